Background: an optimization exercise with open tools, aiming at small area and few clock cycles. Do not read the settings as production practice.
Only simulation tests tie the RTL to the original design; equivalence was not proved.
The runs stand in the order in which they began. Some may have run side by side, so a run need not build on the results above it, and the first need not be the original design.
Not every run is shown, and edits may drop behaviour that the tests do not exercise.
No activity file was given, so power comes from the tool's default toggle rates.

### flow/config.mk
export PLATFORM = sky130hd
export DESIGN_NAME = pipeline_top
export DESIGN_NICKNAME = pipeline_top
export VERILOG_FILES = /design/flow/design.v
export SDC_FILE = /design/flow/constraint.sdc
export NUM_CORES = 4
export LEC_CHECK = 0
export CAP_MARGIN = 20
export CORE_MARGIN = 2
export CORE_UTILIZATION = 40
export SLEW_MARGIN = 20
export SYNTH_HIERARCHICAL = 1
export SYNTH_MINIMUM_KEEP_SIZE = 0
### flow/constraint.sdc
create_clock -name core_clock -period 10.0 [get_ports {clk}]
set_input_delay 2.0000 -clock core_clock [delete_from_list [all_inputs] [get_ports {clk}]]
set_output_delay 2.0000 -clock core_clock [all_outputs]
set_load 0.01 [all_outputs]
### flow/design.v
module rf_aoi3(s, d, y);
    input [2:0] s;
    input [2:0] d;
    output y;
    assign y = ~((s[0] & d[0]) | (s[1] & d[1]) | (s[2] & d[2]));
endmodule
module rf_read(sel, q, y);
    input [31:1] sel;
    input [32*31-1:0] q;    
    output [31:0] y;
    genvar b, g;
    generate
        for (b = 0; b < 32; b = b + 1) begin : bt
            wire [10:0] n;
            for (g = 0; g < 10; g = g + 1) begin : grp
                rf_aoi3 a(.s(sel[3*g+3:3*g+1]),
                          .d({q[32*(3*g+2)+b], q[32*(3*g+1)+b], q[32*(3*g)+b]}),
                          .y(n[g]));
            end
            assign n[10] = ~(sel[31] & q[32*30+b]);
            assign y[b] = ~&n;
        end
    endgenerate
endmodule
module pipeline_top(clk,rst,imem_addr,imem_rdata,dmem_addr,dmem_wdata,dmem_wstrb,dmem_rdata);
    input clk,rst;
    output [31:0] imem_addr;
    input [31:0] imem_rdata;
    output [31:0] dmem_addr,dmem_wdata;
    output [3:0] dmem_wstrb;
    input [31:0] dmem_rdata;
    reg [31:2] pc;
    assign imem_addr = {pc, 2'b00};
    wire [31:0] ins = imem_rdata;
    wire [2:0] f3 = ins[14:12];
    wire is_load   = ~ins[6] & ~ins[5] & ~ins[4];
    wire is_opimm  = ~ins[6] & ~ins[5] &  ins[4];
    wire is_store  = ~ins[6] &  ins[5] & ~ins[4];
    wire is_op     = ~ins[6] &  ins[5] &  ins[4];
    wire is_branch =  ins[6] & ~ins[2];
    wire is_jalr   =  ins[6] &  ins[2] & ~ins[3];
    wire is_jal    =  ins[6] &  ins[3];
    wire is_alu    = ~ins[6] & ins[4];           
    wire [31:0] rs1, rs2, wb;
    wire reg_we = rst & ~is_store & ~is_branch;
    wire [4:0] ra1 = ins[19:15], ra2 = ins[24:20], wa = ins[11:7];
    wire [32*31-1:0] rq;
    wire [31:1] sel1, sel2;
    genvar g;
    generate
        for (g = 1; g < 32; g = g + 1) begin : r
            reg [31:0] x;
            always @(posedge clk)
                if (reg_we && wa == g)
                    x <= wb;
            assign rq[32*(g-1) +: 32] = x;
            assign sel1[g] = (ra1 == g);
            assign sel2[g] = (ra2 == g);
        end
    endgenerate
    rf_read rd1 (.sel(sel1), .q(rq), .y(rs1));
    rf_read rd2 (.sel(sel2), .q(rq), .y(rs2));
    wire [31:0] imm_is = {{21{ins[31]}}, ins[30:25], is_store ? ins[11:7] : ins[24:20]};
    wire use_rs2 = is_op | is_branch;
    wire [31:0] b = use_rs2 ? rs2 : imm_is;
    wire sub = is_branch | (is_alu & (f3[1] & ~f3[2])) | (is_op & ins[30] & (f3 == 3'b000));
    wire [31:0] bx = sub ? ~b : b;
    wire [32:0] sum = {1'b0, rs1} + {1'b0, bx} + {32'd0, sub};
    wire ltu = ~sum[32];
    wire lt = (rs1[31] ^ b[31]) ? rs1[31] : sum[31];
    wire [31:0] x_xor = rs1 ^ b;
    wire eq = ~|x_xor;
    wire shl = ~f3[2];
    reg [31:0] a_rev, s_rev;
    integer k;
    always @(*) for (k = 0; k < 32; k = k + 1) a_rev[k] = rs1[31-k];
    wire [31:0] sh_in = shl ? a_rev : rs1;
    wire fill = ins[30] & rs1[31] & f3[2];
    wire [32:0] sh_full = $signed({fill, sh_in}) >>> b[4:0];
    wire [31:0] sh_out = sh_full[31:0];
    always @(*) for (k = 0; k < 32; k = k + 1) s_rev[k] = sh_out[31-k];
    wire [31:0] shifted = shl ? s_rev : sh_out;
    reg [31:0] alu;
    always @(*) begin
        case (f3)
            3'b000: alu = sum[31:0];
            3'b001: alu = shifted;
            3'b010: alu = {31'd0, lt};
            3'b011: alu = {31'd0, ltu};
            3'b100: alu = x_xor;
            3'b101: alu = shifted;
            3'b110: alu = rs1 | b;
            default: alu = rs1 & b;
        endcase
    end
    wire [1:0] ba = sum[1:0];
    assign dmem_addr = sum[31:0];
    assign dmem_wdata = {
        f3[1] ? rs2[31:24] : (f3[0] ? rs2[15:8] : rs2[7:0]),
        f3[1] ? rs2[23:16] : rs2[7:0],
        (f3[1] | f3[0]) ? rs2[15:8] : rs2[7:0],
        rs2[7:0]};
    wire [3:0] strb = f3[1] ? 4'b1111 :
                      f3[0] ? (ba[1] ? 4'b1100 : 4'b0011) :
                      (4'b0001 << ba);
    assign dmem_wstrb = (rst & is_store) ? strb : 4'b0000;
    wire [7:0] lbyte = ba[1] ? (ba[0] ? dmem_rdata[31:24] : dmem_rdata[23:16])
                             : (ba[0] ? dmem_rdata[15:8]  : dmem_rdata[7:0]);
    wire [7:0] lhigh = ba[1] ? dmem_rdata[31:24] : dmem_rdata[15:8];
    wire lsign = ~f3[2] & (f3[0] ? lhigh[7] : lbyte[7]);
    wire [31:0] ldata = f3[1] ? dmem_rdata :
                        {{16{lsign}}, f3[0] ? lhigh : {8{lsign}}, lbyte};
    wire [31:2] pc_inc = pc + 30'd1;
    wire [31:2] imm_bj = {{12{ins[31]}}, is_jal ? ins[19:12] : {8{ins[31]}},
                          is_jal ? ins[20] : ins[7], ins[30:25],
                          is_jal ? ins[24:22] : ins[11:9]};
    wire [31:2] pc_tgt = pc + imm_bj;
    wire cond = f3[0] ^ (f3[2] ? (f3[1] ? ltu : lt) : eq);
    wire [31:2] pc_next = is_jalr ? sum[31:2] :
                          (is_jal | (is_branch & cond)) ? pc_tgt : pc_inc;
    assign wb = ins[6] ? {pc_inc, 2'b00} : is_load ? ldata : alu;
    always @(posedge clk or negedge rst) begin
        if (!rst)
            pc <= 30'd0;
        else
            pc <= pc_next;
    end
endmodule
### flow/run.sh
#!/bin/bash
# synth_recipe.tcl (not shown) runs the flow's synth.tcl, then flattens the netlist and writes it again
# the make line also repeats each setting of config.mk as NAME=value (left out here)
make -C /OpenROAD-flow-scripts/flow DESIGN_CONFIG=/design/flow/config.mk WORK_HOME=/design/flow/orfs CLKGATE_MAP_FILE= SYNTH_SCRIPT=/design/flow/synth_recipe.tcl finish
==> flow_metrics.py, run 1 <==
metrics = {
    "drt": {
        "num_vias": 44532,
        "drtIter0Drc": 10087,
        "final_antenna_net_count": 0,
        "wirelength_um": 228000,
        "drcViolationCount": 0,
        "dr.pass1.iters": 13,
        "post_drt_wl_per_cell_um": 36.2,
        "via_per_inst": 7.09,
    },
    "floorplanning": {
        "die_height_um": 361,
        "die_area_sq_um": 130000,
        "io_pins": 166,
        "start_util_pct": 40.2,
        "core_region_area_sq_um": 127000,
        "rows": 131,
        "die_w_um": 361,
    },
    "clock_tree": {
        "cts.clk_slew.worst_paths_ns": 0.06,
        "cts_tree": "yes",
        "cts_buffers": 104,
        "clockBufferDepth": 3,
        "clock_sinks": 1022,
        "clock_latency_ns": 0.76,
        "htree_levels": 3,
        "cts-root-buf": "clkbuf_16",
    },
    "global_route": {
        "grt_max_degree": 61,
        "grt_pass1_wl_um": 314000,
        "antenna_found_initial": 7,
        "grt_pass1_vias": 41700,
        "track_usage_pct": 33.7,
        "globalRoute.totalOverflow": 0,
    },
    "sta": {
        "fin_crit_ns": 10.03,
        "hold_viol_final": 0,
        "setup_violations": 1,
        "fmax_mhz": 99.7,
        "finalMaxSlewViolations": 0,
        "tightest_slew_ns": 1.20,
        "fin_ws_ns": -0.0277,
        "min_period_over_period_pct": 100,
        "finalClockSkew_ns": 0.0644,
        "rsz0062_at_grt": "true",
        "max_slew_margin_pct": 20.0,
    },
    "place": {
        "gp_congestion": 1.04,
        "dpl_cell_area_sq_um": 59800,
        "post-place-ws_ns": -0.246,
        "port_buffers": 161,
        "hpwlAfterDp_um": 163000,
    },
    "worst_setup_path": {
        "endpoint_kind": "output port",
        "worstRegToRegCells": 13,
        "cp_max_fo": 6,
        "critPathKind": "input pin to output port",
        "cp-start-kind": "input pin",
        "startpoint": "imem_rdata[20]",
        "rr_startpoint": "r[22].x[31]",
        "cp.required_ns": 8.00,
        "worst_ep_arrival_time_ns": 8.03,
    },
    "synth": {
        "synth_flop_cell": "edfxtp_1",
        "synth_seq_cells": 1022,
        "yosysSeqAreaShare_pct": 59.9,
        "synth_area_sq_um": 51000,
        "syn_area_per_cell_sq_um": 13.5,
        "postSynthCellCount": 3793,
        "synth_edf_count": 992,
        "async_flop_share_pct": 2.94,
        "ys_warn_count": 7,
        "ys_types": 98,
    },
    "power_and_ir_drop": {
        "seq_power_share_pct": 38.8,
        "p_leak_nw": 22.5,
        "finalPower_mw": 13.7,
        "power_switching_mw": 4.64,
        "power-per-cell-area_nw_per_um2": 215,
        "p_int_mw": 9.06,
        "clock_power_share_pct": 28.8,
        "vdd_drop_max_mv": 0.150,
        "p_comb_share_pct": 32.4,
        "switching_share_pct": 33.9,
    },
    "final_layout": {
        "postLayoutCoreUtil_pct": 50.1,
        "area_growth_pct": 24.6,
        "nNetsFinal": 4722,
        "stdcell_area_sq_um": 63600,
        "drive_above_1_share_pct": 21.5,
    },
    "min_path": {
        "min_from": "pc[12]",
        "holdPathStages": 3,
        "hold_class": "register to register",
    },
    "outcome": {
        "so_faults": "setup timing",
        "status": "finished with violations",
    },
    "flow_run": {
        "maxCapViolations": 0,
    },
}
-- logic make-up after synthesis --
logic type | share of synthesized area (%)
DFF | 59.9
buffers and inverters | 1.96
adders and majority gates | 3.17
other | 0.00735
xor gates and xnor gates | 1.99
muxes | 3.02
AOI/OAI and AO/OA | 22.2
and+or+nand+nor | 7.76
-- timing repair --
action                                  in CTS  in global routing
hold buffers                                 0                  0
gates resized for setup                     12                 24
pin swaps                                   10                 21
buffers inserted                             8                 12
cloned                                       0                  1
endpoints found under the setup margin      10                 14
-- path summary, 6_finish.rpt --
path	endpoint	slack, ns
max reg2reg	pc[29]	3.93
max in group asynchronous	pc[2]	8.30
min	pc[12]	0.77
min reg2reg	pc[12]	0.77
min in group asynchronous	pc[27]	1.31
max	dmem_addr[19]	-0.03
-- critical path, cell delays in order --
cell	delay (ns)
clkdlybuf4s50_1	0.45
buf_12	0.17
nor2b_1	0.19
and4b_2	0.33
buf_4	0.19
buf_12	0.14
a222oi_1	0.44
nand4_1	0.17
buf_4	0.21
a2111o_1	0.39
mux2i_1	0.28
xnor2_1	0.16
ha_1	0.26
a21oi_1	0.20
o21ai_1	0.16
buf_4	0.16
a311o_1	0.38
o2bb2ai_1	0.24
or2_2	0.34
nor3_1	0.22
xnor2_1	0.27
clkdlybuf4s50_1	0.63
-- synthesized netlist by cell type, drive strengths merged (51+ instances only) --
library cell	instances	area (sq um)
buf	51	278
mux2i	78	781
o21ai	136	684
nand2	246	926
clkbuf	93	349
nand3	63	328
a2111o	65	732
ha	126	1580
nand4	146	913
a222oi	643	6440
inv	95	359
xnor2	83	746
a21oi	180	905
edfxtp	992	29800
nor2	185	694
-- power groups by stage --
stage | combinational, mW | sequential (mW) | clock, mW
CTS | 4.31 | 5.31 | 3.97
floorplan | 1.98 | 5.39 | 0
global placement | 4.26 | 5.40 | 0
global route | 4.61 | 5.32 | 4.16
finish | 4.44 | 5.31 | 3.94
detailed placement | 4.28 | 5.40 | 0
-- cell type report --
class / count / area [sq um]
Timing Repair Buffer: 771 / 6680
Fill cell: 10935 / 63400
Sequential cell: 1022 / 30500
Tap cell: 1662 / 2080
Antenna cell: 3 / 7.51
Clock buffer: 122 / 2670
Clock inverter: 72 / 790
Inverter: 99 / 374
Multi-Input combinational cell: 2530 / 20500
-- metal layers --
layer / GRT usage, % / wire, um / up-vias
met2: 51.5 / 99800 / 3512
met4: 20.7 / 16500 / 6
met1: 43.5 / 81800 / 22141
met5: 0 / 95 / -
li1: - / - / 18330
met3: 7.69 / 29300 / 543
-- cells in the final DEF (no fill, tap or decap), types with 14 or more instances in the layout --
| master | Yosys | final |
|---|---|---|
| o21ai_0 | 133 | 121 |
| nand2b_1 | 20 | 18 |
| clkinv_2 | 0 | 18 |
| inv_1 | 93 | 93 |
| a221oi_1 | 21 | 20 |
| and3_1 | 18 | 17 |
| buf_4 | 4 | 568 |
| a2111o_1 | 65 | 65 |
| buf_12 | 0 | 38 |
| clkinv_1 | 4 | 33 |
| nor4_1 | 21 | 17 |
| mux2i_1 | 78 | 74 |
| nor2_1 | 185 | 111 |
| clkbuf_16 | 0 | 104 |
| nor3_1 | 39 | 25 |
| a21oi_1 | 179 | 172 |
| a21o_1 | 47 | 47 |
| o211ai_1 | 21 | 21 |
| mux2_2 | 40 | 40 |
| nand3_1 | 62 | 61 |
| a211oi_1 | 30 | 30 |
| edfxtp_1 | 992 | 992 |
| and2_1 | 14 | 14 |
| a222oi_1 | 643 | 643 |
| nand2_1 | 245 | 244 |
| nand4_1 | 146 | 146 |
| nor2_4 | 0 | 67 |
| dfrtp_1 | 30 | 30 |
| ha_1 | 126 | 125 |
| clkdlybuf4s50_1 | 0 | 148 |
| a31oi_1 | 36 | 32 |
| clkbuf_1 | 93 | 18 |
| xor2_1 | 31 | 31 |
| xnor2_1 | 82 | 81 |
-- registers in the layout, indices dropped and copies added (netlist names) --
register	flops
pc	30
r.x	992
-- modules after synthesis, one instance, submodules excluded --
module | cell area (sq um) | cells inside | flops+latches | times used
rf_aoi3 | 10.0 | 1 | 0 | 640
rf_read | 915 | 131 | 0 | 2
pipeline_top | 42800 | 2891 | 1022 | 1
-- through the flow --
step / instances / hold WS, ns / TNS, ns
global placement: 6055 / 0.747 / -1.20
CTS: 6265 / 0.759 / 0
finish: 6281 / 0.765 / -0.0277
global route: 6278 / 0.777 / -0.303
detailed placement: 6063 / 0.751 / -0.876
floorplan: 3794 / 0.689 / 0
Testbench counts, summed over its fixed seeds: cycles 25,674.
==> inputs of run 2 (changes only) <==
--- a/flow/design.v
+++ b/flow/design.v
@@ -1,2 +1,39 @@
+module alu_add(a, b, sub, sum);
+    input [31:0] a, b;
+    input sub;
+    output [32:0] sum;
+    wire [31:0] bx = sub ? ~b : b;
+    assign sum = {1'b0, a} + {1'b0, bx} + {32'd0, sub};
+endmodule
+module alu_muxi(a, b, s, y);
+    input a, b, s;
+    output y;
+    assign y = ~(s ? b : a);
+endmodule
+module alu_shift(a, sh, shl, arith, sr);
+    input [31:0] a;
+    input [4:0] sh;
+    input shl, arith;
+    output [31:0] sr;
+    wire fill_n = ~(arith & a[31]);           
+    wire fill = arith & a[31];
+    wire [31:0] x [0:5];
+    genvar i, l;
+    generate
+        for (i = 0; i < 32; i = i + 1) begin : l0
+            alu_muxi m (.a(a[i]), .b(a[31-i]), .s(shl), .y(x[0][i]));
+        end
+        for (l = 0; l < 5; l = l + 1) begin : lv
+            for (i = 0; i < 32; i = i + 1) begin : bt
+                if (i + (1 << l) < 32) begin : in
+                    alu_muxi m (.a(x[l][i]), .b(x[l][i + (1 << l)]), .s(sh[l]), .y(x[l+1][i]));
+                end else begin : fl
+                    alu_muxi m (.a(x[l][i]), .b((l % 2 == 0) ? fill_n : fill), .s(sh[l]), .y(x[l+1][i]));
+                end
+            end
+        end
+    endgenerate
+    assign sr = x[5];
+endmodule
 module rf_aoi3(s, d, y);
     input [2:0] s;
@@ -65,33 +102,16 @@
     wire [31:0] b = use_rs2 ? rs2 : imm_is;
     wire sub = is_branch | (is_alu & (f3[1] & ~f3[2])) | (is_op & ins[30] & (f3 == 3'b000));
-    wire [31:0] bx = sub ? ~b : b;
-    wire [32:0] sum = {1'b0, rs1} + {1'b0, bx} + {32'd0, sub};
+    wire [32:0] sum;
+    alu_add add (.a(rs1), .b(b), .sub(sub), .sum(sum));
     wire ltu = ~sum[32];
     wire lt = (rs1[31] ^ b[31]) ? rs1[31] : sum[31];
-    wire [31:0] x_xor = rs1 ^ b;
-    wire eq = ~|x_xor;
-    wire shl = ~f3[2];
-    reg [31:0] a_rev, s_rev;
+    wire [31:0] p = rs1 ^ b;
+    wire [31:0] gn = rs1 & b;
+    wire eq = ~|p;
     integer k;
-    always @(*) for (k = 0; k < 32; k = k + 1) a_rev[k] = rs1[31-k];
-    wire [31:0] sh_in = shl ? a_rev : rs1;
-    wire fill = ins[30] & rs1[31] & f3[2];
-    wire [32:0] sh_full = $signed({fill, sh_in}) >>> b[4:0];
-    wire [31:0] sh_out = sh_full[31:0];
-    always @(*) for (k = 0; k < 32; k = k + 1) s_rev[k] = sh_out[31-k];
-    wire [31:0] shifted = shl ? s_rev : sh_out;
-    reg [31:0] alu;
-    always @(*) begin
-        case (f3)
-            3'b000: alu = sum[31:0];
-            3'b001: alu = shifted;
-            3'b010: alu = {31'd0, lt};
-            3'b011: alu = {31'd0, ltu};
-            3'b100: alu = x_xor;
-            3'b101: alu = shifted;
-            3'b110: alu = rs1 | b;
-            default: alu = rs1 & b;
-        endcase
-    end
+    wire [31:0] sr;
+    alu_shift shf (.a(rs1), .sh(b[4:0]), .shl(~f3[2]), .arith(ins[30] & f3[2]), .sr(sr));
+    reg [31:0] sl;
+    always @(*) for (k = 0; k < 32; k = k + 1) sl[k] = sr[31-k];
     wire [1:0] ba = sum[1:0];
     assign dmem_addr = sum[31:0];
@@ -105,19 +125,65 @@
                       (4'b0001 << ba);
     assign dmem_wstrb = (rst & is_store) ? strb : 4'b0000;
-    wire [7:0] lbyte = ba[1] ? (ba[0] ? dmem_rdata[31:24] : dmem_rdata[23:16])
-                             : (ba[0] ? dmem_rdata[15:8]  : dmem_rdata[7:0]);
-    wire [7:0] lhigh = ba[1] ? dmem_rdata[31:24] : dmem_rdata[15:8];
-    wire lsign = ~f3[2] & (f3[0] ? lhigh[7] : lbyte[7]);
-    wire [31:0] ldata = f3[1] ? dmem_rdata :
-                        {{16{lsign}}, f3[0] ? lhigh : {8{lsign}}, lbyte};
     wire [31:2] pc_inc = pc + 30'd1;
     wire [31:2] imm_bj = {{12{ins[31]}}, is_jal ? ins[19:12] : {8{ins[31]}},
                           is_jal ? ins[20] : ins[7], ins[30:25],
                           is_jal ? ins[24:22] : ins[11:9]};
-    wire [31:2] pc_tgt = pc + imm_bj;
+    wire [29:0] tg [0:5];
+    wire [29:0] tp [0:5];
+    assign tg[0] = pc & imm_bj;
+    assign tp[0] = pc ^ imm_bj;
+    genvar tl, ti;
+    generate
+        for (tl = 0; tl < 5; tl = tl + 1) begin : tlv
+            for (ti = 0; ti < 30; ti = ti + 1) begin : tbt
+                if ((ti >> tl) & 1) begin : c
+                    assign tg[tl+1][ti] = tg[tl][ti] | (tp[tl][ti] & tg[tl][((ti >> tl) << tl) - 1]);
+                    assign tp[tl+1][ti] = tp[tl][ti] & tp[tl][((ti >> tl) << tl) - 1];
+                end else begin : n
+                    assign tg[tl+1][ti] = tg[tl][ti];
+                    assign tp[tl+1][ti] = tp[tl][ti];
+                end
+            end
+        end
+    endgenerate
+    wire [31:2] pc_tgt = tp[0] ^ {tg[5][28:0], 1'b0};
     wire cond = f3[0] ^ (f3[2] ? (f3[1] ? ltu : lt) : eq);
-    wire [31:2] pc_next = is_jalr ? sum[31:2] :
-                          (is_jal | (is_branch & cond)) ? pc_tgt : pc_inc;
-    assign wb = ins[6] ? {pc_inc, 2'b00} : is_load ? ldata : alu;
+    wire take = is_jal | (is_branch & cond);
+    wire [31:2] pc_next = ({30{is_jalr}} & sum[31:2]) |
+                          ({30{take}} & pc_tgt) |
+                          ({30{~is_jalr & ~take}} & pc_inc);
+    wire s_add = is_alu & (f3 == 3'b000);
+    wire s_sll = is_alu & (f3 == 3'b001);
+    wire s_slt = is_alu & (f3 == 3'b010);
+    wire s_sltu = is_alu & (f3 == 3'b011);
+    wire s_sr  = is_alu & (f3 == 3'b101);
+    wire s_p   = is_alu & (f3 == 3'b100 || f3 == 3'b110);    
+    wire s_g   = is_alu & (f3 == 3'b110 || f3 == 3'b111);    
+    wire s_pc  = ins[6];
+    wire l_w   = is_load & f3[1];
+    wire l_h   = is_load & ~f3[1] & f3[0];
+    wire l_b   = is_load & ~f3[1] & ~f3[0];
+    wire [3:0] l_lane0 = {4{is_load}} & (4'b0001 << ba);        
+    wire l_mid_lo = l_w | (l_h & ~ba[1]);                        
+    wire l_mid_hi = l_h & ba[1];                                 
+    wire [7:0] lbyte = ba[1] ? (ba[0] ? dmem_rdata[31:24] : dmem_rdata[23:16])
+                             : (ba[0] ? dmem_rdata[15:8]  : dmem_rdata[7:0]);
+    wire lsign = ~f3[2] & (f3[0] ? (ba[1] ? dmem_rdata[31] : dmem_rdata[15]) : lbyte[7]);
+    wire l_ext_mid = l_b & lsign;                                
+    wire l_ext_hi = (l_b | l_h) & lsign;                         
+    wire [31:0] ld_part;
+    assign ld_part[7:0] = ({8{l_lane0[0]}} & dmem_rdata[7:0]) | ({8{l_lane0[1]}} & dmem_rdata[15:8]) |
+                          ({8{l_lane0[2]}} & dmem_rdata[23:16]) | ({8{l_lane0[3]}} & dmem_rdata[31:24]);
+    assign ld_part[15:8] = ({8{l_mid_lo}} & dmem_rdata[15:8]) | ({8{l_mid_hi}} & dmem_rdata[31:24]) |
+                           {8{l_ext_mid}};
+    assign ld_part[31:16] = ({16{l_w}} & dmem_rdata[31:16]) | {16{l_ext_hi}};
+    assign wb = ({32{s_add}} & sum[31:0]) |
+                ({32{s_sll}} & sl) |
+                ({32{s_sr}} & sr) |
+                ({32{s_p}} & p) |
+                ({32{s_g}} & gn) |
+                {31'd0, (s_slt & lt) | (s_sltu & ltu)} |
+                ({32{s_pc}} & {pc_inc, 2'b00}) |
+                ld_part;
     always @(posedge clk or negedge rst) begin
         if (!rst)
==> flow/flow/run.sh (new file) <==
#!/bin/bash
# The standard layout (standard.sh), with two changes made through ORFS's
# own hooks: the port buffers are buf_2 cells instead of the slow
# clkdlybuf4s50 delay cells, and every step that sizes or inserts buffers
# is kept off the largest buffer cells (flow/dont_use.tcl).
here=$(pwd)
export BUFFER_PORTS_ARGS="-buffer_cell sky130_fd_sc_hd__buf_2"
for step in FLOORPLAN GLOBAL_PLACE RESIZE REPAIR_TIMING_POST_PLACE DETAIL_PLACE CTS GLOBAL_ROUTE DETAIL_ROUTE; do
    export PRE_${step}_TCL=$here/flow/dont_use.tcl
done
bash standard.sh > standard.log 2>&1
status=$?
grep -l "dont_use.tcl: large buffers" orfs/logs/*/*/*/*.log > hooks_applied.log 2>&1
exit $status
==> flow/flow/dont_use.tcl (new file) <==
set_dont_use {sky130_fd_sc_hd__buf_6 sky130_fd_sc_hd__buf_8 sky130_fd_sc_hd__buf_12
              sky130_fd_sc_hd__buf_16 sky130_fd_sc_hd__bufbuf_8 sky130_fd_sc_hd__bufbuf_16
              sky130_fd_sc_hd__clkbuf_16 sky130_fd_sc_hd__bufinv_8 sky130_fd_sc_hd__bufinv_16
              sky130_fd_sc_hd__clkdlybuf4s50_1 sky130_fd_sc_hd__clkdlybuf4s50_2}
puts "flow/dont_use.tcl: large buffers set dont_use"
==> flow/standard.sh (new file) <==
#!/bin/bash
# synth_recipe.tcl (not shown) runs the flow's synth.tcl, then flattens the netlist and writes it again
# the make line also repeats each setting of config.mk as NAME=value (left out here)
make -C /OpenROAD-flow-scripts/flow DESIGN_CONFIG=/design/flow/config.mk WORK_HOME=/design/flow/orfs CLKGATE_MAP_FILE= SYNTH_SCRIPT=/design/flow/synth_recipe.tcl "${@:-finish}"
--- a/flow/config.mk
+++ b/flow/config.mk
@@ -8,5 +8,9 @@
 export CAP_MARGIN = 20
 export CORE_MARGIN = 2
-export CORE_UTILIZATION = 40
+export CORE_UTILIZATION = 50
+export CTS_BUF_LIST = sky130_fd_sc_hd__clkbuf_8
+export CTS_CLUSTER_DIAMETER = 60
+export CTS_CLUSTER_SIZE = 16
+export GPL_TIMING_DRIVEN = 0
 export SLEW_MARGIN = 20
 export SYNTH_HIERARCHICAL = 1
removed: flow/run.sh
==> flow_metrics.py, run 2 <==
metrics = {
    "synth": {
        "yosysTopAreaCell": "edfxtp_1",
        "synth_top_family_by_area": "compound AO/OA/AOI/OAI gates",
        "synthMuxAreaShare_pct": 5.09,
        "synth_flop_cell": "edfxtp_1",
        "ys_types": 89,
        "postSynthCellCount": 3324,
        "synth_compound_area_share_pct": 20.4,
        "yosysSeqAreaShare_pct": 62.2,
        "yosys.area_share.xor_xnor_pct": 1.89,
        "synth_area_sq_um": 49100,
        "syn_area_per_cell_sq_um": 14.8,
        "synthTopCellsByArea": "edfxtp_1, a222oi_1, mux2i_1",
        "synthAdderAreaFrac_pct": 2.67,
        "synth_seq_cells": 1022,
        "synth-simple-area-share_pct": 6.65,
        "synthMostInstantiatedCell": "edfxtp_1",
        "async_flop_share_pct": 2.94,
        "synth_edf_count": 992,
        "synth_top_cell_area_share_pct": 60.7,
        "ys_warn_count": 8,
        "synth.top_cells.by_count": "edfxtp_1, a222oi_1, mux2i_1, nand2_1, nand4_1",
    },
    "drt": {
        "drcViolationCount": 0,
        "drtIter0Drc": 11239,
        "final_antenna_net_count": 0,
        "post_drt_wl_per_cell_um": 43.7,
        "via_per_inst": 8.03,
        "num_vias": 41078,
        "wirelength_um": 223000,
        "dr.pass1.iters": 12,
    },
    "min_path": {
        "hold_class": "register to register",
        "holdPathStages": 1,
        "min_to": "pc[2]",
        "min_from": "pc[2]",
    },
    "worst_setup_path": {
        "cp_cell_sequence": "clkbuf_1 -> nand2_1 -> nor2_4 -> buf_4 -> a222oi_1 -> nand4_1 -> a2111o_1 -> mux2_2 -> inv_1 -> fa_1 -> nand2b_1 -> a211oi_2 -> o211ai_1 -> o211ai_1 -> a211oi_1 -> xnor2_1 -> buf_2",
        "worst_ep_arrival_time_ns": 8.08,
        "endpoint_kind": "output port",
        "reg2reg_slack_ns": 2.90,
        "critPathKind": "input pin to output port",
        "cp_common_cell": "o211ai_1",
        "critPathMaxStageDelay_ns": 0.71,
        "critPathSlowestCell": "xnor2_1",
        "cp.required_ns": 8.00,
        "r2r_end": "r[15].x[15]",
        "cp-start-kind": "input pin",
        "worstRegToRegCells": 16,
        "rr_startpoint": "r[10].x[0]",
        "cp_max_fo": 19,
    },
    "place": {
        "port_buffers": 154,
        "dpl_cell_area_sq_um": 53600,
        "hpwlAfterDp_um": 161000,
        "gp_congestion": 1.09,
    },
    "final_layout": {
        "multi_input_area_sq_um": 19000,
        "largest_reg_flops": 992,
        "largest-register": "r.x",
        "final_common_cell": "edfxtp_1",
        "area_growth_pct": 13.0,
        "drive_above_1_share_pct": 19.4,
        "num-fill-cells": 7770,
        "nNetsFinal": 3949,
        "layout_common_cells": "edfxtp_1, a222oi_1, buf_2",
        "stdcell_area_sq_um": 55500,
        "top_regs": "r.x: 992 flops, pc: 30 flops",
        "postLayoutCoreUtil_pct": 57.2,
        "seq_area_sq_um": 30500,
    },
    "clock_tree": {
        "clockBufferDepth": 3,
        "clock_sinks": 1022,
        "hold_buffers": 0,
        "cts-root-buf": "clkbuf_8",
        "cts.clk_slew.worst_paths_ns": 0.08,
        "clock_latency_ns": 0.84,
        "cts_tree": "yes",
        "cts_buffers": 87,
        "htree_levels": 3,
    },
    "floorplanning": {
        "core_region_area_sq_um": 97000,
        "die_area_sq_um": 101000,
        "die_height_um": 317,
        "rows": 114,
        "io_pins": 166,
        "start_util_pct": 50.6,
        "die_w_um": 317,
    },
    "sta": {
        "finalMaxSlewViolations": 0,
        "setup_violations": 6,
        "max_slew_margin_pct": 14.1,
        "fin_crit_ns": 10.08,
        "fin_ws_ns": -0.0822,
        "rsz0062_at_grt": "false",
        "min_period_over_period_pct": 101,
        "fmax_mhz": 99.2,
        "tightest_slew_ns": 1.28,
        "hold_viol_final": 0,
        "finalClockSkew_ns": 0.0649,
    },
    "global_route": {
        "grt_pass1_vias": 38655,
        "met3_usage_pct": 14.1,
        "grt_use_met1_pct": 55.8,
        "antenna_found_initial": 12,
        "grt_pass1_wl_um": 302000,
        "grt_busiest_layer": "met2",
        "globalRoute.totalOverflow": 0,
        "track_usage_pct": 43.4,
        "use_met2_pct": 65.0,
        "grt_max_degree": 33,
    },
    "outcome": {
        "status": "finished with violations",
        "so_faults": "setup timing",
    },
    "power_and_ir_drop": {
        "power-per-cell-area_nw_per_um2": 206,
        "vdd_drop_max_mv": 0.144,
        "finalPower_mw": 11.4,
        "p_leak_nw": 19.4,
    },
    "flow_run": {
        "maxCapViolations": 0,
    },
}
[run 2: metrics by stage]
| stage | setup TNS (ns) | setup slack (ns) | hold slack, ns | cells |
|---|---|---|---|---|
| floorplan | 0 | 0.0204 | 0.605 | 3325 |
| detailed placement | -116.36 | -0.966 | 0.709 | 4953 |
| global route | 0 | 0.0149 | 0.746 | 5114 |
| finish | -0.168 | -0.0822 | 0.714 | 5118 |
| global placement | -7037.41 | -7.41 | 0.681 | 4755 |
| CTS | 0 | 0.0153 | 0.721 | 5105 |
[run 2: layout make-up]
class	count	area share [%]
Clock inverter	52	0.677
Clock buffer	89	2.21
Buffer	85	0.805
Timing Repair Buffer	374	3.95
Sequential cell	1022	55.1
Inverter	27	0.183
Multi-Input combinational cell	2185	34.2
Antenna cell	8	0.0361
Tap cell	1276	2.88
[run 2: cells by family (layout without fill, tap and decap cells)]
kind of cell,count (synthesis),count (layout)
buffers and inverters,118,627
adders and majority gates,101,101
AOI/OAI and AO/OA,1088,1088
xor gates and xnor gates,105,105
and+or+nand+nor,651,651
muxes,238,238
DFF,1022,1022
other,1,10
[run 2: worst max-delay path by stage]
stage / start / cells past startpoint / slack, ns / end
5_1_grt: imem_rdata[21] / 19 / 0.01 / dmem_addr[28]
6_report: imem_rdata[17] / 17 / -0.08 / dmem_addr[20]
3_3_place_gp: imem_rdata[16] / 16 / -7.41 / dmem_addr[24]
2_1_floorplan: imem_rdata[24] / 17 / 0.02 / dmem_addr[30]
4_1_cts: imem_rdata[21] / 20 / 0.02 / dmem_addr[30]
3_5_place_dp: imem_rdata[21] / 20 / -0.97 / dmem_addr[24]
[run 2: per-module statistics from Yosys, one instance, submodules excluded]
module / cells inside / cell area (sq um) / copies in the design / flops+latches
pipeline_top: 1874 / 36300 / 1 / 1022
alu_add: 354 / 2600 / 1 / 0
rf_read: 131 / 915 / 2 / 0
alu_muxi: 1 / 10.0 / 192 / 0
alu_shift: 2 / 10.0 / 1 / 0
rf_aoi3: 1 / 10.0 / 640 / 0
[run 2: power by group]
group	internal [mW]	total [mW]	switching, mW
Sequential	5.20	5.35	0.145
Clock	0.871	2.39	1.52
Combinational	1.04	3.70	2.66
Total	7.11	11.4	4.33
[run 2: timing repair]
| item | in CTS | in global routing |
|---|---|---|
| pin swaps | 10 | 9 |
| cloned | 0 | 0 |
| endpoints found under the setup margin | 30 | 21 |
| resized for setup | 23 | 20 |
| setup buffers | 16 | 6 |
[run 2: routing by layer]
layer,wire length [um],share of wire (%)
met4,16500,7.4
met1,75700,34
met3,35100,16
met5,69,0.031
met2,96200,43
[run 2: critical path, delay by kind of cell]
family	cells	cell delay [ns]
buffers and inverters	4	1.32
XOR/XNOR	1	0.71
adder cells (fa/ha/maj)	1	0.40
AND/OR/NAND/NOR	4	1.60
AO/OA/AOI/OAI	6	1.65
multiplexers	1	0.35
Testbench counts for the RTL of run 2, summed over its fixed seeds: cycles 25,674.
==> inputs of run 3 (changes only) <==
==> flow/flow/run.sh (replaced) <==
#!/bin/bash
here=$(pwd)
export BUFFER_PORTS_ARGS="-buffer_cell sky130_fd_sc_hd__buf_2"
for step in FLOORPLAN GLOBAL_PLACE RESIZE REPAIR_TIMING_POST_PLACE DETAIL_PLACE CTS GLOBAL_ROUTE DETAIL_ROUTE; do
    export PRE_${step}_TCL=$here/flow/dont_use.tcl
done
export CTS_ARGS="-sink_clustering_enable -repair_clock_nets -sink_clustering_size 16 -sink_clustering_max_diameter 60 -buf_list sky130_fd_sc_hd__clkbuf_8 -dont_use_dummy_load"
bash standard.sh > standard.log 2>&1
status=$?
grep -l "dont_use.tcl: large buffers" orfs/logs/*/*/*/*.log > hooks_applied.log 2>&1
exit $status
--- a/flow/config.mk
+++ b/flow/config.mk
@@ -13,4 +13,5 @@
 export CTS_CLUSTER_SIZE = 16
 export GPL_TIMING_DRIVEN = 0
+export SETUP_SLACK_MARGIN = 0.5
 export SLEW_MARGIN = 20
 export SYNTH_HIERARCHICAL = 1
==> flow_metrics.py, run 3 <==
metrics = {
    "synth": {
        "synth_compound_area_share_pct": 20.4,
        "synth_area_sq_um": 49100,
        "synth_seq_cells": 1022,
        "synthAdderAreaFrac_pct": 2.67,
        "synth.top_cells.by_count": "edfxtp_1, a222oi_1, mux2i_1, nand2_1, nand4_1",
        "postSynthCellCount": 3324,
        "yosysTopAreaCell": "edfxtp_1",
        "syn_area_per_cell_sq_um": 14.8,
        "synthMuxAreaShare_pct": 5.09,
        "ys_types": 89,
        "async_flop_share_pct": 2.94,
        "synthTopCellsByArea": "edfxtp_1, a222oi_1, mux2i_1",
        "synth-simple-area-share_pct": 6.65,
        "synth_flop_cell": "edfxtp_1",
        "ys_warn_count": 8,
        "synthMostInstantiatedCell": "edfxtp_1",
        "synth_top_family_by_area": "compound AO/OA/AOI/OAI gates",
        "yosys.area_share.xor_xnor_pct": 1.89,
        "yosysSeqAreaShare_pct": 62.2,
        "synth_edf_count": 992,
        "synth_top_cell_area_share_pct": 60.7,
    },
    "floorplanning": {
        "core_region_area_sq_um": 97000,
        "die_area_sq_um": 101000,
        "die_w_um": 317,
        "start_util_pct": 50.6,
        "die_height_um": 317,
        "rows": 114,
        "io_pins": 166,
    },
    "worst_setup_path": {
        "cp.required_ns": 8.00,
        "crit_family": "compound AO/OA/AOI/OAI gates",
        "critPathSlowestCell": "a2111o_1",
        "cp-start-kind": "input pin",
        "critPathKind": "input pin to output port",
        "cp_max_fo": 17,
        "endpoint_kind": "output port",
        "worst-path-buf-inv": 5,
        "cp_common_cell": "buf_2",
        "worst_ep_arrival_time_ns": 7.66,
        "critPathMaxStageDelay_ns": 0.70,
        "cp_cell_sequence": "buf_2 -> nand2b_1 -> buf_4 -> nor2_4 -> buf_4 -> a222oi_1 -> nand4_1 -> a2111o_1 -> a21o_1 -> xor2_1 -> ha_1 -> buf_2 -> nand2_1 -> or3_4 -> o22ai_4 -> a211oi_2 -> a31o_2 -> a211oi_4 -> buf_2",
    },
    "sta": {
        "finalClockSkew_ns": 0.146,
        "fin_crit_ns": 9.66,
        "tightest_slew_ns": 1.11,
        "rsz0062_at_grt": "true",
        "max_slew_margin_pct": 25.7,
        "fmax_mhz": 103,
        "finalMaxSlewViolations": 0,
        "min_period_over_period_pct": 96.6,
        "hold_viol_final": 0,
        "finalSetupTns_ns": 0,
        "setup_violations": 0,
    },
    "power_and_ir_drop": {
        "seq_power_share_pct": 48.1,
        "vdd_drop_max_mv": 0.166,
        "clock_power_share_pct": 18.7,
        "power-per-cell-area_nw_per_um2": 200,
        "p_comb_share_pct": 33.1,
        "p_int_mw": 7.03,
        "power_switching_mw": 4.07,
        "switching_share_pct": 36.7,
        "p_leak_nw": 19.3,
    },
    "clock_tree": {
        "htree_levels": 3,
        "cts_buffers": 85,
        "clock_sinks": 1022,
        "clock_latency_ns": 0.83,
        "cts_tree": "yes",
        "clockBufferDepth": 3,
        "cts.clk_slew.worst_paths_ns": 0.05,
        "cts-root-buf": "clkbuf_8",
    },
    "final_layout": {
        "drive_above_1_share_pct": 19.5,
        "stdcell_count": 5106,
        "largest_reg_flops": 992,
        "largest-register": "r.x",
        "final_common_cell": "edfxtp_1",
        "nNetsFinal": 3989,
        "layout_common_cells": "edfxtp_1, a222oi_1, buf_2",
        "top_regs": "r.x: 992 flops, pc: 30 flops",
        "area_growth_pct": 12.9,
    },
    "global_route": {
        "globalRoute.totalOverflow": 0,
        "antenna_found_initial": 17,
        "grt_max_degree": 33,
        "track_usage_pct": 43.9,
        "grt_pass1_vias": 39146,
        "grt_pass1_wl_um": 305000,
    },
    "outcome": {
        "status": "finished clean",
    },
    "flow_run": {
        "maxCapViolations": 0,
    },
    "drt": {
        "drtIter0Drc": 11023,
        "drcViolationCount": 0,
        "num_vias": 41512,
        "dr.pass1.iters": 13,
        "via_per_inst": 8.13,
        "post_drt_wl_per_cell_um": 44.5,
        "wirelength_um": 227000,
        "final_antenna_net_count": 0,
    },
    "place": {
        "hpwlAfterDp_um": 163000,
        "gp_congestion": 1.03,
        "port_buffers": 154,
        "dp_cells": 4947,
    },
    "min_path": {
        "hold_class": "register to register",
    },
}
## run 3: cell types whose count changed in the layout (fill, tap and decap cells not counted), sizes merged
cell	before	now
buf	407	445
clkinv	23	0
clkinvlp	6	0
diode	8	10
inv	50	27
## run 3: per-stage QoR
step	hold WS (ns)	utilization, %	power (mW)	setup WS (ns)	instance area, sq um
after floorplan	0.605	-	7.23	0.550	49200
after global placement	0.604	53.1	8.71	-6.60	51500
after detailed placement	0.611	55.2	8.81	-1.08	53600
after CTS	0.623	56.9	10.9	0.462	55100
after global routing	0.670	57.1	11.4	0.468	55400
final	0.630	57.1	11.1	0.335	55400
## run 3: final cells by class
class                           instances  area, sq um
Buffer                                 91          517
Tap cell                             1276         1600
Inverter                               27          101
Fill cell                            7688        41600
Timing Repair Buffer                  410         2370
Multi-Input combinational cell       2185        19100
Sequential cell                      1022        30500
Clock buffer                           85         1170
Antenna cell                           10         25.0
## run 3: what timing repair did
| item | in CTS | in global routing |
|---|---|---|
| setup buffers | 36 | 28 |
| pin swaps | 28 | 45 |
| endpoints found under the setup margin | 156 | 24 |
| hold buffers | 0 | 0 |
| resized for setup | 65 | 46 |
| endpoints found under the hold margin | 0 | 0 |
## run 3: routing by layer
layer	track usage, %	up-vias	part of all wire [%]
met3	15.2	860	16
li1	-	16156	-
met1	55.1	20410	33
met2	64.4	4074	42
met4	29.8	12	8.7
met5	0	-	0.052
## run 3: modules after synthesis, one instance, submodules excluded
module	cells	copies in the design	area [sq um]	flip-flops and latches
rf_read	131	2	915	0
pipeline_top	1874	1	36300	1022
alu_shift	2	1	10.0	0
alu_muxi	1	192	10.0	0
alu_add	354	1	2600	0
rf_aoi3	1	640	10.0	0
## run 3: power by group through the flow
stage	logic, mW	registers, mW	clock network (mW)
after detailed placement	3.37	5.44	0
after CTS	3.46	5.34	2.09
after floorplan	1.81	5.42	0
after global placement	3.24	5.46	0
after global routing	3.77	5.35	2.23
final	3.68	5.34	2.08
## run 3: path summary, 6_finish.rpt
check / start / cells past startpoint / endpoint / slack [ns]
min in group asynchronous: rst / 1 / pc[27] / 1.36
worst max register to register: r[16].x[14] / 24 / pc[26] / 3.06
worst min-delay path: pc[2] / 1 / pc[2] / 0.63
worst max-delay path: imem_rdata[22] / 19 / dmem_addr[29] / 0.34
max in group asynchronous: rst / 1 / pc[18] / 8.00
worst min register to register: pc[2] / 1 / pc[2] / 0.63
## run 3: cells by family (layout without fill, tap and decap cells)
family	Yosys count	after routing
simple gates	651	651
mux	238	238
buf+inv	118	613
flops	1022	1022
fa+ha+maj	101	101
compound gates	1088	1088
other cells	1	12
xor+xnor	105	105
==> inputs of run 4 (changes only) <==
==> flow/run.sh (new file) <==
#!/bin/bash
# synth_recipe.tcl (not shown) runs the flow's synth.tcl, then flattens the netlist and writes it again
# the make line also repeats each setting of config.mk as NAME=value (left out here)
make -C /OpenROAD-flow-scripts/flow DESIGN_CONFIG=/design/flow/config.mk WORK_HOME=/design/flow/orfs CLKGATE_MAP_FILE= SYNTH_SCRIPT=/design/flow/synth_recipe.tcl finish
--- a/flow/config.mk
+++ b/flow/config.mk
@@ -9,7 +9,4 @@
 export CORE_MARGIN = 2
 export CORE_UTILIZATION = 50
-export CTS_BUF_LIST = sky130_fd_sc_hd__clkbuf_8
-export CTS_CLUSTER_DIAMETER = 60
-export CTS_CLUSTER_SIZE = 16
 export GPL_TIMING_DRIVEN = 0
 export SETUP_SLACK_MARGIN = 0.5
removed: flow/flow/run.sh
removed: flow/flow/dont_use.tcl
removed: flow/standard.sh
==> flow_metrics.py, run 4 <==
metrics = {
    "outcome": {
        "status": "finished clean",
    },
    "drt": {
        "wirelength_um": 234000,
        "post_drt_wl_per_cell_um": 44.5,
        "num_vias": 42629,
        "via_per_inst": 8.13,
        "final_antenna_net_count": 0,
        "dr.pass1.iters": 14,
        "drcViolationCount": 0,
        "drtIter0Drc": 11608,
    },
    "global_route": {
        "antenna_found_initial": 17,
        "grt_pass1_vias": 40152,
        "grt_pass1_wl_um": 316000,
        "globalRoute.totalOverflow": 0,
        "track_usage_pct": 45.4,
        "grt_max_degree": 32,
    },
    "worst_setup_path": {
        "critPathSlowestCell": "nand4_1",
        "cp-start-kind": "input pin",
        "cp_cell_sequence": "buf_2 -> clkbuf_8 -> nand3b_1 -> buf_12 -> nor2_4 -> buf_4 -> buf_16 -> a222oi_1 -> nand4_1 -> a2111o_1 -> a21o_1 -> xor2_2 -> ha_4 -> or2_2 -> a21boi_1 -> a31oi_4 -> a2111oi_2 -> o311a_4 -> clkdlybuf4s50_1",
        "cp.required_ns": 8.00,
        "worst_ep_arrival_time_ns": 7.80,
        "cp_max_fo": 19,
        "critPathKind": "input pin to output port",
        "critPathMaxStageDelay_ns": 0.81,
        "endpoint_kind": "output port",
    },
    "min_path": {
        "hold_class": "register to register",
    },
    "power_and_ir_drop": {
        "p_comb_share_pct": 30.9,
        "p_int_mw": 8.83,
        "seq_power_share_pct": 39.9,
        "p_leak_nw": 21.4,
        "power-per-cell-area_nw_per_um2": 219,
        "switching_share_pct": 34.3,
        "vdd_drop_max_mv": 0.172,
        "clock_power_share_pct": 29.2,
        "power_switching_mw": 4.60,
    },
    "clock_tree": {
        "hold_buffers": 0,
        "cts-root-buf": "clkbuf_16",
        "clockBufferDepth": 3,
        "htree_levels": 3,
        "clock_sinks": 1022,
        "cts.clk_slew.worst_paths_ns": 0.06,
        "cts_buffers": 103,
        "clock_latency_ns": 0.73,
        "cts_tree": "yes",
    },
    "final_layout": {
        "drive_above_1_share_pct": 19.4,
        "largest_reg_flops": 992,
        "largest-register": "r.x",
        "final_common_cell": "edfxtp_1",
        "area_growth_pct": 25.1,
        "postLayoutCoreUtil_pct": 63.3,
        "top_regs": "r.x: 992 flops, pc: 30 flops",
        "nNetsFinal": 4041,
        "layout_common_cells": "edfxtp_1, a222oi_1, mux2i_1",
    },
    "sta": {
        "fin_crit_ns": 9.80,
        "rsz0062_at_grt": "true",
        "finalClockSkew_ns": 0.0495,
        "hold_viol_final": 0,
        "worst_hold_slack_ns": 0.675,
        "fmax_mhz": 102,
        "min_period_over_period_pct": 98.0,
        "setup_violations": 0,
        "max_slew_margin_pct": 27.4,
        "finalMaxSlewViolations": 0,
        "tightest_slew_ns": 1.08,
    },
    "synth": {
        "yosys.area_share.xor_xnor_pct": 1.89,
        "synthAdderAreaFrac_pct": 2.67,
        "synth_seq_cells": 1022,
        "synth_top_cell_area_share_pct": 60.7,
        "synth_area_sq_um": 49100,
        "synth_edf_count": 992,
        "async_flop_share_pct": 2.94,
        "synthMostInstantiatedCell": "edfxtp_1",
        "syn_area_per_cell_sq_um": 14.8,
        "yosysTopAreaCell": "edfxtp_1",
        "synth_top_family_by_area": "compound AO/OA/AOI/OAI gates",
        "synth-simple-area-share_pct": 6.65,
        "synth.top_cells.by_count": "edfxtp_1, a222oi_1, mux2i_1, nand2_1, nand4_1",
        "synthTopCellsByArea": "edfxtp_1, a222oi_1, mux2i_1",
        "synth_compound_area_share_pct": 20.4,
        "ys_warn_count": 8,
        "synthMuxAreaShare_pct": 5.09,
        "synth_flop_cell": "edfxtp_1",
        "postSynthCellCount": 3324,
        "ys_types": 89,
        "yosysSeqAreaShare_pct": 62.2,
    },
    "place": {
        "hpwlAfterDp_um": 166000,
        "port_buffers": 154,
        "gp_congestion": 1.02,
    },
    "floorplanning": {
        "core_region_area_sq_um": 97000,
        "io_pins": 166,
        "die_w_um": 317,
        "die_height_um": 317,
        "rows": 114,
        "start_util_pct": 50.6,
        "die_area_sq_um": 101000,
    },
    "flow_run": {
        "maxCapViolations": 0,
    },
}
==> run 4: worst max-delay path, delay by kind of cell <==
kind | cells | cell delay (ns)
AOI/OAI and AO/OA | 7 | 2.53
and+or+nand+nor | 4 | 1.31
adders and majority gates | 1 | 0.25
xor gates and xnor gates | 1 | 0.22
buffers and inverters | 6 | 1.47
==> run 4: through the flow <==
step / worst slack, ns / cells / setup TNS [ns] / instance area, sq um / power [mW]
global placement: -6.79 / 4755 / -5963.88 / 52300 / 8.93
floorplan: 0.550 / 3325 / 0 / 49200 / 7.23
CTS: 0.383 / 5215 / 0 / 61100 / 13.2
detailed placement: -1.99 / 4952 / -442.95 / 56500 / 9.11
global route: 0.254 / 5238 / 0 / 61400 / 13.7
finish: 0.204 / 5243 / 0 / 61400 / 13.4
==> run 4: area by class of cell <==
type | instances | area (sq um)
Tap cell | 1276 | 1600
Clock buffer | 126 | 2700
Clock inverter | 66 | 713
Inverter | 27 | 101
Sequential cell | 1022 | 30500
Multi-Input combinational cell | 2185 | 19400
Antenna cell | 6 | 15.0
Fill cell | 6971 | 35600
Timing Repair Buffer | 444 | 5800
Buffer | 91 | 561
==> run 4: final timing paths <==
path,from,end,slack (ns),depth (start not counted)
setup / recovery,imem_rdata[21],dmem_addr[31],0.20,19
hold / removal,pc[2],pc[2],0.68,1
setup reg to reg,r[13].x[28],pc[14],3.15,22
hold reg to reg,pc[2],pc[2],0.68,1
max in group asynchronous,rst,pc[8],8.35,2
min in group asynchronous,rst,pc[17],1.19,1
==> run 4: cell families (layout without fill, tap and decap cells) <==
| group | after synthesis | count (layout) |
|---|---|---|
| AOI/OAI and AO/OA | 1088 | 1088 |
| muxes | 238 | 238 |
| buffers and inverters | 118 | 754 |
| other | 1 | 8 |
| DFF | 1022 | 1022 |
| xor gates and xnor gates | 105 | 105 |
| and+or+nand+nor | 651 | 651 |
| adders and majority gates | 101 | 101 |
==> run 4: power groups by stage <==
stage | clock (mW) | sequential [mW] | combinational, mW
2_1_floorplan | 0 | 5.42 | 1.81
3_3_place_gp | 0 | 5.48 | 3.45
3_5_place_dp | 0 | 5.45 | 3.66
4_1_cts | 3.91 | 5.36 | 3.89
5_1_grt | 4.08 | 5.37 | 4.23
6_report | 3.92 | 5.37 | 4.15
==> run 4: what timing repair did <==
| action | CTS | global route |
|---|---|---|
| endpoints found under the setup margin | 771 | 27 |
| hold endpoints to repair | 0 | 0 |
| gates resized for setup | 154 | 49 |
| pin swaps | 64 | 41 |
| buffers inserted | 71 | 22 |
==> run 4: modules after synthesis, one instance, submodules excluded <==
module | cells inside | flip-flops and latches | area [sq um]
alu_add | 354 | 0 | 2600
alu_muxi | 1 | 0 | 10.0
pipeline_top | 1874 | 1022 | 36300
rf_aoi3 | 1 | 0 | 10.0
rf_read | 131 | 0 | 915
alu_shift | 2 | 0 | 10.0
==> run 4: layer usage <==
layer / GRT usage (%) / vias to the layer above / wire [um]
li1: - / 16403 / -
met1: 57.2 / 20985 / 77500
met2: 66.7 / 4274 / 98700
met3: 14.8 / 951 / 36700
met4: 31.3 / 16 / 20500
met5: 0.426 / - / 163
==> inputs of run 5 (changes only) <==
--- a/flow/design.v
+++ b/flow/design.v
@@ -4,5 +4,23 @@
     output [32:0] sum;
     wire [31:0] bx = sub ? ~b : b;
-    assign sum = {1'b0, a} + {1'b0, bx} + {32'd0, sub};
+    wire [32:0] g [0:6];
+    wire [32:0] p [0:6];
+    assign g[0] = {a & bx, sub};
+    assign p[0] = {a ^ bx, 1'b0};
+    genvar l, i;
+    generate
+        for (l = 0; l < 6; l = l + 1) begin : lv
+            for (i = 0; i < 33; i = i + 1) begin : bt
+                if ((i >> l) & 1) begin : c
+                    assign g[l+1][i] = g[l][i] | (p[l][i] & g[l][((i >> l) << l) - 1]);
+                    assign p[l+1][i] = p[l][i] & p[l][((i >> l) << l) - 1];
+                end else begin : n
+                    assign g[l+1][i] = g[l][i];
+                    assign p[l+1][i] = p[l][i];
+                end
+            end
+        end
+    endgenerate
+    assign sum = {g[6][32], p[0][32:1] ^ g[6][31:0]};
 endmodule
 module alu_muxi(a, b, s, y);
@@ -35,4 +53,21 @@
     endgenerate
     assign sr = x[5];
+endmodule
+module pc_ha(a, b, s, c);
+    input a, b;
+    output s, c;
+    assign {c, s} = a + b;
+endmodule
+module pc_incr(pc, y);
+    input [29:0] pc;
+    output [29:0] y;
+    wire [30:0] c;
+    assign c[0] = 1'b1;
+    genvar i;
+    generate
+        for (i = 0; i < 30; i = i + 1) begin : h
+            pc_ha u (.a(pc[i]), .b(c[i]), .s(y[i]), .c(c[i+1]));
+        end
+    endgenerate
 endmodule
 module rf_aoi3(s, d, y);
@@ -125,5 +160,6 @@
                       (4'b0001 << ba);
     assign dmem_wstrb = (rst & is_store) ? strb : 4'b0000;
-    wire [31:2] pc_inc = pc + 30'd1;
+    wire [31:2] pc_inc;
+    pc_incr pinc (.pc(pc), .y(pc_inc));
     wire [31:2] imm_bj = {{12{ins[31]}}, is_jal ? ins[19:12] : {8{ins[31]}},
                           is_jal ? ins[20] : ins[7], ins[30:25],
==> flow/flow/run.sh (new file) <==
#!/bin/bash
here=$(pwd)
export BUFFER_PORTS_ARGS="-buffer_cell sky130_fd_sc_hd__buf_2"
for step in FLOORPLAN GLOBAL_PLACE RESIZE REPAIR_TIMING_POST_PLACE DETAIL_PLACE CTS GLOBAL_ROUTE DETAIL_ROUTE; do
    export PRE_${step}_TCL=$here/flow/dont_use.tcl
done
export CTS_ARGS="-sink_clustering_enable -repair_clock_nets -sink_clustering_size 16 -sink_clustering_max_diameter 60 -buf_list sky130_fd_sc_hd__clkbuf_8 -dont_use_dummy_load"
bash standard.sh > standard.log 2>&1
status=$?
grep -l "dont_use.tcl: large buffers" orfs/logs/*/*/*/*.log > hooks_applied.log 2>&1
exit $status
==> flow/flow/dont_use.tcl (new file) <==
set_dont_use {sky130_fd_sc_hd__buf_6 sky130_fd_sc_hd__buf_8 sky130_fd_sc_hd__buf_12
              sky130_fd_sc_hd__buf_16 sky130_fd_sc_hd__bufbuf_8 sky130_fd_sc_hd__bufbuf_16
              sky130_fd_sc_hd__clkbuf_16 sky130_fd_sc_hd__bufinv_8 sky130_fd_sc_hd__bufinv_16
              sky130_fd_sc_hd__clkdlybuf4s50_1 sky130_fd_sc_hd__clkdlybuf4s50_2}
puts "flow/dont_use.tcl: large buffers set dont_use"
==> flow/standard.sh (new file) <==
#!/bin/bash
# synth_recipe.tcl (not shown) runs the flow's synth.tcl, then flattens the netlist and writes it again
# the make line also repeats each setting of config.mk as NAME=value (left out here)
make -C /OpenROAD-flow-scripts/flow DESIGN_CONFIG=/design/flow/config.mk WORK_HOME=/design/flow/orfs CLKGATE_MAP_FILE= SYNTH_SCRIPT=/design/flow/synth_recipe.tcl "${@:-finish}"
--- a/flow/config.mk
+++ b/flow/config.mk
@@ -9,4 +9,7 @@
 export CORE_MARGIN = 2
 export CORE_UTILIZATION = 50
+export CTS_BUF_LIST = sky130_fd_sc_hd__clkbuf_8
+export CTS_CLUSTER_DIAMETER = 60
+export CTS_CLUSTER_SIZE = 16
 export GPL_TIMING_DRIVEN = 0
 export SETUP_SLACK_MARGIN = 0.5
removed: flow/run.sh
==> flow_metrics.py, run 5 <==
metrics = {
    "floorplanning": {
        "core_region_area_sq_um": 95000,
        "rows": 113,
        "die_height_um": 314,
        "start_util_pct": 50.4,
        "die_w_um": 314,
        "die_area_sq_um": 98300,
        "io_pins": 166,
    },
    "sta": {
        "fin_crit_ns": 9.64,
        "finalSetupTns_ns": 0,
        "rsz0062_at_grt": "true",
        "fin_ws_ns": 0.356,
        "setup_violations": 0,
        "finalMaxSlewViolations": 0,
        "tightest_slew_ns": 1.13,
        "finalClockSkew_ns": 0.148,
        "fmax_mhz": 104,
        "min_period_over_period_pct": 96.4,
        "hold_viol_final": 0,
        "max_slew_margin_pct": 24.5,
    },
    "power_and_ir_drop": {
        "vdd_drop_max_mv": 0.114,
        "finalPower_mw": 10.6,
        "power-per-cell-area_nw_per_um2": 193,
        "p_leak_nw": 19.4,
    },
    "final_layout": {
        "largest_reg_flops": 992,
        "top_regs": "r.x: 992 flops, pc: 30 flops",
        "num-fill-cells": 7584,
        "nNetsFinal": 3964,
        "largest-register": "r.x",
        "area_growth_pct": 15.1,
        "postLayoutCoreUtil_pct": 58.0,
        "layout_common_cells": "edfxtp_1, a222oi_1, buf_2",
        "final_common_cell": "edfxtp_1",
        "drive_above_1_share_pct": 20.5,
        "stdcell_count": 5040,
    },
    "synth": {
        "yosysSeqAreaShare_pct": 63.7,
        "ys_warn_count": 9,
        "postSynthCellCount": 3109,
        "synth_flop_cell": "edfxtp_1",
        "synthMostInstantiatedCell": "edfxtp_1",
        "syn_area_per_cell_sq_um": 15.4,
        "synth_edf_count": 992,
        "synth_seq_cells": 1022,
        "synth_top_cell_area_share_pct": 62.2,
        "synth.top_cells.by_count": "edfxtp_1, a222oi_1, mux2i_1, nand4_1, nand2_1",
        "synthTopCellsByArea": "edfxtp_1, a222oi_1, mux2i_1",
        "yosysTopAreaCell": "edfxtp_1",
        "synth_area_sq_um": 47900,
        "ys_types": 64,
        "async_flop_share_pct": 2.94,
    },
    "drt": {
        "final_antenna_net_count": 0,
        "drcViolationCount": 0,
        "wirelength_um": 215000,
        "dr.pass1.iters": 11,
        "via_per_inst": 7.93,
        "post_drt_wl_per_cell_um": 42.6,
        "num_vias": 39947,
        "drtIter0Drc": 10111,
    },
    "flow_run": {
        "maxCapViolations": 0,
    },
    "worst_setup_path": {
        "critPathSlowestCell": "nand4_1",
        "endpoint_kind": "output port",
        "cp-start-kind": "input pin",
        "worst_ep_arrival_time_ns": 7.64,
        "critPathMaxStageDelay_ns": 0.73,
        "worst-path-buf-inv": 6,
        "cp_max_fo": 13,
        "cp.required_ns": 8.00,
        "crit_family": "compound AO/OA/AOI/OAI gates",
        "cp_common_cell": "clkbuf_8",
        "critPathKind": "input pin to output port",
        "cp_cell_sequence": "buf_4 -> clkbuf_8 -> buf_4 -> nor3_4 -> clkbuf_8 -> clkbuf_8 -> a222oi_1 -> nand4_1 -> a2111o_1 -> a21o_1 -> xor2_1 -> ha_1 -> nand4_1 -> or2_4 -> o31a_1 -> and4_4 -> nor3_4 -> o41ai_4 -> o21bai_1 -> fa_2 -> buf_2",
    },
    "global_route": {
        "grt_max_degree": 33,
        "grt_pass1_vias": 37369,
        "track_usage_pct": 42.2,
        "globalRoute.totalOverflow": 0,
        "antenna_found_initial": 18,
        "grt_pass1_wl_um": 289000,
    },
    "min_path": {
        "hold_class": "register to register",
    },
    "place": {
        "hpwlAfterDp_um": 151000,
        "post-place-ws_ns": -1.94,
        "gp_congestion": 1.07,
        "dp_cells": 4731,
        "port_buffers": 158,
    },
    "clock_tree": {
        "cts.clk_slew.worst_paths_ns": 0.05,
        "clock_sinks": 1022,
        "cts-root-buf": "clkbuf_8",
        "clockBufferDepth": 3,
        "cts_tree": "yes",
        "hold_buffers": 0,
        "cts_buffers": 85,
        "clock_latency_ns": 0.81,
        "htree_levels": 3,
    },
    "outcome": {
        "status": "finished clean",
    },
}
-- run 5: repair_timing --
action	in CTS	in global routing
resized for setup	95	83
cloned	7	2
pin swaps	78	103
setup buffers	112	94
endpoints found under the setup margin	687	8
-- run 5: path summary, 6_finish.rpt --
check	start	to	slack, ns	cells past startpoint
max	imem_rdata[22]	dmem_addr[31]	0.36	21
min	pc[2]	pc[2]	0.74	3
max reg2reg	r[28].x[14]	r[20].x[0]	2.56	21
min reg2reg	pc[2]	pc[2]	0.74	3
max in group asynchronous	rst	pc[7]	8.04	1
min in group asynchronous	rst	pc[31]	1.40	1
-- run 5: cells by family (layout without fill, tap and decap cells) --
group                      Yosys count  count (layout)  synth area share (%)
AOI/OAI and AO/OA                 1008            1008                  19.5
and+or+nand+nor                    515             515                  5.36
DFF                               1022            1022                  63.7
muxes                              242             242                  5.34
xor gates and xnor gates            80              80                  1.46
buffers and inverters              110             766                  1.06
other                                2              12                0.0157
adders and majority gates          130             130                  3.55
-- run 5: per-layer routing --
metal	track usage (%)	part of all wire (%)	vias to the layer above
li1	-	-	15691
met1	54.1	34	19645
met2	61.3	42	3891
met3	14.2	16	698
met4	27.9	8.1	22
met5	0	0.12	-
-- run 5: area by class of cell --
cell class                 instances  area (sq um)  area share, %
antenna                            9          22.5         0.0408
buffer                            79           478          0.867
clock buffer                      85          1170           2.12
inverter                          31           116          0.211
multi-input combinational       1978         17900           32.5
sequential                      1022         30500           55.4
tap                             1265          1580           2.87
timing repair buffer             571          3330           6.04
-- run 5: per-stage QoR --
step                hold slack [ns]  cell area (sq um)
finish                        0.735              55100
global route                  0.789              55100
CTS                           0.729              54400
detailed placement            0.718              52500
global placement              0.705              50400
floorplan                     0.717              48000
-- run 5: worst register-to-register path, delay by kind of cell, from the launching register on --
family / cells / cell delay [ns]
adder cells (fa/ha/maj): 2 / 0.95
XOR/XNOR: 1 / 0.15
AND/OR/NAND/NOR: 9 / 2.55
flip-flops: 1 / 0.40
multiplexers: 1 / 0.29
buffers and inverters: 2 / 0.68
AO/OA/AOI/OAI: 6 / 2.14
-- run 5: per-module statistics from Yosys, one instance, submodules excluded --
module	cells inside	cell area, sq um	flip-flops and latches
pc_incr	1	3.75	0
alu_add	198	1590	0
pc_ha	1	12.5	0
alu_shift	2	10.0	0
rf_read	131	915	0
rf_aoi3	1	10.0	0
alu_muxi	1	10.0	0
pipeline_top	1784	35800	1022
-- run 5: where the power goes --
group	switching [mW]	internal [mW]	leakage (nW)	total, mW
Clock	1.31	0.757	0.611	2.07
Sequential	0.0938	5.19	9.45	5.28
Combinational	2.28	1.00	9.32	3.28
Total	3.68	6.95	19.4	10.6
Testbench counts for the RTL of run 5, summed over its fixed seeds: cycles 25,674.
==> inputs of run 6 (changes only) <==
--- a/flow/config.mk
+++ b/flow/config.mk
@@ -6,5 +6,5 @@
 export NUM_CORES = 4
 export LEC_CHECK = 0
-export CAP_MARGIN = 20
+export CAP_MARGIN = 10
 export CORE_MARGIN = 2
 export CORE_UTILIZATION = 50
@@ -14,5 +14,5 @@
 export GPL_TIMING_DRIVEN = 0
 export SETUP_SLACK_MARGIN = 0.5
-export SLEW_MARGIN = 20
+export SLEW_MARGIN = 10
 export SYNTH_HIERARCHICAL = 1
 export SYNTH_MINIMUM_KEEP_SIZE = 0
==> flow_metrics.py, run 6 <==
metrics = {
    "synth": {
        "synthTopCellsByArea": "edfxtp_1, a222oi_1, mux2i_1",
        "synth_area_sq_um": 47900,
        "synth_edf_count": 992,
        "synthMostInstantiatedCell": "edfxtp_1",
        "async_flop_share_pct": 2.94,
        "ys_types": 64,
        "syn_area_per_cell_sq_um": 15.4,
        "synth_seq_cells": 1022,
        "synth.top_cells.by_count": "edfxtp_1, a222oi_1, mux2i_1, nand4_1, nand2_1",
        "yosysSeqAreaShare_pct": 63.7,
        "ys_warn_count": 9,
        "synth_top_cell_area_share_pct": 62.2,
        "yosysTopAreaCell": "edfxtp_1",
        "synth_flop_cell": "edfxtp_1",
        "postSynthCellCount": 3109,
    },
    "final_layout": {
        "largest-register": "r.x",
        "stdcell_area_sq_um": 54300,
        "top_regs": "r.x: 992 flops, pc: 30 flops",
        "final_common_cell": "edfxtp_1",
        "postLayoutCoreUtil_pct": 57.2,
        "nNetsFinal": 3840,
        "layout_common_cells": "edfxtp_1, a222oi_1, mux2i_1",
        "area_growth_pct": 13.4,
        "largest_reg_flops": 992,
        "drive_above_1_share_pct": 18.8,
    },
    "power_and_ir_drop": {
        "p_comb_share_pct": 30.6,
        "clock_power_share_pct": 19.5,
        "p_int_mw": 6.93,
        "switching_share_pct": 34.6,
        "p_leak_nw": 18.9,
        "finalPower_mw": 10.6,
        "vdd_drop_max_mv": 0.131,
        "seq_power_share_pct": 49.9,
        "power_switching_mw": 3.66,
        "power-per-cell-area_nw_per_um2": 195,
    },
    "place": {
        "post-place-ws_ns": -1.90,
        "dpl_cell_area_sq_um": 52300,
        "hpwlAfterDp_um": 149000,
        "gp_congestion": 1.07,
        "port_buffers": 158,
    },
    "global_route": {
        "grt_pass1_wl_um": 288000,
        "grt_pass1_vias": 37159,
        "antenna_found_initial": 18,
        "globalRoute.totalOverflow": 0,
        "grt_max_degree": 34,
        "met3_usage_pct": 14.2,
        "use_met2_pct": 60.6,
        "grt_busiest_layer": "met2",
        "grt_use_met1_pct": 54.0,
        "track_usage_pct": 42.1,
    },
    "clock_tree": {
        "clock_latency_ns": 0.80,
        "clock_sinks": 1022,
        "cts-root-buf": "clkbuf_8",
        "hold_buffers": 0,
        "cts.clk_slew.worst_paths_ns": 0.06,
        "cts_tree": "yes",
        "htree_levels": 3,
        "clockBufferDepth": 3,
        "cts_buffers": 85,
    },
    "sta": {
        "setup_violations": 0,
        "fmax_mhz": 103,
        "fin_crit_ns": 9.69,
        "finalClockSkew_ns": 0.111,
        "finalMaxSlewViolations": 0,
        "tightest_slew_ns": 1.08,
        "max_slew_margin_pct": 26.0,
        "min_period_over_period_pct": 96.9,
        "hold_viol_final": 0,
        "fin_ws_ns": 0.305,
        "rsz0062_at_grt": "true",
    },
    "worst_setup_path": {
        "cp.required_ns": 8.00,
        "cp_cell_sequence": "buf_2 -> clkbuf_8 -> nand3b_1 -> buf_4 -> nor2_4 -> buf_4 -> buf_1 -> a222oi_1 -> nand4_1 -> a2111o_1 -> mux2_2 -> xor2_1 -> ha_1 -> nand4_1 -> or3_1 -> and4_4 -> nor3_4 -> o41ai_2 -> o21bai_1 -> fa_2 -> buf_2",
        "endpoint_kind": "output port",
        "worst_ep_arrival_time_ns": 7.69,
        "critPathSlowestCell": "a2111o_1",
        "cp-start-kind": "input pin",
        "cp_max_fo": 12,
        "critPathKind": "input pin to output port",
        "crit_family": "simple AND/OR/NAND/NOR gates",
        "worst-path-buf-inv": 6,
        "critPathMaxStageDelay_ns": 0.61,
    },
    "floorplanning": {
        "die_area_sq_um": 98300,
        "start_util_pct": 50.4,
        "die_height_um": 314,
        "rows": 113,
        "core_region_area_sq_um": 95000,
        "io_pins": 166,
        "die_w_um": 314,
    },
    "outcome": {
        "status": "finished clean",
    },
    "drt": {
        "post_drt_wl_per_cell_um": 43.3,
        "dr.pass1.iters": 11,
        "drtIter0Drc": 9738,
        "drcViolationCount": 0,
        "wirelength_um": 213000,
        "final_antenna_net_count": 0,
        "num_vias": 39392,
        "via_per_inst": 8.01,
    },
    "flow_run": {
        "maxCapViolations": 0,
    },
    "min_path": {
        "hold_class": "register to register",
    },
}
[run 6: changes by cell type in the layout (fill, tap and decap cells not counted), sizes merged]
cell,previous run,this run
buf,560,467
clkbuf,175,144
[run 6: cell type report]
| cell class | count | area, sq um |
|---|---|---|
| antenna | 9 | 22.5 |
| clock buffer | 85 | 1170 |
| tap | 1265 | 1580 |
| buffer | 79 | 465 |
| inverter | 31 | 116 |
| fill | 7675 | 40700 |
| multi-input combinational | 1978 | 17800 |
| sequential | 1022 | 30500 |
| timing repair buffer | 447 | 2600 |
[run 6: stage by stage]
stage          hold WS [ns]   TNS, ns  std cells
2_1_floorplan         0.717         0       3110
3_3_place_gp          0.705  -3581.79       4533
3_5_place_dp          0.714   -702.87       4705
4_1_cts               0.729         0       4896
5_1_grt               0.791         0       4909
6_report              0.747         0       4916
[run 6: cells by family after synthesis]
logic type      share of synthesized area [%]
compound gates                           19.5
xor+xnor                                 1.46
fa+ha+maj                                3.55
buf+inv                                  1.06
flops                                    63.7
mux                                      5.34
other cells                            0.0157
simple gates                             5.36
[run 6: final timing paths]
check,slack (ns),to,cells after the start,from
max in group asynchronous,8.05,pc[7],1,rst
setup reg to reg,1.98,r[27].x[31],33,pc[2]
hold reg to reg,0.75,pc[2],3,pc[2]
setup / recovery,0.31,dmem_addr[31],21,imem_rdata[20]
hold / removal,0.75,pc[2],3,pc[2]
min in group asynchronous,1.39,pc[16],1,rst
[run 6: layer usage]
| layer | up-vias | wire (um) |
|---|---|---|
| li1 | 15441 | - |
| met1 | 19519 | 72400 |
| met2 | 3684 | 89000 |
| met3 | 726 | 33900 |
| met4 | 22 | 17400 |
| met5 | - | 140 |
[run 6: worst register-to-register path: cells and delay by family, from the launching register on]
kind / cells / cell delay [ns]
buffers and inverters: 1 / 0.51
and+or+nand+nor: 1 / 0.70
adders and majority gates: 30 / 5.88
AOI/OAI and AO/OA: 1 / 0.22
DFF: 1 / 0.40
[run 6: Yosys stat by module, one instance, submodules excluded]
module        cells  times used  cell area [sq um]
alu_shift         2           1               10.0
alu_muxi          1         192               10.0
rf_aoi3           1         640               10.0
rf_read         131           2                915
pc_ha             1          30               12.5
pc_incr           1           1               3.75
alu_add         198           1               1590
pipeline_top   1784           1              35800
[run 6: power by group through the flow]
stage / Sequential (mW) / Clock, mW / Combinational, mW
after floorplan: 5.38 / 0 / 1.60
after global placement: 5.42 / 0 / 2.84
after detailed placement: 5.38 / 0 / 3.00
after CTS: 5.28 / 2.07 / 3.07
after global routing: 5.29 / 2.23 / 3.35
final: 5.28 / 2.07 / 3.24
[run 6: repair_timing]
item / 4_1_cts / 5_1_grt
buffers inserted: 101 / 11
cloned: 5 / 0
resized for setup: 93 / 17
setup endpoints to repair: 807 / 11
pin swaps: 85 / 25
==> inputs of run 7 (changes only) <==
--- a/flow/flow/run.sh
+++ b/flow/flow/run.sh
@@ -5,5 +5,5 @@
     export PRE_${step}_TCL=$here/flow/dont_use.tcl
 done
-export CTS_ARGS="-sink_clustering_enable -repair_clock_nets -sink_clustering_size 16 -sink_clustering_max_diameter 60 -buf_list sky130_fd_sc_hd__clkbuf_8 -dont_use_dummy_load"
+export CTS_ARGS="-sink_clustering_enable -repair_clock_nets -sink_clustering_size 16 -sink_clustering_max_diameter 100 -buf_list sky130_fd_sc_hd__clkbuf_8 -dont_use_dummy_load"
 bash standard.sh > standard.log 2>&1
 status=$?
--- a/flow/config.mk
+++ b/flow/config.mk
@@ -10,5 +10,5 @@
 export CORE_UTILIZATION = 50
 export CTS_BUF_LIST = sky130_fd_sc_hd__clkbuf_8
-export CTS_CLUSTER_DIAMETER = 60
+export CTS_CLUSTER_DIAMETER = 100
 export CTS_CLUSTER_SIZE = 16
 export GPL_TIMING_DRIVEN = 0
==> flow_metrics.py, run 7 <==
metrics = {
    "outcome": {
        "status": "finished clean",
    },
    "global_route": {
        "grt_pass1_wl_um": 287000,
        "track_usage_pct": 41.9,
        "grt_pass1_vias": 37275,
        "globalRoute.totalOverflow": 0,
        "antenna_found_initial": 16,
        "grt_max_degree": 34,
    },
    "sta": {
        "rsz0062_at_grt": "true",
        "min_period_over_period_pct": 97.8,
        "tightest_slew_ns": 1.08,
        "hold_viol_final": 0,
        "fmax_mhz": 102,
        "fin_crit_ns": 9.78,
        "setup_violations": 0,
        "finalSetupTns_ns": 0,
        "finalClockSkew_ns": 0.115,
        "finalMaxSlewViolations": 0,
        "max_slew_margin_pct": 25.8,
    },
    "synth": {
        "async_flop_share_pct": 2.94,
        "ys_types": 64,
        "synth_edf_count": 992,
        "synth_flop_cell": "edfxtp_1",
        "postSynthCellCount": 3109,
        "syn_area_per_cell_sq_um": 15.4,
        "synth.top_cells.by_count": "edfxtp_1, a222oi_1, mux2i_1, nand4_1, nand2_1",
        "synth_top_cell_area_share_pct": 62.2,
        "synth_seq_cells": 1022,
        "ys_warn_count": 9,
        "yosysTopAreaCell": "edfxtp_1",
        "synth_area_sq_um": 47900,
        "synthMostInstantiatedCell": "edfxtp_1",
        "synthTopCellsByArea": "edfxtp_1, a222oi_1, mux2i_1",
        "yosysSeqAreaShare_pct": 63.7,
    },
    "power_and_ir_drop": {
        "power-per-cell-area_nw_per_um2": 193,
        "finalPower_mw": 10.5,
        "vdd_drop_max_mv": 0.127,
        "p_leak_nw": 19.0,
    },
    "clock_tree": {
        "htree_levels": 3,
        "clock_latency_ns": 0.81,
        "hold_buffers": 0,
        "clock_sinks": 1022,
        "clockBufferDepth": 3,
        "cts-root-buf": "clkbuf_8",
        "cts.clk_slew.worst_paths_ns": 0.11,
        "cts_tree": "yes",
        "cts_buffers": 75,
    },
    "worst_setup_path": {
        "cp.required_ns": 8.00,
        "critPathKind": "input pin to output port",
        "worst_ep_arrival_time_ns": 7.78,
        "cp_max_fo": 15,
        "cp-start-kind": "input pin",
        "cp_cell_sequence": "buf_2 -> clkbuf_8 -> nand2b_2 -> clkbuf_8 -> clkbuf_4 -> nor2_4 -> clkbuf_8 -> buf_1 -> a222oi_1 -> nand4_1 -> a2111o_1 -> nand2_1 -> o21ai_0 -> xor2_1 -> ha_1 -> nand2_1 -> o21ai_1 -> o21bai_2 -> a21oi_1 -> o21bai_1 -> a21oi_1 -> xnor2_1 -> buf_2",
        "endpoint_kind": "output port",
        "cp_common_cell": "clkbuf_8",
        "critPathSlowestCell": "nor2_4",
        "critPathMaxStageDelay_ns": 0.62,
    },
    "drt": {
        "dr.pass1.iters": 13,
        "drtIter0Drc": 10192,
        "via_per_inst": 8.01,
        "num_vias": 39597,
        "post_drt_wl_per_cell_um": 43.2,
        "drcViolationCount": 0,
        "wirelength_um": 214000,
        "final_antenna_net_count": 0,
    },
    "final_layout": {
        "area_growth_pct": 13.6,
        "final_common_cell": "edfxtp_1",
        "top_regs": "r.x: 992 flops, pc: 30 flops",
        "largest-register": "r.x",
        "drive_above_1_share_pct": 19.2,
        "layout_common_cells": "edfxtp_1, a222oi_1, buf_2",
        "stdcell_count": 4945,
        "largest_reg_flops": 992,
        "stdcell_area_sq_um": 54400,
        "nNetsFinal": 3872,
    },
    "floorplanning": {
        "io_pins": 166,
        "die_height_um": 314,
        "die_area_sq_um": 98300,
        "start_util_pct": 50.4,
        "die_w_um": 314,
        "core_region_area_sq_um": 95000,
        "rows": 113,
    },
    "place": {
        "dpl_cell_area_sq_um": 52300,
        "port_buffers": 158,
        "dp_cells": 4705,
        "gp_congestion": 1.07,
        "hpwlAfterDp_um": 149000,
    },
    "flow_run": {
        "maxCapViolations": 0,
    },
    "min_path": {
        "hold_class": "register to register",
    },
}
[run 7: where the power goes]
part,switching [mW],total (mW),internal (mW)
clock network,1.31,1.98,0.674
logic,2.25,3.23,0.975
registers,0.0919,5.28,5.19
total,3.65,10.5,6.84
[run 7: cell families after synthesis]
group | share of synthesized area [%]
and+or+nand+nor | 5.36
adders and majority gates | 3.55
muxes | 5.34
xor gates and xnor gates | 1.46
other | 0.0157
buffers and inverters | 1.06
AOI/OAI and AO/OA | 19.5
DFF | 63.7
[run 7: layer usage]
layer | global-route usage, % | up-vias | share of wire, %
li1 | - | 15493 | -
met1 | 54.2 | 19536 | 34
met2 | 60.2 | 3866 | 42
met3 | 13.1 | 686 | 16
met4 | 29.3 | 16 | 8.2
met5 | 0 | - | 0.046
[run 7: worst max-delay path, delay by kind of cell]
kind	cells	cell delay, ns
and+or+nand+nor	5	1.26
buffers and inverters	7	1.45
xor gates and xnor gates	2	0.74
AOI/OAI and AO/OA	8	1.89
adders and majority gates	1	0.39
[run 7: Yosys stat by module, one instance, submodules excluded]
module | cells inside | times used
pipeline_top | 1784 | 1
alu_add | 198 | 1
rf_read | 131 | 2
pc_ha | 1 | 30
alu_muxi | 1 | 192
alu_shift | 2 | 1
rf_aoi3 | 1 | 640
pc_incr | 1 | 1
[run 7: worst paths after layout]
kind	from	endpoint	slack, ns	cells past startpoint
max reg2reg	pc[2]	r[4].x[31]	1.97	33
min	pc[2]	pc[2]	0.75	3
max in group asynchronous	rst	pc[7]	8.14	1
min reg2reg	pc[2]	pc[2]	0.75	3
max	imem_rdata[22]	dmem_addr[14]	0.22	23
min in group asynchronous	rst	pc[16]	1.31	1
[run 7: through the flow]
stage / hold slack (ns) / util [%] / worst slack, ns
floorplan: 0.717 / - / 0.514
global placement: 0.705 / 53.0 / -4.17
detailed placement: 0.714 / 55.1 / -1.90
CTS: 0.740 / 56.8 / 0.501
global route: 0.800 / 57.3 / 0.338
finish: 0.751 / 57.3 / 0.225
[run 7: final cells by class]
type                    instances  area (sq um)
diodes                          6          15.0
multi-input cells            1978         17800
inverters                      31           116
flip-flops and latches       1022         30500
clock buffers                  75          1030
plain buffers                  79           465
fillers                      7647         40600
well taps                    1265          1580
repair buffers                489          2860
[run 7: timing repair]
item / 4_1_cts / 5_1_grt
endpoints found under the setup margin: 832 / 11
gates cloned: 4 / 4
pin swaps: 71 / 41
setup buffers: 90 / 61
gates resized for setup: 82 / 32
==> inputs of run 8 (changes only) <==
==> flow/flow/run.sh (replaced) <==
#!/bin/bash
here=$(pwd)
export BUFFER_PORTS_ARGS="-buffer_cell sky130_fd_sc_hd__buf_1"
for step in FLOORPLAN GLOBAL_PLACE RESIZE REPAIR_TIMING_POST_PLACE DETAIL_PLACE CTS GLOBAL_ROUTE DETAIL_ROUTE; do
    export PRE_${step}_TCL=$here/flow/dont_use.tcl
done
export CTS_ARGS="-sink_clustering_enable -repair_clock_nets -sink_clustering_size 16 -sink_clustering_max_diameter 60 -buf_list sky130_fd_sc_hd__clkbuf_8 -dont_use_dummy_load"
bash standard.sh > standard.log 2>&1
status=$?
grep -l "dont_use.tcl: large buffers" orfs/logs/*/*/*/*.log > hooks_applied.log 2>&1
exit $status
--- a/flow/config.mk
+++ b/flow/config.mk
@@ -10,5 +10,5 @@
 export CORE_UTILIZATION = 50
 export CTS_BUF_LIST = sky130_fd_sc_hd__clkbuf_8
-export CTS_CLUSTER_DIAMETER = 100
+export CTS_CLUSTER_DIAMETER = 60
 export CTS_CLUSTER_SIZE = 16
 export GPL_TIMING_DRIVEN = 0
==> flow_metrics.py, run 8 <==
metrics = {
    "power_and_ir_drop": {
        "finalPower_mw": 10.6,
        "p_int_mw": 6.90,
        "switching_share_pct": 35.0,
        "power_switching_mw": 3.72,
        "p_comb_share_pct": 30.2,
        "p_leak_nw": 18.5,
        "seq_power_share_pct": 49.8,
        "vdd_drop_max_mv": 0.125,
        "clock_power_share_pct": 20.0,
        "power-per-cell-area_nw_per_um2": 196,
    },
    "worst_setup_path": {
        "worst_ep_arrival_time_ns": 7.75,
        "endpoint": "dmem_addr[31]",
        "worstRegToRegCells": 32,
        "cp-start-kind": "input pin",
        "cp_max_fo": 10,
        "startpoint": "imem_rdata[19]",
        "critPathKind": "input pin to output port",
        "rr_startpoint": "pc[2]",
        "reg2reg_slack_ns": 2.04,
        "cp.required_ns": 8.00,
        "r2r_end": "r[25].x[30]",
        "endpoint_kind": "output port",
    },
    "global_route": {
        "grt_pass1_vias": 37462,
        "track_usage_pct": 42.7,
        "grt_max_degree": 33,
        "grt_pass1_wl_um": 291000,
        "globalRoute.totalOverflow": 0,
        "antenna_found_initial": 20,
    },
    "drt": {
        "via_per_inst": 8.04,
        "num_vias": 39607,
        "wirelength_um": 215000,
        "final_antenna_net_count": 0,
        "post_drt_wl_per_cell_um": 43.7,
        "drtIter0Drc": 10560,
        "dr.pass1.iters": 14,
        "drcViolationCount": 0,
    },
    "final_layout": {
        "largest-register": "r.x",
        "largest_reg_flops": 992,
        "layout_common_cells": "edfxtp_1, a222oi_1, buf_1",
        "nNetsFinal": 3853,
        "postLayoutCoreUtil_pct": 57.1,
        "drive_above_1_share_pct": 15.0,
        "final_common_cell": "edfxtp_1",
        "top_regs": "r.x: 992 flops, pc: 30 flops",
        "area_growth_pct": 13.2,
    },
    "synth": {
        "synth_area_sq_um": 47900,
        "synth_top_cell_area_share_pct": 62.2,
        "synthTopCellsByArea": "edfxtp_1, a222oi_1, mux2i_1",
        "synthMostInstantiatedCell": "edfxtp_1",
        "async_flop_share_pct": 2.94,
        "yosysTopAreaCell": "edfxtp_1",
        "ys_warn_count": 9,
        "synth_seq_cells": 1022,
        "ys_types": 64,
        "yosysSeqAreaShare_pct": 63.7,
        "syn_area_per_cell_sq_um": 15.4,
        "synth_edf_count": 992,
        "postSynthCellCount": 3109,
        "synth.top_cells.by_count": "edfxtp_1, a222oi_1, mux2i_1, nand4_1, nand2_1",
        "synth_flop_cell": "edfxtp_1",
    },
    "floorplanning": {
        "die_w_um": 314,
        "start_util_pct": 50.4,
        "rows": 113,
        "die_area_sq_um": 98300,
        "die_height_um": 314,
        "io_pins": 166,
        "core_region_area_sq_um": 95000,
    },
    "clock_tree": {
        "cts_buffers": 87,
        "clockBufferDepth": 3,
        "cts_tree": "yes",
        "hold_buffers": 0,
        "cts-root-buf": "clkbuf_8",
        "clock_latency_ns": 0.82,
        "cts.clk_slew.worst_paths_ns": 0.06,
        "htree_levels": 3,
        "clock_sinks": 1022,
    },
    "place": {
        "gp_congestion": 1.02,
        "post-place-ws_ns": -2.29,
        "port_buffers": 158,
        "hpwlAfterDp_um": 152000,
    },
    "sta": {
        "finalMaxSlewViolations": 0,
        "max_slew_margin_pct": 26.7,
        "worst_hold_slack_ns": 0.740,
        "hold_viol_final": 0,
        "finalSetupTns_ns": 0,
        "fin_crit_ns": 9.75,
        "finalClockSkew_ns": 0.142,
        "min_period_over_period_pct": 97.5,
        "rsz0062_at_grt": "true",
        "fin_ws_ns": 0.247,
        "fmax_mhz": 103,
        "setup_violations": 0,
        "tightest_slew_ns": 1.07,
    },
    "min_path": {
        "hold_class": "register to register",
    },
    "flow_run": {
        "maxCapViolations": 0,
    },
    "outcome": {
        "status": "finished clean",
    },
}
-- run 8: cell counts after synthesis --
No cell type changed its count.
-- run 8: power by group through the flow --
| stage | clock network (mW) | registers (mW) | logic (mW) |
|---|---|---|---|
| 2_1_floorplan | 0 | 5.38 | 1.60 |
| 3_3_place_gp | 0 | 5.42 | 2.82 |
| 3_5_place_dp | 0 | 5.39 | 2.97 |
| 4_1_cts | 2.13 | 5.29 | 3.05 |
| 5_1_grt | 2.27 | 5.30 | 3.32 |
| 6_report | 2.12 | 5.29 | 3.20 |
-- run 8: worst max-delay path, stage by stage --
cell,delay (ns)
clkbuf_2,0.29
nand2b_2,0.31
nor3_2,0.17
buf_2,0.25
buf_2,0.23
a222oi_1,0.55
nand4_1,0.55
a2111o_1,0.70
ha_1,0.37
nand4_1,0.25
nor2_2,0.24
nand2_1,0.08
or3_1,0.30
and4_4,0.17
nor3_4,0.21
o41ai_4,0.12
o21bai_1,0.20
fa_2,0.53
buf_2,0.17
-- run 8: worst min-delay path by stage --
stage / cells after the start / slack (ns) / end / from
2_1_floorplan: 2 / 0.72 / pc[8] / pc[8]
3_5_place_dp: 3 / 0.73 / pc[2] / pc[2]
4_1_cts: 3 / 0.75 / pc[2] / pc[2]
5_1_grt: 2 / 0.81 / pc[8] / pc[8]
3_3_place_gp: 3 / 0.73 / pc[2] / pc[2]
6_report: 3 / 0.74 / pc[2] / pc[2]
-- run 8: metal layers --
| layer | vias up | track usage, % | share of wire, % |
|---|---|---|---|
| met4 | 20 | 28.6 | 8.3 |
| met1 | 19496 | 53.6 | 34 |
| met3 | 798 | 13.1 | 15 |
| met5 | - | 0 | 0.060 |
| met2 | 3846 | 63.7 | 43 |
| li1 | 15447 | - | - |
-- run 8: through the flow --
step / std cells / area, sq um
floorplan: 3110 / 48000
global placement: 4533 / 50200
detailed placement: 4702 / 52100
CTS: 4905 / 54000
global route: 4922 / 54200
finish: 4925 / 54200
-- run 8: cell families after synthesis --
group | after synthesis | share of synthesized area (%)
adders and majority gates | 130 | 3.55
DFF | 1022 | 63.7
and+or+nand+nor | 515 | 5.36
other | 2 | 0.0157
muxes | 242 | 5.34
buffers and inverters | 110 | 1.06
xor gates and xnor gates | 80 | 1.46
AOI/OAI and AO/OA | 1008 | 19.5
-- run 8: layout make-up --
cell class	instances	area, sq um
Fill cell	7641	40800
Timing Repair Buffer	456	2460
Sequential cell	1022	30500
Inverter	31	116
Buffer	79	475
Clock buffer	87	1200
Multi-Input combinational cell	1980	17800
Antenna cell	5	12.5
Tap cell	1265	1580
-- run 8: timing repair --
action	4_1_cts	5_1_grt
setup buffers	109	13
cloned	7	0
pin swaps	99	20
setup endpoints to repair	949	11
gates resized for setup	118	14
-- run 8: modules after synthesis (local to each module, per instance) --
| module | area [sq um] | flops+latches | times used | cells inside |
|---|---|---|---|---|
| alu_add | 1590 | 0 | 1 | 198 |
| alu_muxi | 10.0 | 0 | 192 | 1 |
| alu_shift | 10.0 | 0 | 1 | 2 |
| pc_ha | 12.5 | 0 | 30 | 1 |
| pc_incr | 3.75 | 0 | 1 | 1 |
| pipeline_top | 35800 | 1022 | 1 | 1784 |
| rf_aoi3 | 10.0 | 0 | 640 | 1 |
| rf_read | 915 | 0 | 2 | 131 |

## what the ideal ports hide
The flow's constraints put no driver on any port. The routed layouts listed below were extracted and timed again, unchanged, in two steps.
Step 1, drivers: a clkbuf_16 drives clk and a buf_2 each remaining input, both assumed.
Step 2 times the ports against the registers' clock, not the clock port: input delays grow and output delays shrink by t, the midpoint of the rising clock arrivals with the driver on.
Slacks: ideal ports / drivers / drivers and shift; pairs: ideal ports / drivers.
| run | t, ns | setup WS [ns] | hold WS [ns] | worst slew at a driven data input, ns | pins driven straight from the clock port |
|---|---|---|---|---|---|
| run 1 | 0.805 | -0.028 / -0.051 / -0.051 | 0.765 / 0.765 / 0.765 | 0.14 | 1 |
| run 2 | 0.878 | -0.082 / -0.108 / -0.108 | 0.714 / 0.714 / 0.714 | 0.07 | 1 |
| run 3 | 0.832 | 0.335 / 0.309 / 0.297 | 0.630 / 0.630 / 0.630 | 0.09 | 1 |
| run 4 | 0.776 | 0.204 / 0.181 / 0.181 | 0.675 / 0.675 / 0.675 | 0.08 | 1 |
| run 5 | 0.803 | 0.356 / 0.293 / 0.115 | 0.735 / 0.735 / 0.735 | 0.14 | 1 |
| run 6 | 0.805 | 0.305 / 0.248 / 0.132 | 0.747 / 0.747 / 0.747 | 0.11 | 1 |
| run 7 | 0.827 | 0.225 / 0.187 / 0.068 | 0.751 / 0.751 / 0.751 | 0.12 | 1 |
| run 8 | 0.811 | 0.247 / 0.191 / 0.086 | 0.740 / 0.740 / 0.740 | 0.15 | 1 |
The setup slack of run 5, which loses most, moves by -0.063 ns with the drivers and by -0.241 ns with both steps.
